Context: an optimization exercise on an open-source flow, tuned for small area. The choices shown serve that exercise and are no tape-out recipe. In this exercise RTL edits were held to simulation tests only and were not proved equivalent to the original. The runs stand in the order in which they began. Some may have run side by side, so a run need not build on the results above it, and the first need not be the original design. Some runs may be left out. An edit can pass the tests and still lose a function that they never use. No activity file was given, so power comes from the tool's default toggle rates.

[flow/design.v]
`timescale 1ns / 1ps
module ALU(A, B, OP, F, ZF, OF);
input [31:0] A, B;
input [2:0] OP;
output reg [31:0] F;
output reg ZF, OF;
always @(*)
begin
	case(OP)
		3'b000:
		begin
			F = A & B;
			OF = 0;
		end
		3'b001:
		begin
			F = A | B;
			OF = 0;
		end
		3'b010:
		begin
			F = A ^ B;
			OF = 0;
		end
		3'b011:
		begin
			F = ~(A | B);
			OF = 0;
		end
		3'b100:
		begin
			F = A + B;
			OF = (A[31] == B[31]) && (F[31] != A[31]);
		end
		3'b101:
		begin
			F = A - B;
			OF = (A[31] != B[31]) && (F[31] != A[31]);
		end
		3'b110:
		begin
			if (A < B)
			begin
				F = 32'b00000000000000000000000000000001;
			end
			else
			begin
				F = 32'b00000000000000000000000000000000; 
			end
			OF = 0;
		end
		default:
		begin
			F = B << A;
			OF = 0;
		end
	endcase
	ZF = (F == 32'b0);
end
endmodule
`timescale 1ns / 1ps
module Reg(RA,RB,WR,WA,WD,RDA,RDB,Clk,Reset);
input [4:0] RA,RB,WA;
input [31:0] WD;
input WR,Clk,Reset;
output reg [31:0] RDA, RDB;
reg [31:0] REG[0:31];
reg [5:0] i;
always @ (posedge Clk or posedge Reset)
begin
	if(Reset)
		for(i=0;i<32;i=i+1)
			REG[i] <= 0;
	else
	begin
		if(WR)
			REG[WA] <= WD;
	end
end 
always @(*)
	begin
		RDA = REG[RA];
		RDB = REG[RB];
	end
endmodule
`timescale 1ns / 1ps
module qzl(Rst, Clk, Instr, op, rs, rt, rd, func);
input Rst,Clk;
input [31:0] Instr;
reg [31:0] Incode;
output reg [5:0] op,func;
output reg [4:0] rs,rt,rd;
always @(posedge Clk)
	Incode <= Instr;
always @(Incode)
begin
	op = Incode[31:26];
	rs = Incode[25:21];
	rt = Incode[20:16];
	rd = Incode[15:11];
	func = Incode[5:0];
end
endmodule
`timescale 1ns / 1ps
module CPU(Rst, Clk, Instr, ZF, OF, alu_out);
output ZF, OF;
output [31:0] alu_out;
input Rst, Clk;
input [31:0] Instr;
wire [5:0] op,func;
wire [4:0] rd,rs,rt;
reg [2:0] alu_op;
reg write;
wire [31:0]outa, outb, alu_out;
qzl x1(Rst, Clk, Instr, op, rs, rt, rd, func);
always @(func, write)
begin
		write = 1;
	case(func)
		6'b100000:
		alu_op = 3'b100;
		6'b100010:
		alu_op = 3'b101;
		6'b100100:
		alu_op = 3'b000;
		6'b100101:
		alu_op = 3'b001;
		6'b100110:
		alu_op = 3'b010;
		6'b100111:
		alu_op = 3'b011;
		6'b101011:
		alu_op = 3'b110;
		6'b000100:
		alu_op = 3'b111;
		default:
		begin
			alu_op = 000;
			write = 0;
		end
	endcase
end
Reg x2(rs, rt, write, rd, alu_out, outa, outb, Clk, Rst);
ALU x3(outa, outb, alu_op, alu_out, ZF, OF);
endmodule
`timescale 1ns / 1ps
module Top(Rst, Clk, SW, Instr, LED);
input Rst, Clk;
input [2:0] SW;
input [31:0] Instr;
output reg [7:0] LED;
wire ZF, OF;
wire [31:0] tmp;
CPU x4(Rst, Clk, Instr, ZF, OF, tmp);
always @(SW, tmp, ZF, OF)
begin
	case(SW)
		3'b000:
			LED = tmp[7:0];
		3'b001:
			LED = tmp[15:8];
		3'b010:
			LED = tmp[23:16];
		3'b011:
			LED = tmp[31:24];
		3'b100:
		begin
			LED[5:0] = 0;
			LED[6] = ZF;
			LED[7] = OF;
		end
		default:
			LED = 0;
	endcase
end
endmodule
[flow/run.sh]
#!/bin/bash
# synth_recipe.tcl (not shown) runs the flow's synth.tcl, then flattens the netlist and writes it again
# the make line also repeats each setting of config.mk as NAME=value (left out here)
make -C /OpenROAD-flow-scripts/flow DESIGN_CONFIG=/design/flow/config.mk WORK_HOME=/design/flow/orfs CLKGATE_MAP_FILE= SYNTH_SCRIPT=/design/flow/synth_recipe.tcl finish
[flow/config.mk]
export PLATFORM = sky130hd
export DESIGN_NAME = Top
export DESIGN_NICKNAME = Top
export VERILOG_FILES = /design/flow/design.v
export SDC_FILE = /design/flow/constraint.sdc
export NUM_CORES = 4
export LEC_CHECK = 0
export CAP_MARGIN = 20
export CORE_MARGIN = 2
export CORE_UTILIZATION = 30
export PLACE_DENSITY = 0.45
export SETUP_SLACK_MARGIN = 0.3
export SLEW_MARGIN = 20
[flow/constraint.sdc]
create_clock -name core_clock -period 14.0 [get_ports {Clk}]
set_input_delay 2.8000 -clock core_clock [delete_from_list [all_inputs] [get_ports {Clk}]]
set_output_delay 2.8000 -clock core_clock [all_outputs]
set_load 0.01 [all_outputs]
==> impl_metrics.toml, run 1 <==
[status]
status = "complete, no violations"

[global_routing]
grt_pass1_wl_um = 493000
grt_max_degree = 167
grt_pass1_vias = 59200
grtUsageTotal_pct = 34.0
antenna_found_initial = 43
grt_overflow = 0

[drt]
drt_drc_violations_left = 0
drt.antenna.violating_nets = 0
routed_wirelength_um = 362000
dr.pass1.iters = 9
viasPerCell = 6.53
initialDrtViolationCount = 10300
num_vias = 63400
wire_per_inst_um = 37.3

[setup_path]
cp.required_ns = 11.20
slowest_stage = "nor2_2"
path_max_fanout = 34
endpoint_kind = "primary output"
path_cells = "nand2_1 > nor2_2 > buf_4 > a222oi_1 > and3_1 > a31oi_2 > ha_1 > inv_1 > a21o_1 > o32ai_1 > o21ai_0 > o21a_1 > a31oi_1 > o21bai_1 > a221oi_1 > mux2i_1 > a211oi_4 > buf_4 > nand3_1 > nor4_1 > nand4_1 > o32ai_2 > clkdlybuf4s50_1"
crit_type = "flip-flop to primary output"
cp.arrival_ns = 10.25
worstSetupStartpointType = "flip-flop"
crit_path_max_incr_delay_ns = 1.04
path_common_cell = "buf_4"

[clock_network]
cts_buffers = 121
cts_sinks = 1045
holdBufCountCts = 0
root_buffer = "clkbuf_16"
path_clk_slew_ns = 0.06
cts_tree = "yes"
cts_setup_buffers = 0
clk_path_buf_depth = 3
cts_resized = 0
worst_skew_pair.late_latency_ns = 0.83
htree_levels = 3

[logic_synthesis]
yosysWarningCount = 6
synth_nets = 7356
syn_area_sq_um = 60900
synth_cells = 7202
synth_ff_type = "dfrtp_1"
synth-async-reset-ratio_pct = 98.0
seq_area_frac_synth_pct = 42.8
synth_edf_count = 0
syn_avg_cell_area_sq_um = 8.45
synth.ff_latch_count = 1045
ys_types = 115

[layout]
register_area_sq_um = 26100
nets = 7054
final_common_cell = "dfrtp_1"
drive_above_1_share_pct = 10.8
fill_cells = 21000
mostFrequentLayoutCells = "dfrtp_1, nand3_1, nor2_1"
synthToLayoutAreaGrowth_pct = 13.1
multi_input_area_sq_um = 32200

[power_and_ir_drop]
irDropWorstVdd_mv = 0.127
p_total_mw = 8.49
power_density_nw_per_um2 = 123
p_leak_nw = 30.3

[placement]
place_congestion = 0.955
post-dp-hpwl_um = 227000
io_buffers = 33

[timing]
holdWs_ns = 0.495
finalCritPeriodShare_pct = 93.2
max_slew_margin_pct = 12.5
worstMarginPinSlew_ns = 1.31
setup_violations = 0
maxSlewViolCount = 0
rsz0062_at_grt = "no"
setup-tns-final_ns = 0
period_needed_ns = 13.05
fin_skew_ns = 0.0904
final_hold_viol_count = 0
timing.fmax_mhz = 76.6

[die]
die_h_um = 454
core_sq_um = 202000
die_w_um = 454
start_util_pct = 30.2
die_area_sq_um = 207000
num_rows = 165
ioPinCount = 45

[flow_run]
cap_violations = 0

[worst_hold_path]
holdCritPathClass = "flip-flop to flip-flop"
## routing by layer
metal / GRT usage [%] / part of all wire [%]
met1: 43.2 / 39
met4: 21.9 / 7.4
met2: 49.3 / 42
met5: 0.210 / 0.056
met3: 11.3 / 12
## final timing paths
| path | cells past startpoint | end | slack (ns) | from |
|---|---|---|---|---|
| max reg2reg | 22 | x4.x2.REG[9][27] | 5.21 | x4.x1.Incode[25] |
| min | 2 | x4.x2.REG[1][0] | 0.50 | x4.x2.REG[1][0] |
| max in group asynchronous | 5 | x4.x2.REG[23][10] | 8.74 | Rst |
| max | 23 | LED[6] | 0.95 | x4.x1.Incode[25] |
| min in group asynchronous | 2 | x4.x2.REG[2][7] | 2.54 | Rst |
| min reg2reg | 2 | x4.x2.REG[1][0] | 0.50 | x4.x2.REG[1][0] |
## layout make-up
| class | instances | area share, % |
|---|---|---|
| clock buffer | 175 | 5.19 |
| inverter | 115 | 0.633 |
| clock inverter | 55 | 1.06 |
| tap | 2672 | 4.86 |
| timing repair buffer | 285 | 3.54 |
| sequential | 1045 | 37.9 |
| multi-input combinational | 5332 | 46.8 |
| antenna | 28 | 0.102 |
## power by group
group,leakage [nW],switching (mW),total (mW),internal [mW]
registers,14.1,0.242,3.50,3.26
clock network,2.12,1.46,3.49,2.03
logic,14.0,1.06,1.50,0.439
total,30.3,2.76,8.49,5.73
## logic make-up after synthesis
group / after synthesis / share of synthesized area (%)
AOI/OAI and AO/OA: 1972 / 20.8
xor gates and xnor gates: 30 / 0.432
adders and majority gates: 117 / 2.43
buffers and inverters: 825 / 5.68
DFF: 1045 / 42.8
muxes: 141 / 2.65
and+or+nand+nor: 3072 / 25.3
## state kept, by name (all words and copies together) (netlist names)
register / count
x4.x2.REG: 1024
x4.x1.Incode: 21
## worst max-delay path, delay by kind of cell, from the launching register on
kind / cells / cell delay (ns)
and+or+nand+nor: 6 / 2.43
muxes: 1 / 0.25
adders and majority gates: 1 / 0.42
DFF: 1 / 0.68
AOI/OAI and AO/OA: 11 / 4.05
buffers and inverters: 4 / 1.52
## cells in the mapped netlist (22+ instances only)
cell | count | area (sq um)
and3_1 | 484 | 3030
a21oi_1 | 589 | 2950
buf_2 | 161 | 806
mux2i_1 | 54 | 541
a32oi_1 | 37 | 324
nor4_1 | 59 | 369
and4_1 | 22 | 193
a221oi_1 | 43 | 377
a21o_1 | 22 | 165
dfrtp_1 | 1024 | 25600
o21ai_0 | 555 | 2780
a22o_1 | 31 | 272
a221o_1 | 30 | 300
inv_1 | 110 | 413
clkbuf_1 | 504 | 1890
a31oi_1 | 42 | 263
ha_1 | 115 | 1440
o32a_1 | 22 | 220
a2111oi_0 | 134 | 1170
nor3_1 | 66 | 330
nand2b_1 | 28 | 175
nand4_1 | 227 | 1420
nor2_1 | 699 | 2620
nand3_1 | 686 | 3430
a22oi_1 | 216 | 1620
mux2_2 | 78 | 878
nand2_1 | 610 | 2290
## per-stage QoR
| step | cells | util [%] | setup slack [ns] | instance area [sq um] |
|---|---|---|---|---|
| global placement | 9448 | 31.9 | 1.77 | 64400 |
| finish | 9707 | 34.1 | 0.951 | 68800 |
| detailed placement | 9449 | 31.9 | 2.24 | 64400 |
| global route | 9686 | 34.1 | 0.962 | 68800 |
| floorplan | 7202 | - | -2.91 | 60900 |
| CTS | 9679 | 34.0 | 1.34 | 68700 |
==> run 2: changes to the inputs <==
==> flow/design.v (replaced) <==
module ALU(A, B, OP, F, ZF, OF);
input [31:0] A, B;
input [2:0] OP;
output [31:0] F;
output ZF, OF;
wire sub = OP[0] | OP[1];                
wire [31:0] Bx = B ^ {32{sub}};
wire [31:0] P = A ^ Bx;
wire [31:0] G = A & Bx;
reg [31:0] g1, p1;
integer i, s;
always @(*)
begin
	g1 = G;
	p1 = P;
	g1[0] = G[0] | (P[0] & sub);
	for (s = 1; s < 32; s = s * 2)
		for (i = 2*s - 1; i < 32; i = i + 2*s) begin
			g1[i] = g1[i] | (p1[i] & g1[i-s]);
			p1[i] = p1[i] & p1[i-s];
		end
	for (s = 8; s >= 1; s = s / 2)
		for (i = 3*s - 1; i < 32; i = i + 2*s) begin
			g1[i] = g1[i] | (p1[i] & g1[i-s]);
			p1[i] = p1[i] & p1[i-s];
		end
end
wire [32:0] c = {g1, sub};
wire ltu = ~c[32];
wire [31:0] SH = (|A[31:5]) ? 32'b0 : (B << A[4:0]);
reg [3:0] tt;
always @(*)
	case (OP)
		3'b000: tt = 4'b1000;
		3'b001: tt = 4'b1110;
		3'b010: tt = 4'b0110;
		3'b011: tt = 4'b0001;
		3'b100: tt = 4'b0110;
		3'b101: tt = 4'b1001;
		default: tt = 4'b0000;
	endcase
wire o_sum = OP[2] & ~OP[1];
wire o_slt = OP[2] & OP[1] & ~OP[0];
wire [31:0] L;
genvar j;
generate for (j = 0; j < 32; j = j + 1) begin : b
	assign L[j] = tt[{A[j], B[j]}];
end endgenerate
assign F = (L ^ ({32{o_sum}} & c[31:0])) | SH & {32{OP[2] & OP[1] & OP[0]}} | {31'b0, o_slt & ltu};
assign OF = o_sum & (c[32] ^ c[31]);
assign ZF = ~|F;
endmodule
module Reg(RA, RB, WR, WA, WD, RDA, RDB, Clk, Reset);
input [4:0] RA, RB, WA;
input [31:0] WD;
input WR, Clk, Reset;
output [31:0] RDA, RDB;
reg [31:0] V;
wire [31:0] wsel = WR ? (32'b1 << WA) : 32'b0;
wire [31:0] asel = V & (32'b1 << RA);
wire [31:0] bsel = V & (32'b1 << RB);
always @(posedge Clk or posedge Reset)
	if (Reset)
		V <= 32'b0;
	else
		V <= V | wsel;
genvar i;
wire [31:0] ta [0:32];
wire [31:0] tb [0:32];
assign ta[0] = 32'b0;
assign tb[0] = 32'b0;
generate
	for (i = 0; i < 32; i = i + 1) begin : r
		reg [31:0] d;
		always @(posedge Clk)
			if (wsel[i])
				d <= WD;
		assign ta[i+1] = ta[i] | ({32{asel[i]}} & d);
		assign tb[i+1] = tb[i] | ({32{bsel[i]}} & d);
	end
endgenerate
assign RDA = ta[32];
assign RDB = tb[32];
endmodule
module qzl(Clk, Instr, rs, rt, rd, func);
input Clk;
input [31:0] Instr;
output [4:0] rs, rt, rd;
output [5:0] func;
reg [31:0] Incode;
always @(posedge Clk)
	Incode <= Instr;
assign rs = Incode[25:21];
assign rt = Incode[20:16];
assign rd = Incode[15:11];
assign func = Incode[5:0];
endmodule
module CPU(Rst, Clk, Instr, ZF, OF, alu_out);
output ZF, OF;
output [31:0] alu_out;
input Rst, Clk;
input [31:0] Instr;
wire [5:0] func;
wire [4:0] rd, rs, rt;
reg [2:0] alu_op;
reg write;
wire [31:0] outa, outb;
qzl x1(Clk, Instr, rs, rt, rd, func);
always @(*)
begin
	write = 1'b1;
	case (func)
		6'b100000: alu_op = 3'b100;
		6'b100010: alu_op = 3'b101;
		6'b100100: alu_op = 3'b000;
		6'b100101: alu_op = 3'b001;
		6'b100110: alu_op = 3'b010;
		6'b100111: alu_op = 3'b011;
		6'b101011: alu_op = 3'b110;
		6'b000100: alu_op = 3'b111;
		default:
		begin
			alu_op = 3'b000;
			write = 1'b0;
		end
	endcase
end
Reg x2(rs, rt, write, rd, alu_out, outa, outb, Clk, Rst);
ALU x3(outa, outb, alu_op, alu_out, ZF, OF);
endmodule
module Top(Rst, Clk, SW, Instr, LED);
input Rst, Clk;
input [2:0] SW;
input [31:0] Instr;
output reg [7:0] LED;
wire ZF, OF;
wire [31:0] tmp;
CPU x4(Rst, Clk, Instr, ZF, OF, tmp);
always @(*)
begin
	case (SW)
		3'b000: LED = tmp[7:0];
		3'b001: LED = tmp[15:8];
		3'b010: LED = tmp[23:16];
		3'b011: LED = tmp[31:24];
		3'b100: LED = {OF, ZF, 6'b000000};
		default: LED = 8'h00;
	endcase
end
endmodule
==> flow/flow/run.sh (new file) <==
#!/bin/bash
# Standard ORFS layout, except that synthesis maps with an area-oriented ABC
# script (flow/abc_area.script) in place of ORFS's delay-oriented one. The
# rest of the ORFS scripts are used unchanged from a private copy.
set -euo pipefail
cd "$(dirname "$0")/.."
rm -rf scripts_own
cp -r "$FLOW_HOME/scripts" scripts_own
cp flow/abc_area.script scripts_own/abc_speed.script
bash standard.sh SCRIPTS_DIR="$PWD/scripts_own" finish > own_flow.log 2>&1
==> flow/flow/abc_area.script (new file) <==
&get -n
&st
&dch -f
&nf -R 1000
&put
==> flow/standard.sh (new file) <==
#!/bin/bash
# synth_recipe.tcl (not shown) runs the flow's synth.tcl, then flattens the netlist and writes it again
# the make line also repeats each setting of config.mk as NAME=value (left out here)
make -C /OpenROAD-flow-scripts/flow DESIGN_CONFIG=/design/flow/config.mk WORK_HOME=/design/flow/orfs CLKGATE_MAP_FILE= SYNTH_SCRIPT=/design/flow/synth_recipe.tcl "${@:-finish}"
--- a/flow/config.mk
+++ b/flow/config.mk
@@ -7,7 +7,8 @@
 export LEC_CHECK = 0
 export CAP_MARGIN = 20
 export CORE_MARGIN = 2
-export CORE_UTILIZATION = 30
-export PLACE_DENSITY = 0.45
+export CORE_UTILIZATION = 50
+export CTS_BUF_LIST = sky130_fd_sc_hd__clkbuf_8
+export PLACE_DENSITY = 0.6
 export SETUP_SLACK_MARGIN = 0.3
 export SLEW_MARGIN = 20
removed: flow/run.sh
==> run 2 against run 1 <==
Still clean on timing, DRC and antenna. Global-route usage grew 1.2 points. Clock skew shrank 0.040 ns. Area after synthesis shrank 22%. Critical path type unchanged.
==> impl_metrics.toml, run 2 <==
[drt]
viasPerCell = 7.36
drt_drc_violations_left = 0
routed_wirelength_um = 175000
dr.pass1.iters = 11
wl_met3_um = 20500
drt.antenna.violating_nets = 0
initialDrtViolationCount = 6586
num_vias = 36500
route.met2.wl_um = 80400
highest_layer = "met5"
met1_length_um = 68000
wire_per_inst_um = 35.4

[timing]
timing.fmax_mhz = 76.4
setup-tns-final_ns = 0
final_hold_viol_count = 0
worstMarginPinSlew_ns = 1.11
period_needed_ns = 13.09
setup_violations = 0
fin_skew_ns = 0.0508
finalCritPeriodShare_pct = 93.5
maxSlewViolCount = 0
rsz0062_at_grt = "no"
max_slew_margin_pct = 25.6

[logic_synthesis]
yosysTopAreaCell = "edfxtp_1"
syn_area_sq_um = 47400
ys_types = 53
yosysMostFrequentCell = "edfxtp_1"
yosys-top-cells-count = "edfxtp_1, a221o_1, nand2_1"
synth_edf_count = 1024
synth-async-reset-ratio_pct = 2.97
seq_area_frac_synth_pct = 67.5
synth_ff_type = "edfxtp_1"
syn_avg_cell_area_sq_um = 15.1
synth.area.top_cells = "edfxtp_1, a221o_1, a222oi_1"
synth.ff_latch_count = 1077
synth_cells = 3143
synth_nets = 3211
synth_top_area_share_pct = 64.9
yosysWarningCount = 5

[die]
core_sq_um = 93600
num_rows = 112
die_w_um = 312
die_area_sq_um = 97200
start_util_pct = 50.6
ioPinCount = 45
die_h_um = 312

[layout]
fin_cells = 4957
drive_above_1_share_pct = 14.1
final_common_cell = "edfxtp_1"
largest_reg_flops = 1024
nets = 3628
mostFrequentLayoutCells = "edfxtp_1, a221o_1, nand2_1"
regMostFlops = "x4.x2.r.d"
top_regs = "x4.x2.r.d x1024, x4.x2.V x32, x4.x1.Incode x21"
synthToLayoutAreaGrowth_pct = 15.5

[setup_path]
path_max_fanout = 33
endpoint_kind = "primary output"
crit_type = "flip-flop to primary output"
slowest_stage = "clkdlybuf4s50_1"
crit_path_max_incr_delay_ns = 0.63
cp.required_ns = 11.20
worstSetupStartpointType = "flip-flop"
path_common_cell = "a221o_1"
cp.arrival_ns = 10.29

[global_routing]
grt_pass1_vias = 35800
grt_pass1_wl_um = 249000
grtUsageTotal_pct = 35.3
grt_max_degree = 40
grt_overflow = 0
antenna_found_initial = 4

[clock_network]
worst_skew_pair.late_latency_ns = 0.87
htree_levels = 4
clk_path_buf_depth = 3
cts_buffers = 175
root_buffer = "clkbuf_8"
path_clk_slew_ns = 0.06
cts_tree = "yes"
cts_sinks = 1077
holdBufCountCts = 0

[flow_run]
cap_violations = 0

[power_and_ir_drop]
p_leak_nw = 18.3
irDropWorstVdd_mv = 0.114
p_total_mw = 7.72
power_density_nw_per_um2 = 141

[placement]
post-dp-hpwl_um = 109000
io_buffers = 33
dp_cells = 4629
place_congestion = 0.975

[worst_hold_path]
holdCritPathClass = "flip-flop to flip-flop"

[status]
status = "complete, no violations"
-- run 2: final cells by class --
| class | instances | area [sq um] |
|---|---|---|
| fillers | 7599 | 38900 |
| flip-flops and latches | 1077 | 32000 |
| multi-input cells | 2024 | 15900 |
| clock buffers | 178 | 2450 |
| repair buffers | 240 | 1970 |
| well taps | 1254 | 1570 |
| clock inverters | 138 | 692 |
| inverters | 42 | 161 |
| diodes | 4 | 10.0 |
-- run 2: cell families (layout without fill, tap and decap cells) --
logic type	after synthesis	after routing	share of synthesized area (%)
flops	1077	1077	67.5
simple gates	740	740	7.86
xor+xnor	62	62	1.15
buf+inv	42	598	0.333
other cells	0	4	0
fa+ha+maj	31	31	0.819
compound gates	1093	1093	20.3
mux	98	98	2.08
-- run 2: layer usage --
layer  vias up  global-route usage, %
li1      15000                      -
met4         2                   14.1
met3       390                   8.49
met2      2696                   54.7
met5         -                  0.247
met1     18400                   48.0
-- run 2: critical path, delay by kind of cell, from the launching register on --
family,cells,cell delay (ns)
buf+inv,4,1.38
compound gates,23,6.28
xor+xnor,1,0.16
flops,1,0.41
simple gates,8,1.18
-- run 2: worst paths after layout --
kind	end	slack [ns]	cells past startpoint	start
setup / recovery	LED[5]	0.91	36	x4.x1.Incode[21]
hold / removal	x4.x2.V[13]	0.49	1	x4.x2.V[13]
setup reg to reg	x4.x2.r[9].d[22]	4.30	32	x4.x1.Incode[21]
hold reg to reg	x4.x2.V[13]	0.49	1	x4.x2.V[13]
max in group asynchronous	x4.x2.V[30]	11.29	3	Rst
min in group asynchronous	x4.x2.V[18]	2.36	3	Rst
-- run 2: per-stage QoR --
| step | instance area (sq um) | setup slack (ns) | hold slack [ns] | utilization, % |
|---|---|---|---|---|
| after floorplan | 47400 | 0.319 | 0.449 | - |
| after global placement | 51300 | 0.680 | 0.466 | 54.8 |
| after detailed placement | 51400 | 0.608 | 0.471 | 54.9 |
| after CTS | 54500 | 0.313 | 0.490 | 58.3 |
| after global routing | 54700 | 0.632 | 0.513 | 58.4 |
| final | 54700 | 0.908 | 0.490 | 58.4 |
-- run 2: where the power goes --
part / leakage [nW] / switching, mW / total, mW / internal, mW
registers: 9.96 / 0.0387 / 3.84 / 3.81
clock network: 1.80 / 1.27 / 2.50 / 1.23
logic: 6.53 / 0.935 / 1.37 / 0.439
-- run 2: repair_timing --
action / CTS / global route
resized for setup: 10 / 19
pin swaps: 0 / 4
endpoints found under the setup margin: 8 / 4
setup buffers: 0 / 5
==> run 3: changes to the inputs <==
--- a/flow/design.v
+++ b/flow/design.v
@@ -64,23 +64,28 @@
 		V <= 32'b0;
 	else
 		V <= V | wsel;
-genvar i;
-wire [31:0] ta [0:32];
-wire [31:0] tb [0:32];
-assign ta[0] = 32'b0;
-assign tb[0] = 32'b0;
+genvar i, j, g;
 generate
 	for (i = 0; i < 32; i = i + 1) begin : r
 		reg [31:0] d;
 		always @(posedge Clk)
 			if (wsel[i])
 				d <= WD;
-		assign ta[i+1] = ta[i] | ({32{asel[i]}} & d);
-		assign tb[i+1] = tb[i] | ({32{bsel[i]}} & d);
+	end
+	for (j = 0; j < 32; j = j + 1) begin : c
+		wire [10:0] qa, qb;
+		for (g = 0; g < 10; g = g + 1) begin : t
+			assign qa[g] = ~((r[3*g].d[j] & asel[3*g]) | (r[3*g+1].d[j] & asel[3*g+1])
+				| (r[3*g+2].d[j] & asel[3*g+2]));
+			assign qb[g] = ~((r[3*g].d[j] & bsel[3*g]) | (r[3*g+1].d[j] & bsel[3*g+1])
+				| (r[3*g+2].d[j] & bsel[3*g+2]));
+		end
+		assign qa[10] = ~((r[30].d[j] & asel[30]) | (r[31].d[j] & asel[31]));
+		assign qb[10] = ~((r[30].d[j] & bsel[30]) | (r[31].d[j] & bsel[31]));
+		assign RDA[j] = ~&qa[3:0] | ~&qa[7:4] | ~&qa[10:8];
+		assign RDB[j] = ~&qb[3:0] | ~&qb[7:4] | ~&qb[10:8];
 	end
 endgenerate
-assign RDA = ta[32];
-assign RDB = tb[32];
 endmodule
 module qzl(Clk, Instr, rs, rt, rd, func);
 input Clk;
==> flow/run.sh (new file) <==
#!/bin/bash
# synth_recipe.tcl (not shown) runs the flow's synth.tcl, then flattens the netlist and writes it again
# the make line also repeats each setting of config.mk as NAME=value (left out here)
make -C /OpenROAD-flow-scripts/flow DESIGN_CONFIG=/design/flow/config.mk WORK_HOME=/design/flow/orfs CLKGATE_MAP_FILE= SYNTH_SCRIPT=/design/flow/synth_recipe.tcl finish
--- a/flow/config.mk
+++ b/flow/config.mk
@@ -7,8 +7,10 @@
 export LEC_CHECK = 0
 export CAP_MARGIN = 20
 export CORE_MARGIN = 2
-export CORE_UTILIZATION = 50
+export CORE_UTILIZATION = 45
 export CTS_BUF_LIST = sky130_fd_sc_hd__clkbuf_8
-export PLACE_DENSITY = 0.6
-export SETUP_SLACK_MARGIN = 0.3
+export CTS_CLUSTER_DIAMETER = 50
+export CTS_CLUSTER_SIZE = 12
+export PLACE_DENSITY = 0.55
+export SETUP_SLACK_MARGIN = 0.2
 export SLEW_MARGIN = 20
removed: flow/flow/run.sh
removed: flow/flow/abc_area.script
removed: flow/standard.sh
==> run 3 against run 2 <==
Still clean on timing, DRC and antenna. Non-clock buffer count up 102. Hold slack lost 0.0073 ns. Flip-flop and latch count stayed put. Utilization down 7.8 points. Synthesized cell count increased by 60%. Maximum frequency shrank 0.45%. Largest cell class unchanged.
==> impl_metrics.toml, run 3 <==
[setup_path]
crit_type = "flip-flop to primary output"
path_cells = "buf_4 > nor3b_2 > nand2_1 > buf_4 > o22ai_1 > or4_1 > and4bb_1 > inv_2 > ha_1 > nand4_1 > inv_1 > o31a_1 > a21boi_2 > o211ai_1 > a21oi_1 > o311a_1 > or2_1 > a311oi_1 > o221ai_2 > buf_4 > or4_1 > o31ai_2 > clkdlybuf4s50_1"
worstSetupStartpointType = "flip-flop"
worst-r2r-setup-slack_ns = 4.98
path_max_fanout = 34
crit_path_max_incr_delay_ns = 1.08
endpoint_kind = "primary output"
crit_family = "simple AND/OR/NAND/NOR gates"
cp.required_ns = 11.20
slowest_stage = "nor3b_2"
crit_buf_inv = 6
path_common_cell = "buf_4"
cp.arrival_ns = 10.35

[drt]
routed_wirelength_um = 370000
initialDrtViolationCount = 13600
drt.antenna.violating_nets = 0
viasPerCell = 8.39
dr.pass1.iters = 9
wire_per_inst_um = 53.9
drt_drc_violations_left = 0
num_vias = 57600

[global_routing]
use_met1_pct = 67.6
top_usage_layer = "met2"
grt_pass1_wl_um = 472000
antenna_found_initial = 58
use_met3_pct = 36.2
grtUsageMet2_pct = 73.6
grt_pass1_vias = 50300
grt_max_degree = 65
grtUsageTotal_pct = 57.6
grt_overflow = 0

[status]
status = "complete, no violations"

[layout]
register_area_sq_um = 32000
multi_input_area_sq_um = 21000
mostFrequentLayoutCells = "nand2_1, edfxtp_1, o22ai_1"
regMostFlops = "x4.x2.r.d"
drive_above_1_share_pct = 15.2
largest_reg_flops = 1024
top_regs = "x4.x2.r.d x1024, x4.x2.V x32, x4.x1.Incode x21"
fill_cells = 11100
design_area_sq_um = 60900
nets = 5141
synthToLayoutAreaGrowth_pct = 11.3
final_common_cell = "nand2_1"

[timing]
max_slew_margin_pct = 9.85
period_needed_ns = 13.15
worstMarginPinSlew_ns = 1.34
maxSlewViolCount = 0
setup_violations = 0
final_hold_viol_count = 0
finalCritPeriodShare_pct = 93.9
rsz0062_at_grt = "no"
setup_slack_ns = 0.848
fin_skew_ns = 0.0809
setup-tns-final_ns = 0
timing.fmax_mhz = 76.0

[placement]
io_buffers = 33
place_congestion = 1.06
placed_area_sq_um = 57800
post-dp-hpwl_um = 224000
place_ws_ns = 2.39

[clock_network]
cts_sinks = 1077
cts_setup_buffers = 0
path_clk_slew_ns = 0.08
worst_skew_pair.late_latency_ns = 0.98
root_buffer = "clkbuf_8"
holdBufCountCts = 0
clk_path_buf_depth = 3
htree_levels = 4
cts_resized = 0
cts_buffers = 135
cts_tree = "yes"

[logic_synthesis]
synth.area.top_cells = "edfxtp_1, o22ai_1, nand2_1"
synth_ff_type = "edfxtp_1"
ys_types = 100
yosysTopAreaCell = "edfxtp_1"
yosys-top-cells-count = "nand2_1, edfxtp_1, o22ai_1"
synth-async-reset-ratio_pct = 2.97
yosysMostFrequentCell = "nand2_1"
syn_avg_cell_area_sq_um = 10.9
seq_area_frac_synth_pct = 58.5
synth_edf_count = 1024
synth_nets = 5094
synth.ff_latch_count = 1077
synth_cells = 5026
syn_area_sq_um = 54700
yosysWarningCount = 5
synth_top_area_share_pct = 56.2

[power_and_ir_drop]
p_leak_nw = 19.4
irDropWorstVdd_mv = 0.112
p_total_mw = 7.56
power_density_nw_per_um2 = 124

[die]
ioPinCount = 45
die_area_sq_um = 124000
num_rows = 127
die_w_um = 353
die_h_um = 353
start_util_pct = 45.5
core_sq_um = 120000

[worst_hold_path]
holdCritPathClass = "flip-flop to flip-flop"

[flow_run]
cap_violations = 0
==> run 3: cell count changes after synthesis, moves of 85 or more <==
| cell | change |
|---|---|
| a221o_1 | -460 |
| or3_1 | +85 |
| o22ai_1 | +661 |
| nor4_1 | +121 |
| nor3_1 | +158 |
| buf_2 | +130 |
| nand2_1 | +825 |
| a22oi_1 | -117 |
| clkbuf_1 | +208 |
| a222oi_1 | -218 |
==> run 3: final cells by class <==
class,instances,area share (%)
inverters,46,0.284
repair buffers,342,4.48
clock buffers,138,3.12
diodes,73,0.300
flip-flops and latches,1077,52.6
well taps,1612,3.31
multi-input cells,3471,34.5
clock inverters,102,1.46
==> run 3: cell families (layout without fill, tap and decap cells) <==
logic type               Yosys count  in the layout  synth area share, %
AO/OA/AOI/OAI                   1124           1124                 13.7
other                              0             73                    0
adder cells (fa/ha/maj)           31             31                0.709
flip-flops                      1077           1077                 58.5
buffers and inverters            478            628                 4.09
multiplexers                     190            190                 3.74
AND/OR/NAND/NOR                 2070           2070                 18.4
XOR/XNOR                          56             56                0.897
==> run 3: stage by stage <==
step	util [%]	hold WS (ns)	cells
final	50.6	0.482	6861
after global routing	50.5	0.486	6799
after CTS	50.4	0.481	6785
after detailed placement	48.1	0.463	6545
after global placement	48.1	0.460	6545
after floorplan	-	0.741	5026
==> run 3: power breakdown <==
| part | switching (mW) | internal, mW | total (mW) |
|---|---|---|---|
| Combinational | 1.07 | 0.270 | 1.34 |
| Clock | 1.40 | 1.14 | 2.54 |
| Sequential | 0.119 | 3.55 | 3.67 |
| Total | 2.59 | 4.96 | 7.56 |
==> run 3: worst paths after layout <==
check / startpoint / end / cells past startpoint
worst min register to register: x4.x2.V[11] / x4.x2.V[11] / 1
worst max-delay path: x4.x1.Incode[24] / LED[6] / 23
min in group asynchronous: Rst / x4.x2.V[18] / 3
max in group asynchronous: Rst / x4.x2.V[16] / 3
worst max register to register: x4.x1.Incode[24] / x4.x2.r[26].d[23] / 21
worst min-delay path: x4.x2.V[11] / x4.x2.V[11] / 1
==> run 3: worst reg2reg max path: cells and delay by family (launching register included) <==
kind            cells  cell delay (ns)
xor+xnor            1             0.23
flops               1             0.59
simple gates        5             2.75
fa+ha+maj           1             0.35
compound gates      9             2.42
buf+inv             5             2.20
==> run 3: per-layer routing <==
layer / vias up / wire length, um
met3: 2564 / 72700
met4: 41 / 39400
met5: - / 1140
met2: 7690 / 136000
li1: 19600 / -
met1: 27700 / 121000
==> run 4: changes to the inputs <==
==> flow/flow/run.sh (new file) <==
#!/bin/bash
set -euo pipefail
cd "$(dirname "$0")/.."
rm -rf scripts_own
cp -r "$FLOW_HOME/scripts" scripts_own
cp flow/abc_area.script scripts_own/abc_speed.script
CTS="-sink_clustering_enable -repair_clock_nets -dont_use_dummy_load"
CTS="$CTS -buf_list sky130_fd_sc_hd__clkbuf_4 -sink_clustering_size 8 -sink_clustering_max_diameter 40"
BP="-inputs -outputs -buffer_cell sky130_fd_sc_hd__buf_1"
bash standard.sh SCRIPTS_DIR="$PWD/scripts_own" "CTS_ARGS=$CTS" "BUFFER_PORTS_ARGS=$BP" finish > own_flow.log 2>&1
==> flow/flow/abc_area.script (new file) <==
&get -n
&st
&dch -f
&nf -R 1000
&put
==> flow/standard.sh (new file) <==
#!/bin/bash
# synth_recipe.tcl (not shown) runs the flow's synth.tcl, then flattens the netlist and writes it again
# the make line also repeats each setting of config.mk as NAME=value (left out here)
make -C /OpenROAD-flow-scripts/flow DESIGN_CONFIG=/design/flow/config.mk WORK_HOME=/design/flow/orfs CLKGATE_MAP_FILE= SYNTH_SCRIPT=/design/flow/synth_recipe.tcl "${@:-finish}"
==> flow/config.mk (replaced) <==
export PLATFORM = sky130hd
export DESIGN_NAME = Top
export DESIGN_NICKNAME = Top
export VERILOG_FILES = /design/flow/design.v
export SDC_FILE = /design/flow/constraint.sdc
export NUM_CORES = 4
export LEC_CHECK = 0
export CAP_MARGIN = 15
export CORE_MARGIN = 2
export CORE_UTILIZATION = 50
export CTS_BUF_LIST = sky130_fd_sc_hd__clkbuf_4
export CTS_CLUSTER_DIAMETER = 40
export CTS_CLUSTER_SIZE = 8
export PLACE_DENSITY = 0.6
export SETUP_SLACK_MARGIN = 0.1
export SLEW_MARGIN = 15
removed: flow/run.sh
==> run 4 against run 3 <==
Still clean. First-iteration DRC count fell by 30%. Via count is 38% lower. Combinational power down 38%. Die area fell by 24%. Global-route usage fell by 20 points. Sequential power about the same. Count of clock-buffer cells in the layout grew 30. Critical path type unchanged. Largest cell class unchanged.
==> impl_metrics.toml, run 4 <==
[flow_run]
cap_violations = 0

[die]
num_rows = 111
ioPinCount = 45
die_h_um = 307
core_sq_um = 91400
die_w_um = 307
start_util_pct = 50.2
die_area_sq_um = 94300

[clock_network]
cts_tree = "yes"
holdBufCountCts = 0
clk_path_buf_depth = 3
cts_sinks = 1077
path_clk_slew_ns = 0.08
cts_resized = 0
cts_setup_buffers = 0
cts_buffers = 168
htree_levels = 4
worst_skew_pair.late_latency_ns = 1.14
root_buffer = "clkbuf_4"

[layout]
synthToLayoutAreaGrowth_pct = 10.3
register_area_sq_um = 32000
top_regs = "x4.x2.r.d x1024, x4.x2.V x32, x4.x1.Incode x21"
fin_cells = 4439
fill_cells = 7332
drive_above_1_share_pct = 12.5
regMostFlops = "x4.x2.r.d"
final_common_cell = "edfxtp_1"
multi_input_area_sq_um = 14500
nets = 3312
largest_reg_flops = 1024
mostFrequentLayoutCells = "edfxtp_1, a222oi_1, nand4_1"

[drt]
routed_wirelength_um = 182000
drt_drc_violations_left = 0
drt.antenna.violating_nets = 0
viasPerCell = 8.07
initialDrtViolationCount = 9455
wire_per_inst_um = 41.1
dr.pass1.iters = 13
num_vias = 35800

[logic_synthesis]
synth.area.top_cells = "edfxtp_1, a222oi_1, nand4_1"
yosys.area_share.simple_pct = 7.98
synth-async-reset-ratio_pct = 2.97
syn_area_sq_um = 45900
ys_types = 58
synth_top_family_by_area = "compound AO/OA/AOI/OAI gates"
synth_top_area_share_pct = 67.0
yosysMostFrequentCell = "edfxtp_1"
synth_compound_area_share_pct = 17.5
syn_avg_cell_area_sq_um = 15.9
yosysWarningCount = 5
synth_nets = 2957
seq_area_frac_synth_pct = 69.6
synth_cells = 2889
synth.ff_latch_count = 1077
yosys.area_share.xor_xnor_pct = 1.13
muxShareOfSynthArea_pct = 2.77
synth_ff_type = "edfxtp_1"
yosysTopAreaCell = "edfxtp_1"
yosys-top-cells-count = "edfxtp_1, a222oi_1, nand4_1"
synthAdderAreaFrac_pct = 0.845
synth_edf_count = 1024

[placement]
io_buffers = 33
place_congestion = 0.982
post-dp-hpwl_um = 105000
dp_cells = 4258

[setup_path]
path_max_fanout = 33
worstSetupStartpointType = "flip-flop"
endpoint_kind = "primary output"
crit_type = "flip-flop to primary output"
cp.required_ns = 11.20
slowest_stage = "clkinv_1"
crit_path_max_incr_delay_ns = 0.90
r2r_start = "x4.x1.Incode[21]"
r2r_end = "x4.x2.r[8].d[27]"
worst-r2r-setup-slack_ns = 5.55
cp.arrival_ns = 10.22
r2r_cells = 21

[global_routing]
grt_pass1_wl_um = 251000
grt_max_degree = 65
grt_pass1_vias = 35200
grtUsageTotal_pct = 37.8
grt_overflow = 0
antenna_found_initial = 12

[timing]
maxSlewViolCount = 0
rsz0062_at_grt = "no"
final_hold_viol_count = 0
worstMarginPinSlew_ns = 1.19
setup_violations = 0
finalCritPeriodShare_pct = 93.0
max_slew_margin_pct = 19.9
fin_skew_ns = 0.133
period_needed_ns = 13.02
timing.fmax_mhz = 76.8
setup-tns-final_ns = 0

[worst_hold_path]
min-delay-start = "x4.x2.V[8]"
holdCritPathClass = "flip-flop to flip-flop"
hold_end = "x4.x2.V[8]"
holdPathStages = 1

[power_and_ir_drop]
p_leak_nw = 15.6
irDropWorstVdd_mv = 0.0926
p_sw_mw = 1.67
power_frac_clock_pct = 25.8
power.internal_mw = 4.44
pwr-share-comb_pct = 13.6
p_total_mw = 6.11
power_density_nw_per_um2 = 121
switching_share_pct = 27.3
pwr-share-seq_pct = 60.6

[status]
status = "complete, no violations"
-- run 4: cell types whose count changed in the layout (fill, tap and decap cells not counted), moves of 55 or more --
cell	previous run	this run
nand2_1	1036	103
o22ai_1	685	13
a222oi_1	0	640
nor3_1	188	10
clkbuf_4	0	168
buf_4	303	149
clkbuf_8	138	0
nor4_1	127	11
nand4_1	84	197
or3_1	90	7
a22oi_1	3	77
inv_1	63	0
diode_2	73	11
or4_1	57	2
-- run 4: power by group through the flow --
stage	clock, mW	sequential (mW)	combinational [mW]
after floorplan	0	3.77	0.442
after global placement	0	3.77	0.769
after detailed placement	0	3.77	0.791
after CTS	1.59	3.70	0.793
after global routing	1.72	3.70	0.867
final	1.58	3.70	0.834
-- run 4: stage by stage --
step                hold WS (ns)  utilization [%]  cell area (sq um)  setup slack (ns)
CTS                        0.493             55.3              50500              1.26
floorplan                  0.448                -              45900              2.21
finish                     0.491             55.4              50600             0.982
global placement           0.466             53.9              49300              2.65
detailed placement         0.478             53.9              49300              2.49
global route               0.517             55.4              50600             0.564
-- run 4: worst max-delay path by stage --
stage	from	endpoint	cells past startpoint
2_1_floorplan	x4.x1.Incode[25]	LED[6]	21
3_3_place_gp	x4.x1.Incode[24]	LED[6]	31
3_5_place_dp	x4.x1.Incode[24]	LED[6]	31
4_1_cts	x4.x1.Incode[24]	LED[6]	31
5_1_grt	x4.x1.Incode[24]	LED[6]	31
6_report	x4.x1.Incode[24]	LED[6]	31
-- run 4: worst max-delay path, delay by kind of cell (launching register included) --
kind	cells	cell delay, ns
AOI/OAI and AO/OA	9	2.48
buffers and inverters	7	2.73
xor gates and xnor gates	1	0.12
and+or+nand+nor	14	3.40
DFF	1	0.33
-- run 4: area by class of cell --
class / count / share of cell area (%)
flip-flops and latches: 1077 / 63.1
multi-input cells: 1794 / 28.7
inverters: 18 / 0.133
diodes: 11 / 0.0544
repair buffers: 185 / 2.59
clock buffers: 168 / 2.49
well taps: 1186 / 2.93
-- run 4: logic make-up (layout without fill, tap and decap cells) --
| group | Yosys count | after routing |
|---|---|---|
| flops | 1077 | 1077 |
| compound gates | 896 | 896 |
| simple gates | 684 | 684 |
| mux | 124 | 124 |
| xor+xnor | 59 | 59 |
| fa+ha+maj | 31 | 31 |
| buf+inv | 18 | 371 |
| other cells | 0 | 11 |
-- run 4: per-layer routing --
layer,vias up,wire [um],part of all wire [%],GRT usage [%]
li1,14200,-,-,-
met1,17700,62000,34,46.6
met2,3293,78000,43,55.2
met3,627,30100,17,16.0
met4,2,12100,6.7,23.3
met5,-,29,0.016,0.413
==> run 5: changes to the inputs <==
--- a/flow/config.mk
+++ b/flow/config.mk
@@ -7,10 +7,10 @@
 export LEC_CHECK = 0
 export CAP_MARGIN = 15
 export CORE_MARGIN = 2
-export CORE_UTILIZATION = 50
+export CORE_UTILIZATION = 55
 export CTS_BUF_LIST = sky130_fd_sc_hd__clkbuf_4
 export CTS_CLUSTER_DIAMETER = 40
 export CTS_CLUSTER_SIZE = 8
-export PLACE_DENSITY = 0.6
+export PLACE_DENSITY = 0.7
 export SETUP_SLACK_MARGIN = 0.1
 export SLEW_MARGIN = 15
==> run 5 against run 4 <==
Cell area shrank 0.56%. Utilization grew 5.7 points. Setup slack lost 0.38 ns. Area after synthesis is the same. Synthesized cell count is the same. Critical path depth shrank 2. Critical path type unchanged. Largest cell class unchanged. Largest power group unchanged. Highest routed layer unchanged.
==> impl_metrics.toml, run 5 <==
[timing]
setup-tns-final_ns = 0
setup_violations = 0
period_needed_ns = 13.39
finalCritPeriodShare_pct = 95.7
timing.fmax_mhz = 74.7
fin_skew_ns = 0.135
worstMarginPinSlew_ns = 1.20
setup_slack_ns = 0.607
final_hold_viol_count = 0
maxSlewViolCount = 0
max_slew_margin_pct = 19.9
rsz0062_at_grt = "no"

[die]
die_area_sq_um = 85800
num_rows = 105
die_w_um = 293
ioPinCount = 45
start_util_pct = 55.7
core_sq_um = 82400
die_h_um = 293

[logic_synthesis]
synth_ff_type = "edfxtp_1"
synth_cells = 2889
synth-async-reset-ratio_pct = 2.97
syn_avg_cell_area_sq_um = 15.9
yosysTopAreaCell = "edfxtp_1"
syn_area_sq_um = 45900
yosys-top-cells-count = "edfxtp_1, a222oi_1, nand4_1"
ys_types = 58
synth_top_area_share_pct = 67.0
synth.area.top_cells = "edfxtp_1, a222oi_1, nand4_1"
yosysMostFrequentCell = "edfxtp_1"
synth_nets = 2957
seq_area_frac_synth_pct = 69.6
yosysWarningCount = 5
synth_edf_count = 1024
synth.ff_latch_count = 1077

[global_routing]
grtUsageMet2_pct = 55.4
grt_overflow = 0
grt_pass1_wl_um = 243000
top_usage_layer = "met2"
use_met1_pct = 51.3
use_met3_pct = 15.7
antenna_found_initial = 10
grt_pass1_vias = 35400
grtUsageTotal_pct = 40.1
grt_max_degree = 43

[setup_path]
cp.arrival_ns = 10.59
worst-r2r-setup-slack_ns = 5.42
r2r_cells = 21
cp.required_ns = 11.20
worstSetupStartpointType = "flip-flop"
cp.depth = 29
crit_buf_inv = 6
crit_family = "simple AND/OR/NAND/NOR gates"
crit_path_max_incr_delay_ns = 1.05
endpoint_kind = "primary output"
path_max_fanout = 42
crit_type = "flip-flop to primary output"
r2r_start = "x4.x1.Incode[25]"
r2r_end = "x4.x2.r[23].d[19]"
slowest_stage = "dfxtp_1"

[drt]
initialDrtViolationCount = 10800
num_vias = 36200
wire_per_inst_um = 40.8
dr.pass1.iters = 15
drt.antenna.violating_nets = 0
routed_wirelength_um = 176000
viasPerCell = 8.41
drt_drc_violations_left = 0

[power_and_ir_drop]
power.internal_mw = 4.41
p_sw_mw = 1.65
power_frac_clock_pct = 25.1
pwr-share-comb_pct = 13.8
p_leak_nw = 15.6
switching_share_pct = 27.2
pwr-share-seq_pct = 61.1
power_density_nw_per_um2 = 120
irDropWorstVdd_mv = 0.0822

[flow_run]
cap_violations = 0

[placement]
place_ws_ns = 2.26
io_buffers = 33
post-dp-hpwl_um = 99100
place_congestion = 0.994

[layout]
top_regs = "x4.x2.r.d x1024, x4.x2.V x32, x4.x1.Incode x21"
mostFrequentLayoutCells = "edfxtp_1, a222oi_1, nand4_1"
final_common_cell = "edfxtp_1"
synthToLayoutAreaGrowth_pct = 9.64
utilization_pct = 61.1
largest_reg_flops = 1024
regMostFlops = "x4.x2.r.d"
nets = 3301
drive_above_1_share_pct = 12.3

[clock_network]
root_buffer = "clkbuf_4"
cts_tree = "yes"
cts_resized = 0
cts_sinks = 1077
holdBufCountCts = 0
htree_levels = 4
path_clk_slew_ns = 0.08
cts_buffers = 158
clk_path_buf_depth = 3
worst_skew_pair.late_latency_ns = 1.08
cts_setup_buffers = 0

[worst_hold_path]
hold_end = "x4.x2.V[26]"
min-delay-start = "x4.x2.V[26]"
holdCritPathClass = "flip-flop to flip-flop"
holdPathStages = 1

[status]
status = "complete, no violations"
[run 5: cell counts after synthesis]
No cell type changed its count.
[run 5: cells by family (layout without fill, tap and decap cells)]
kind of cell	Yosys count	count (layout)	synth area share, %
simple gates	684	684	7.98
other cells	0	8	0
compound gates	896	896	17.5
xor+xnor	59	59	1.13
flops	1077	1077	69.6
mux	124	124	2.77
fa+ha+maj	31	31	0.845
buf+inv	18	360	0.147
[run 5: power by group through the flow]
stage          logic (mW)  clock network [mW]  registers, mW
2_1_floorplan       0.442                   0           3.77
3_3_place_gp        0.762                   0           3.77
3_5_place_dp        0.789                   0           3.77
4_1_cts             0.790                1.52           3.70
5_1_grt             0.863                1.65           3.70
6_report            0.834                1.52           3.70
[run 5: final cells by class]
cell class / instances / area [sq um]
clock buffer: 158 / 1190
timing repair buffer: 184 / 1260
tap: 1070 / 1340
antenna: 8 / 20.0
multi-input combinational: 1794 / 14500
inverter: 18 / 67.6
fill: 6119 / 32000
sequential: 1077 / 32000
[run 5: worst max-delay path by stage]
| stage | startpoint | slack (ns) | endpoint |
|---|---|---|---|
| finish | x4.x1.Incode[25] | 0.61 | LED[6] |
| global route | x4.x1.Incode[25] | 0.35 | LED[6] |
| CTS | x4.x1.Incode[25] | 1.10 | LED[6] |
| detailed placement | x4.x1.Incode[25] | 2.26 | LED[6] |
| floorplan | x4.x1.Incode[25] | 2.21 | LED[6] |
| global placement | x4.x1.Incode[25] | 2.34 | LED[6] |
[run 5: per-layer routing]
metal / vias up / wire, um
met5: - / 48
met4: 8 / 14600
met3: 757 / 32800
met2: 3982 / 72500
met1: 17300 / 55700
li1: 14200 / -
[run 5: stage by stage]
stage               std cells  power [mW]  hold WS [ns]  instance area [sq um]
global placement         4142        4.53         0.466                  49100
global route             4304        6.22         0.513                  50300
finish                   4309        6.05         0.489                  50300
detailed placement       4142        4.56         0.472                  49100
CTS                      4300        6.01         0.489                  50300
floorplan                2889        4.21         0.448                  45900
==> run 6: changes to the inputs <==
--- a/flow/design.v
+++ b/flow/design.v
@@ -27,7 +27,9 @@
 end
 wire [32:0] c = {g1, sub};
 wire ltu = ~c[32];
-wire [31:0] SH = (|A[31:5]) ? 32'b0 : (B << A[4:0]);
+wire [3:0] h = 4'b1 << A[1:0];
+wire [31:0] t0 = ({32{h[0]}} & B) | ({32{h[1]}} & {B[30:0],1'b0}) | ({32{h[2]}} & {B[29:0],2'b0}) | ({32{h[3]}} & {B[28:0],3'b0});
+wire [31:0] SH = (|A[31:5]) ? 32'b0 : (t0 << {A[4:2], 2'b00});
 reg [3:0] tt;
 always @(*)
 	case (OP)
--- a/flow/config.mk
+++ b/flow/config.mk
@@ -7,10 +7,10 @@
 export LEC_CHECK = 0
 export CAP_MARGIN = 15
 export CORE_MARGIN = 2
-export CORE_UTILIZATION = 55
+export CORE_UTILIZATION = 50
 export CTS_BUF_LIST = sky130_fd_sc_hd__clkbuf_4
 export CTS_CLUSTER_DIAMETER = 40
 export CTS_CLUSTER_SIZE = 8
-export PLACE_DENSITY = 0.7
+export PLACE_DENSITY = 0.6
 export SETUP_SLACK_MARGIN = 0.1
 export SLEW_MARGIN = 15
==> run 6 against run 5 <==
Still clean. Cell area about the same. Combinational power rose by 15%. Routed wire length is 3.3% higher. Area after synthesis decreased by 0.29%. Critical path depth decreased by 2. Flip-flop and latch count did not move. Critical path type unchanged. Largest power group unchanged.
==> impl_metrics.toml, run 6 <==
[timing]
finalCritPeriodShare_pct = 91.6
setup_violations = 0
maxSlewViolCount = 0
fin_skew_ns = 0.139
period_needed_ns = 12.82
final_hold_viol_count = 0
max_slew_margin_pct = 22.8
worstMarginPinSlew_ns = 1.15
rsz0062_at_grt = "no"
timing.fmax_mhz = 78.0
setup-tns-final_ns = 0

[global_routing]
grt_overflow = 0
antenna_found_initial = 10
grtUsageTotal_pct = 37.8
grt_pass1_wl_um = 250000
grt_pass1_vias = 35400
grt_max_degree = 65

[drt]
num_vias = 36200
dr.pass1.iters = 13
routed_wirelength_um = 181000
viasPerCell = 8.11
wire_per_inst_um = 40.7
initialDrtViolationCount = 9818
drt.antenna.violating_nets = 0
drt_drc_violations_left = 0

[clock_network]
cts_buffers = 165
cts_setup_buffers = 0
cts_sinks = 1077
path_clk_slew_ns = 0.08
root_buffer = "clkbuf_4"
clk_path_buf_depth = 3
cts_tree = "yes"
worst_skew_pair.late_latency_ns = 1.14
holdBufCountCts = 0
cts_resized = 0
htree_levels = 4

[setup_path]
worstSetupStartpointType = "flip-flop"
startpoint = "x4.x1.Incode[20]"
endpoint_kind = "primary output"
r2r_cells = 19
cp.required_ns = 11.20
path_max_fanout = 34
cp.arrival_ns = 10.02
r2r_start = "x4.x1.Incode[20]"
crit_end = "LED[6]"
crit_type = "flip-flop to primary output"
worst-r2r-setup-slack_ns = 4.67
r2r_end = "x4.x2.r[17].d[27]"

[logic_synthesis]
yosysMostFrequentCell = "edfxtp_1"
syn_area_sq_um = 45800
yosysTopAreaCell = "edfxtp_1"
seq_area_frac_synth_pct = 69.8
yosys-top-cells-count = "edfxtp_1, a222oi_1, nand4_1"
ys_types = 52
synth_cells = 2931
syn_avg_cell_area_sq_um = 15.6
synth_edf_count = 1024
synth.ff_latch_count = 1077
yosysWarningCount = 5
synth_nets = 2999
synth_top_area_share_pct = 67.2
synth.area.top_cells = "edfxtp_1, a222oi_1, nand4_1"
synth_ff_type = "edfxtp_1"
synth-async-reset-ratio_pct = 2.97

[layout]
regMostFlops = "x4.x2.r.d"
utilization_pct = 55.7
synthToLayoutAreaGrowth_pct = 10.0
multi_input_area_sq_um = 14400
largest_reg_flops = 1024
final_common_cell = "edfxtp_1"
fill_cells = 7227
nets = 3346
register_area_sq_um = 32000
drive_above_1_share_pct = 12.2
top_regs = "x4.x2.r.d x1024, x4.x2.V x32, x4.x1.Incode x21"
mostFrequentLayoutCells = "edfxtp_1, a222oi_1, nand4_1"

[die]
start_util_pct = 50.6
ioPinCount = 45
die_area_sq_um = 94000
die_h_um = 307
num_rows = 110
die_w_um = 307
core_sq_um = 90400

[power_and_ir_drop]
irDropWorstVdd_mv = 0.0828
power_density_nw_per_um2 = 125
p_leak_nw = 15.6

[placement]
io_buffers = 33
place_congestion = 0.944
post-dp-hpwl_um = 104000

[worst_hold_path]
holdCritPathClass = "flip-flop to flip-flop"

[flow_run]
cap_violations = 0

[status]
status = "complete, no violations"
-- run 6: where the power goes --
part | internal [mW] | switching, mW | total, mW
Clock | 0.539 | 1.02 | 1.56
Combinational | 0.236 | 0.726 | 0.963
Sequential | 3.73 | 0.0293 | 3.76
Total | 4.51 | 1.78 | 6.28
-- run 6: routing by layer --
layer | track usage [%] | vias to the layer above | part of all wire (%) | wire, um
met5 | 0 | - | 0 | 0
met4 | 23.5 | 0 | 6.5 | 11900
met3 | 12.9 | 611 | 16 | 29800
met2 | 55.9 | 3486 | 44 | 79000
met1 | 48.1 | 17700 | 34 | 60800
li1 | - | 14400 | - | -
-- run 6: worst min path at each step --
| stage | cells past startpoint | startpoint | slack, ns | endpoint |
|---|---|---|---|---|
| 2_1_floorplan | 1 | x4.x2.V[0] | 0.45 | x4.x2.V[0] |
| 3_3_place_gp | 1 | x4.x2.V[6] | 0.47 | x4.x2.V[6] |
| 3_5_place_dp | 1 | x4.x2.V[14] | 0.47 | x4.x2.V[14] |
| 4_1_cts | 1 | x4.x2.V[11] | 0.49 | x4.x2.V[11] |
| 5_1_grt | 1 | x4.x2.V[28] | 0.51 | x4.x2.V[28] |
| 6_report | 1 | x4.x2.V[11] | 0.49 | x4.x2.V[11] |
-- run 6: logic make-up after synthesis --
| kind of cell | count (synthesis) | share of synthesized area [%] |
|---|---|---|
| AO/OA/AOI/OAI | 959 | 18.7 |
| XOR/XNOR | 59 | 1.13 |
| adder cells (fa/ha/maj) | 31 | 0.847 |
| buffers and inverters | 23 | 0.189 |
| flip-flops | 1077 | 69.8 |
| multiplexers | 40 | 0.880 |
| AND/OR/NAND/NOR | 742 | 8.45 |
-- run 6: stage by stage --
step / std cells / total power [mW] / area [sq um] / hold slack, ns / setup WS, ns
after floorplan: 2931 / 4.33 / 45800 / 0.448 / 2.18
after global placement: 4287 / 4.73 / 49100 / 0.465 / 2.58
after detailed placement: 4287 / 4.76 / 49100 / 0.473 / 2.57
after CTS: 4452 / 6.26 / 50400 / 0.488 / 1.36
after global routing: 4456 / 6.48 / 50400 / 0.510 / 0.907
final: 4462 / 6.28 / 50400 / 0.494 / 1.18
-- run 6: layout make-up --
cell class	instances	share of cell area, %
diodes	10	0.0497
repair buffers	180	2.44
well taps	1176	2.92
flip-flops and latches	1077	63.5
multi-input cells	1831	28.5
inverters	23	0.171
clock buffers	165	2.46
-- run 6: critical path, cell delays in order, from the launching register on --
cell      delay (ns)
dfxtp_1         0.94
buf_4           0.37
and3b_1         0.20
buf_4           0.30
a222oi_1        0.35
nand4_1         0.47
nor2_1          0.50
nand4_1         0.51
xnor2_1         0.28
ha_1            0.34
nand4_1         0.10
o211ai_1        0.53
a221oi_1        0.29
o41ai_1         0.96
a21oi_1         0.30
o21ai_0         0.36
a21oi_1         0.15
nor2_1          0.14
xor2_1          0.17
nand2_1         0.07
buf_4           0.26
nor4_1          0.20
nand4_1         0.14
nor4_1          0.37
nor2b_1         0.18
a21oi_1         0.05
nand3_1         0.18
buf_1           0.18
==> run 7: changes to the inputs <==
--- a/flow/config.mk
+++ b/flow/config.mk
@@ -7,10 +7,10 @@
 export LEC_CHECK = 0
 export CAP_MARGIN = 15
 export CORE_MARGIN = 2
-export CORE_UTILIZATION = 50
+export CORE_UTILIZATION = 55
 export CTS_BUF_LIST = sky130_fd_sc_hd__clkbuf_4
 export CTS_CLUSTER_DIAMETER = 40
 export CTS_CLUSTER_SIZE = 8
-export PLACE_DENSITY = 0.6
+export PLACE_DENSITY = 0.7
 export SETUP_SLACK_MARGIN = 0.1
 export SLEW_MARGIN = 15
==> run 7 against run 6 <==
Still clean. Non-clock buffer count fell by 2. Routed wire length down 2.9%. Power decreased by 0.90%. Clock skew rose by 0.023 ns. Critical path type unchanged. Critical endpoint unchanged. Largest power group unchanged. Highest routed layer is now met5.
==> impl_metrics.toml, run 7 <==
[logic_synthesis]
syn_avg_cell_area_sq_um = 15.6
yosysTopAreaCell = "edfxtp_1"
synth_edf_count = 1024
synth_cells = 2931
yosysMostFrequentCell = "edfxtp_1"
synth_ff_type = "edfxtp_1"
yosysWarningCount = 5
ys_types = 52
syn_area_sq_um = 45800
synth_nets = 2999
synth.area.top_cells = "edfxtp_1, a222oi_1, nand4_1"
synth-async-reset-ratio_pct = 2.97
seq_area_frac_synth_pct = 69.8
synth.ff_latch_count = 1077
yosys-top-cells-count = "edfxtp_1, a222oi_1, nand4_1"
synth_top_area_share_pct = 67.2

[drt]
drt.antenna.violating_nets = 0
num_vias = 36800
drt_drc_violations_left = 0
dr.pass1.iters = 15
wire_per_inst_um = 40.6
initialDrtViolationCount = 11300
routed_wirelength_um = 176000
viasPerCell = 8.49

[timing]
rsz0062_at_grt = "no"
holdWs_ns = 0.496
period_needed_ns = 13.06
setup-tns-final_ns = 0
fin_skew_ns = 0.162
timing.fmax_mhz = 76.6
finalCritPeriodShare_pct = 93.3
setup_violations = 0
max_slew_margin_pct = 19.5
worstMarginPinSlew_ns = 1.20
maxSlewViolCount = 0
final_hold_viol_count = 0

[placement]
placed_area_sq_um = 49000
place_congestion = 0.931
post-dp-hpwl_um = 101000
io_buffers = 33
dp_cells = 4179

[power_and_ir_drop]
irDropWorstVdd_mv = 0.0765
p_leak_nw = 15.6
power_density_nw_per_um2 = 124

[global_routing]
grtUsageTotal_pct = 40.5
grt_max_degree = 65
antenna_found_initial = 6
grt_pass1_wl_um = 246000
grt_overflow = 0
grt_pass1_vias = 35900

[die]
core_sq_um = 82200
num_rows = 105
start_util_pct = 55.7
die_area_sq_um = 85600
ioPinCount = 45
die_h_um = 293
die_w_um = 293

[layout]
largest_reg_flops = 1024
synthToLayoutAreaGrowth_pct = 9.61
final_common_cell = "edfxtp_1"
fill_cells = 6198
design_area_sq_um = 50200
regMostFlops = "x4.x2.r.d"
mostFrequentLayoutCells = "edfxtp_1, a222oi_1, nand4_1"
drive_above_1_share_pct = 11.9
top_regs = "x4.x2.r.d x1024, x4.x2.V x32, x4.x1.Incode x21"
utilization_pct = 61.0
fin_cells = 4341
nets = 3335

[setup_path]
endpoint_kind = "primary output"
cp.arrival_ns = 10.26
crit_type = "flip-flop to primary output"
worstSetupStartpointType = "flip-flop"
path_max_fanout = 34
cp.required_ns = 11.20

[worst_hold_path]
holdCritPathClass = "flip-flop to flip-flop"

[status]
status = "complete, no violations"

[clock_network]
root_buffer = "clkbuf_4"
cts_tree = "yes"
holdBufCountCts = 0
path_clk_slew_ns = 0.08
cts_setup_buffers = 0
worst_skew_pair.late_latency_ns = 1.11
cts_buffers = 156
htree_levels = 4
cts_resized = 0
cts_sinks = 1077
clk_path_buf_depth = 3

[flow_run]
cap_violations = 0
-- run 7: cell types whose count changed in the layout (fill, tap and decap cells not counted), moves of 2 or more --
cell and change:
diode_2 -4, clkbuf_4 -9, buf_4 -4, buf_12 +2
-- run 7: final timing paths --
check                                  from           endpoint  slack [ns]  cells past startpoint
min in group asynchronous               Rst        x4.x2.V[16]        1.77                      3
min reg2reg                     x4.x2.V[14]        x4.x2.V[14]        0.50                      1
max in group asynchronous               Rst        x4.x2.V[31]       11.82                      3
max                        x4.x1.Incode[20]             LED[6]        0.94                     27
max reg2reg                x4.x1.Incode[20]  x4.x2.r[31].d[27]        4.24                     19
min                             x4.x2.V[14]        x4.x2.V[14]        0.50                      1
-- run 7: through the flow --
stage	worst slack (ns)	power, mW
2_1_floorplan	2.18	4.33
3_3_place_gp	2.53	4.72
3_5_place_dp	2.52	4.75
4_1_cts	1.44	6.18
5_1_grt	0.637	6.40
6_report	0.943	6.23
-- run 7: layout make-up --
class	count	area [sq um]	area share, %
Timing Repair Buffer	178	1240	2.47
Tap cell	1070	1340	2.67
Antenna cell	6	15.0	0.0299
Inverter	23	86.3	0.172
Sequential cell	1077	32000	63.7
Multi-Input combinational cell	1831	14400	28.6
Clock buffer	156	1170	2.33
-- run 7: power breakdown --
part / internal, mW / total, mW / switching [mW]
logic: 0.234 / 0.964 / 0.730
clock network: 0.511 / 1.50 / 0.988
registers: 3.74 / 3.77 / 0.0301
-- run 7: worst max-delay path: stages, from the launching register on --
cell and delay (ns):
dfxtp_1 0.93, and4b_1 0.28, buf_4 0.31, a222oi_1 0.49, nand4_1 0.43, nor2_1 0.50
nand4_1 0.55, xnor2_1 0.29, ha_1 0.33, a31o_1 0.18, a31oi_1 0.15, o211ai_1 0.54
a221oi_1 0.29, o41ai_1 1.09, a21oi_1 0.33, o21ai_0 0.38, a21oi_1 0.16, nor2_1 0.15
xor2_1 0.15, nand2_1 0.07, buf_4 0.29, nor4_1 0.23, nand4_1 0.13, nor4_1 0.30
nor2b_1 0.16, a21oi_1 0.05, nand3_1 0.21, buf_1 0.19
-- run 7: cell families (layout without fill, tap and decap cells) --
group                      count (synthesis)  in the layout  synth area share (%)
buffers and inverters                     23            357                 0.189
muxes                                     40             40                 0.880
adders and majority gates                 31             31                 0.847
other                                      0              6                     0
xor gates and xnor gates                  59             59                  1.13
and+or+nand+nor                          742            742                  8.45
AOI/OAI and AO/OA                        959            959                  18.7
DFF                                     1077           1077                  69.8
-- run 7: per-layer routing --
metal / vias up / track usage, % / wire (um)
met5: - / 0 / 13
met4: 2 / 27.4 / 13900
met3: 761 / 16.5 / 32400
met2: 3914 / 57.3 / 73800
met1: 17800 / 51.1 / 56200
li1: 14400 / - / -
==> run 8: changes to the inputs <==
==> flow/flow/run.sh (replaced) <==
#!/bin/bash
set -euo pipefail
cd "$(dirname "$0")/.."
rm -rf scripts_own
cp -r "$FLOW_HOME/scripts" scripts_own
cp flow/abc_area.script scripts_own/abc_speed.script
CTS="-sink_clustering_enable -repair_clock_nets -dont_use_dummy_load"
CTS="$CTS -buf_list sky130_fd_sc_hd__clkbuf_4 -sink_clustering_size 10 -sink_clustering_max_diameter 40"
BP="-inputs -outputs -buffer_cell sky130_fd_sc_hd__buf_1"
bash standard.sh SCRIPTS_DIR="$PWD/scripts_own" "CTS_ARGS=$CTS" "BUFFER_PORTS_ARGS=$BP" finish > own_flow.log 2>&1
--- a/flow/config.mk
+++ b/flow/config.mk
@@ -7,10 +7,10 @@
 export LEC_CHECK = 0
 export CAP_MARGIN = 15
 export CORE_MARGIN = 2
-export CORE_UTILIZATION = 55
+export CORE_UTILIZATION = 50
 export CTS_BUF_LIST = sky130_fd_sc_hd__clkbuf_4
 export CTS_CLUSTER_DIAMETER = 40
-export CTS_CLUSTER_SIZE = 8
-export PLACE_DENSITY = 0.7
-export SETUP_SLACK_MARGIN = 0.1
+export CTS_CLUSTER_SIZE = 10
+export PLACE_DENSITY = 0.6
+export SETUP_SLACK_MARGIN = 0.0
 export SLEW_MARGIN = 15
==> run 8 against run 7 <==
Via count down 1.6%. Area after synthesis unchanged. Die area up 9.9%. Utilization down 5.4 points. Sequential share of layout area down 0.10 points. Power about the same. Final cell count up 2.4%. Flip-flop and latch count unchanged. Sequential power about the same. Clock skew down 0.014 ns. Register-to-register slack better by 0.30 ns. Critical endpoint unchanged. Highest routed layer unchanged.
==> impl_metrics.toml, run 8 <==
[status]
status = "complete, no violations"

[placement]
io_buffers = 33
post-dp-hpwl_um = 104000
place_congestion = 0.944
place_ws_ns = 2.57
dp_cells = 4287
placed_area_sq_um = 49100

[drt]
viasPerCell = 8.15
num_vias = 36200
drt_drc_violations_left = 0
dr.pass1.iters = 14
drt.antenna.violating_nets = 0
initialDrtViolationCount = 10000
routed_wirelength_um = 182000
wire_per_inst_um = 40.9

[layout]
utilization_pct = 55.6
fill_cells = 7217
synthToLayoutAreaGrowth_pct = 9.78
fin_cells = 4445
register_area_sq_um = 32000
mostFrequentLayoutCells = "edfxtp_1, a222oi_1, nand4_1"
nets = 3330
largest_reg_flops = 1024
top_regs = "x4.x2.r.d x1024, x4.x2.V x32, x4.x1.Incode x21"
regMostFlops = "x4.x2.r.d"
drive_above_1_share_pct = 11.8
design_area_sq_um = 50300
multi_input_area_sq_um = 14400
final_common_cell = "edfxtp_1"

[worst_hold_path]
holdCritPathClass = "flip-flop to flip-flop"
min-delay-start = "x4.x2.V[11]"
holdPathStages = 1
hold_end = "x4.x2.V[11]"

[power_and_ir_drop]
pwr-share-comb_pct = 15.5
p_sw_mw = 1.77
p_total_mw = 6.23
irDropWorstVdd_mv = 0.0813
switching_share_pct = 28.4
power_frac_clock_pct = 24.0
pwr-share-seq_pct = 60.5
p_leak_nw = 15.5
power.internal_mw = 4.46
power_density_nw_per_um2 = 124

[logic_synthesis]
synth-async-reset-ratio_pct = 2.97
synth_cells = 2931
syn_avg_cell_area_sq_um = 15.6
synth.area.top_cells = "edfxtp_1, a222oi_1, nand4_1"
synth_edf_count = 1024
seq_area_frac_synth_pct = 69.8
synth_top_area_share_pct = 67.2
synth_nets = 2999
yosysMostFrequentCell = "edfxtp_1"
syn_area_sq_um = 45800
synth.ff_latch_count = 1077
yosysWarningCount = 5
yosysTopAreaCell = "edfxtp_1"
synth_ff_type = "edfxtp_1"
yosys-top-cells-count = "edfxtp_1, a222oi_1, nand4_1"
ys_types = 52

[clock_network]
cts_tree = "yes"
root_buffer = "clkbuf_4"
clk_path_buf_depth = 3
cts_buffers = 149
worst_skew_pair.late_latency_ns = 1.14
cts_sinks = 1077
path_clk_slew_ns = 0.09
cts_setup_buffers = 0
htree_levels = 4
cts_resized = 0
holdBufCountCts = 0

[timing]
setup-tns-final_ns = 0
maxSlewViolCount = 0
setup_slack_ns = 1.04
holdWs_ns = 0.493
period_needed_ns = 12.96
setup_violations = 0
max_slew_margin_pct = 21.2
worstMarginPinSlew_ns = 1.18
rsz0062_at_grt = "no"
final_hold_viol_count = 0
fin_skew_ns = 0.148
timing.fmax_mhz = 77.2
finalCritPeriodShare_pct = 92.5

[global_routing]
grt_overflow = 0
antenna_found_initial = 12
grtUsageTotal_pct = 37.8
grt_max_degree = 65
grt_pass1_vias = 35200
grt_pass1_wl_um = 250000

[setup_path]
cp.arrival_ns = 10.16
crit_type = "flip-flop to primary output"
r2r_cells = 19
cp.required_ns = 11.20
endpoint_kind = "primary output"
r2r_end = "x4.x2.r[19].d[27]"
r2r_start = "x4.x1.Incode[20]"
path_max_fanout = 33
worstSetupStartpointType = "flip-flop"
worst-r2r-setup-slack_ns = 4.54

[flow_run]
cap_violations = 0

[die]
num_rows = 110
die_area_sq_um = 94000
die_w_um = 307
die_h_um = 307
start_util_pct = 50.6
ioPinCount = 45
core_sq_um = 90400
## run 8: changes by cell type in the layout (fill, tap and decap cells not counted), sizes merged
cell    change
inv         -1
clkinv      +1
buf         +2
clkbuf      -7
diode       +3
## run 8: worst max-delay path, cell delays in order, from the launching register on
cell and delay, ns:
dfxtp_1 0.94, buf_4 0.37, nor3b_2 0.07, buf_4 0.32
a222oi_1 0.46, nand4_1 0.53, nor2_1 0.53, nand4_1 0.50
xnor2_1 0.27, ha_1 0.34, nand4_1 0.10, o211ai_1 0.55
clkinv_1 0.13, o21ai_0 0.34, nand2_1 0.11, xor2_1 0.18
a21oi_1 0.35, clkinv_1 1.01, nor4_1 0.93, nand4_1 0.17
nor4_1 0.26, nor2b_1 0.18, a21oi_1 0.05, nand3_1 0.18
buf_1 0.18
## run 8: area by class of cell
cell class              instances  share of cell area [%]
repair buffers                180                    2.44
well taps                    1176                    2.93
clock buffers                 149                    2.23
multi-input cells            1831                    28.6
diodes                          9                  0.0448
flip-flops and latches       1077                    63.6
inverters                      23                   0.172
## run 8: routing by layer
metal	up-vias	GRT usage, %	share of wire (%)
li1	14400	-	-
met1	17700	47.9	33
met2	3508	55.8	43
met3	668	13.1	16
met4	2	24.0	6.7
met5	-	0	0.0083
## run 8: cells by family after synthesis
group | after synthesis | share of synthesized area (%)
buf+inv | 23 | 0.189
simple gates | 742 | 8.45
compound gates | 959 | 18.7
mux | 40 | 0.880
flops | 1077 | 69.8
fa+ha+maj | 31 | 0.847
xor+xnor | 59 | 1.13
## run 8: worst max-delay path by stage
stage | from | to | slack (ns) | depth (start not counted)
3_5_place_dp | x4.x1.Incode[20] | LED[6] | 2.57 | 27
3_3_place_gp | x4.x1.Incode[20] | LED[6] | 2.58 | 27
4_1_cts | x4.x1.Incode[20] | LED[6] | 1.31 | 27
5_1_grt | x4.x1.Incode[20] | LED[6] | 0.81 | 24
2_1_floorplan | x4.x1.Incode[4] | LED[6] | 2.18 | 15
6_report | x4.x1.Incode[20] | LED[6] | 1.04 | 24
## run 8: power groups by stage
| stage | clock network, mW | logic, mW | registers, mW |
|---|---|---|---|
| CTS | 1.52 | 0.928 | 3.76 |
| global route | 1.63 | 1.01 | 3.77 |
| detailed placement | 0 | 0.925 | 3.84 |
| finish | 1.50 | 0.965 | 3.76 |
| global placement | 0 | 0.902 | 3.83 |
| floorplan | 0 | 0.500 | 3.83 |
==> run 9: changes to the inputs <==
--- a/flow/config.mk
+++ b/flow/config.mk
@@ -7,10 +7,10 @@
 export LEC_CHECK = 0
 export CAP_MARGIN = 15
 export CORE_MARGIN = 2
-export CORE_UTILIZATION = 50
+export CORE_UTILIZATION = 55
 export CTS_BUF_LIST = sky130_fd_sc_hd__clkbuf_4
 export CTS_CLUSTER_DIAMETER = 40
 export CTS_CLUSTER_SIZE = 10
-export PLACE_DENSITY = 0.6
+export PLACE_DENSITY = 0.7
 export SETUP_SLACK_MARGIN = 0.0
 export SLEW_MARGIN = 15
==> run 9 against run 8 <==
Critical path depth rose by 3. Cell area down 0.40%. Clock power fell by 5%. Final cell count down 2.7%. Critical endpoint unchanged. Largest cell class unchanged.
==> impl_metrics.toml, run 9 <==
[status]
status = "complete, no violations"

[clock_network]
worst_skew_pair.late_latency_ns = 1.08
htree_levels = 4
holdBufCountCts = 0
cts_sinks = 1077
cts_resized = 0
cts_buffers = 140
cts_setup_buffers = 0
cts_tree = "yes"
clk_path_buf_depth = 3
root_buffer = "clkbuf_4"
path_clk_slew_ns = 0.09

[layout]
nets = 3319
largest_reg_flops = 1024
mostFrequentLayoutCells = "edfxtp_1, a222oi_1, nand4_1"
synthToLayoutAreaGrowth_pct = 9.34
utilization_pct = 60.9
regMostFlops = "x4.x2.r.d"
drive_above_1_share_pct = 11.5
top_regs = "x4.x2.r.d x1024, x4.x2.V x32, x4.x1.Incode x21"
final_common_cell = "edfxtp_1"

[die]
die_w_um = 293
num_rows = 105
start_util_pct = 55.7
die_area_sq_um = 85600
core_sq_um = 82200
die_h_um = 293
ioPinCount = 45

[placement]
place_ws_ns = 2.52
place_congestion = 0.931
io_buffers = 33
post-dp-hpwl_um = 101000

[global_routing]
grt_pass1_vias = 35600
grt_pass1_wl_um = 246000
grt_overflow = 0
antenna_found_initial = 8
grt_max_degree = 65
grtUsageTotal_pct = 40.5

[setup_path]
worstSetupStartpointType = "flip-flop"
cp.arrival_ns = 10.27
cp.required_ns = 11.20
r2r_cells = 18
path_max_fanout = 34
endpoint_kind = "primary output"
worst-r2r-setup-slack_ns = 4.22
crit_type = "flip-flop to primary output"
r2r_end = "x4.x2.r[5].d[26]"
r2r_start = "x4.x1.Incode[25]"

[logic_synthesis]
seq_area_frac_synth_pct = 69.8
syn_avg_cell_area_sq_um = 15.6
synth_cells = 2931
synth.ff_latch_count = 1077
yosysTopAreaCell = "edfxtp_1"
synth_top_area_share_pct = 67.2
synth_ff_type = "edfxtp_1"
yosysMostFrequentCell = "edfxtp_1"
ys_types = 52
synth_edf_count = 1024
synth_nets = 2999
syn_area_sq_um = 45800
synth.area.top_cells = "edfxtp_1, a222oi_1, nand4_1"
yosys-top-cells-count = "edfxtp_1, a222oi_1, nand4_1"
yosysWarningCount = 5
synth-async-reset-ratio_pct = 2.97

[timing]
max_slew_margin_pct = 14.4
setup_violations = 0
rsz0062_at_grt = "no"
setup-tns-final_ns = 0
period_needed_ns = 13.07
final_hold_viol_count = 0
maxSlewViolCount = 0
timing.fmax_mhz = 76.5
fin_skew_ns = 0.162
setup_slack_ns = 0.933
holdWs_ns = 0.490
finalCritPeriodShare_pct = 93.3
worstMarginPinSlew_ns = 1.27

[power_and_ir_drop]
irDropWorstVdd_mv = 0.0878
p_total_mw = 6.16
p_leak_nw = 15.5
power_density_nw_per_um2 = 123

[worst_hold_path]
hold_end = "x4.x2.V[15]"
min-delay-start = "x4.x2.V[15]"
holdPathStages = 1
holdCritPathClass = "flip-flop to flip-flop"

[drt]
initialDrtViolationCount = 10900
drt_drc_violations_left = 0
routed_wirelength_um = 176000
dr.pass1.iters = 15
viasPerCell = 8.50
wire_per_inst_um = 40.7
drt.antenna.violating_nets = 0
num_vias = 36800

[flow_run]
cap_violations = 0
==> run 9: cell types whose count changed in the layout (fill, tap and decap cells not counted), sizes merged <==
| cell | before | now |
|---|---|---|
| inv | 0 | 1 |
| buf | 180 | 178 |
| clkbuf | 149 | 140 |
| clkinv | 23 | 22 |
| diode | 9 | 6 |
==> run 9: per-layer routing <==
metal	routed length, um	part of all wire, %	track usage [%]
met1	56800	32	52.2
met2	74600	42	57.7
met3	31300	18	14.7
met4	13300	7.6	26.9
met5	175	0.099	1.08
==> run 9: logic make-up after synthesis <==
logic type / Yosys count / share of synthesized area (%)
simple gates: 742 / 8.45
mux: 40 / 0.880
flops: 1077 / 69.8
buf+inv: 23 / 0.189
xor+xnor: 59 / 1.13
compound gates: 959 / 18.7
fa+ha+maj: 31 / 0.847
==> run 9: final cells by class <==
class / instances / area, sq um
Timing Repair Buffer: 178 / 1240
Sequential cell: 1077 / 32000
Fill cell: 6199 / 32200
Tap cell: 1070 / 1340
Inverter: 23 / 86.3
Clock buffer: 140 / 1050
Multi-Input combinational cell: 1831 / 14400
Antenna cell: 6 / 15.0
==> run 9: critical path: stages, from the launching register on <==
cell and delay (ns):
dfxtp_1 0.96, buf_4 0.37, and4b_1 0.22, buf_4 0.31
a222oi_1 0.40, nand4_1 0.38, nor2_1 0.43, nand4_1 0.53
ha_1 0.51, a31o_1 0.18, a31oi_1 0.15, o211ai_1 0.56
a221oi_1 0.29, o41ai_1 1.16, a21oi_1 0.34, o21ai_0 0.39
a21oi_1 0.16, nor2_1 0.16, xor2_1 0.15, nand2_1 0.07
buf_4 0.30, nor4_1 0.24, nand4_1 0.13, nor4_1 0.31
nor2b_1 0.16, a21oi_1 0.05, nand3_1 0.17, buf_1 0.18
==> run 9: power breakdown <==
part / internal (mW) / switching [mW]
Clock: 0.460 / 0.967
Sequential: 3.74 / 0.0301
Combinational: 0.234 / 0.729
Total: 4.43 / 1.73
==> run 9: worst max-delay path by stage <==
stage / startpoint / to / cells after the start
floorplan: x4.x1.Incode[4] / LED[6] / 15
global placement: x4.x1.Incode[25] / LED[6] / 27
detailed placement: x4.x1.Incode[25] / LED[6] / 27
CTS: x4.x1.Incode[25] / LED[6] / 27
global route: x4.x1.Incode[25] / LED[6] / 27
finish: x4.x1.Incode[25] / LED[6] / 27
==> run 9: metrics by stage <==
step                      instance area, sq um  instances
final                                    50100       4325
after global routing                     50100       4323
after CTS                                50000       4319
after detailed placement                 49000       4179
after global placement                   49000       4179
after floorplan                          45800       2931
==> run 10: changes to the inputs <==
--- a/flow/config.mk
+++ b/flow/config.mk
@@ -7,10 +7,10 @@
 export LEC_CHECK = 0
 export CAP_MARGIN = 15
 export CORE_MARGIN = 2
-export CORE_UTILIZATION = 55
+export CORE_UTILIZATION = 52
 export CTS_BUF_LIST = sky130_fd_sc_hd__clkbuf_4
 export CTS_CLUSTER_DIAMETER = 40
 export CTS_CLUSTER_SIZE = 10
-export PLACE_DENSITY = 0.7
+export PLACE_DENSITY = 0.65
 export SETUP_SLACK_MARGIN = 0.0
 export SLEW_MARGIN = 15
==> run 10 against run 9 <==
Still clean on timing, DRC and antenna. Hold slack better by 0.0038 ns. Critical path depth down 2. Area after synthesis unchanged. Cell area up 0.35%. Global-route usage down 2.0 points. Power up 0.69%. Sequential share of layout area down 0.22 points. Setup slack worse by 0.13 ns. Sequential power about the same. Die area up 5.7%. Final cell count up 2.2%. Largest power group unchanged.
==> impl_metrics.toml, run 10 <==
[flow_run]
cap_violations = 0

[timing]
setup_violations = 0
final_hold_viol_count = 0
max_slew_margin_pct = 18.9
period_needed_ns = 13.19
worstMarginPinSlew_ns = 1.21
setup-tns-final_ns = 0
fin_skew_ns = 0.143
finalCritPeriodShare_pct = 94.2
maxSlewViolCount = 0
rsz0062_at_grt = "no"
timing.fmax_mhz = 75.8

[layout]
top_regs = "x4.x2.r.d x1024, x4.x2.V x32, x4.x1.Incode x21"
multi_input_area_sq_um = 14400
mostFrequentLayoutCells = "edfxtp_1, a222oi_1, nand4_1"
nets = 3331
register_area_sq_um = 32000
synthToLayoutAreaGrowth_pct = 9.72
final_common_cell = "edfxtp_1"
design_area_sq_um = 50200
drive_above_1_share_pct = 11.7
fill_cells = 6817
largest_reg_flops = 1024
regMostFlops = "x4.x2.r.d"

[setup_path]
endpoint_kind = "primary output"
cp.required_ns = 11.20
worstSetupStartpointType = "flip-flop"
path_max_fanout = 34
startpoint = "x4.x1.Incode[19]"
r2r_start = "x4.x1.Incode[19]"
crit_path_max_incr_delay_ns = 0.93
crit_type = "flip-flop to primary output"
slowest_stage = "clkinv_1"
cp.arrival_ns = 10.39

[power_and_ir_drop]
p_sw_mw = 1.75
pwr-share-seq_pct = 60.8
pwr-share-comb_pct = 15.4
switching_share_pct = 28.2
power.internal_mw = 4.45
power_frac_clock_pct = 23.8
power_density_nw_per_um2 = 123
irDropWorstVdd_mv = 0.0853
p_leak_nw = 15.6

[clock_network]
clk_path_buf_depth = 3
path_clk_slew_ns = 0.10
cts_buffers = 146
cts_tree = "yes"
cts_sinks = 1077
holdBufCountCts = 0
root_buffer = "clkbuf_4"
worst_skew_pair.late_latency_ns = 1.15
cts_resized = 0
cts_setup_buffers = 0
htree_levels = 4

[logic_synthesis]
syn_area_sq_um = 45800
synth.ff_latch_count = 1077
synth_edf_count = 1024
yosysTopAreaCell = "edfxtp_1"
synth_cells = 2931
synth_ff_type = "edfxtp_1"
syn_avg_cell_area_sq_um = 15.6
ys_types = 52
seq_area_frac_synth_pct = 69.8
synth.area.top_cells = "edfxtp_1, a222oi_1, nand4_1"
yosys-top-cells-count = "edfxtp_1, a222oi_1, nand4_1"
synth_top_area_share_pct = 67.2
yosysWarningCount = 5
synth-async-reset-ratio_pct = 2.97
yosysMostFrequentCell = "edfxtp_1"
synth_nets = 2999

[drt]
drt_drc_violations_left = 0
wire_per_inst_um = 40.3
routed_wirelength_um = 178000
dr.pass1.iters = 17
initialDrtViolationCount = 11200
viasPerCell = 8.26
num_vias = 36500
drt.antenna.violating_nets = 0

[global_routing]
grt_max_degree = 65
grt_pass1_wl_um = 245000
grt_overflow = 0
grtUsageTotal_pct = 38.5
grt_pass1_vias = 35000
antenna_found_initial = 7

[worst_hold_path]
min-delay-start = "x4.x2.V[27]"
holdCritPathClass = "flip-flop to flip-flop"

[status]
status = "complete, no violations"

[die]
num_rows = 108
ioPinCount = 45
die_area_sq_um = 90400
start_util_pct = 52.6
die_w_um = 301
die_h_um = 301
core_sq_um = 87000

[placement]
io_buffers = 33
placed_area_sq_um = 49100
place_congestion = 0.965
post-dp-hpwl_um = 102000
[run 10: cell counts after synthesis]
Identical to the previous run, type by type.
[run 10: per-stage QoR]
stage                     std cells  setup WS, ns  power, mW  hold slack, ns  utilization (%)
after floorplan                2931          2.18       4.33           0.448                -
after global placement         4269          2.42       4.72           0.465             56.4
final                          4418         0.806       6.20           0.493             57.7
after global routing           4417         0.636       6.37           0.516             57.7
after CTS                      4415          1.09       6.16           0.497             57.7
after detailed placement       4269          2.31       4.75           0.478             56.4
[run 10: logic make-up after synthesis]
group | after synthesis | synth area share (%)
DFF | 1077 | 69.8
AOI/OAI and AO/OA | 959 | 18.7
and+or+nand+nor | 742 | 8.45
xor gates and xnor gates | 59 | 1.13
muxes | 40 | 0.880
adders and majority gates | 31 | 0.847
buffers and inverters | 23 | 0.189
[run 10: power groups by stage]
stage	sequential, mW	combinational [mW]	clock (mW)
final	3.77	0.957	1.47
after global placement	3.84	0.881	0
after CTS	3.77	0.910	1.48
after detailed placement	3.84	0.907	0
after global routing	3.77	0.995	1.61
after floorplan	3.83	0.500	0
[run 10: area by class of cell]
cell class / count / share of cell area (%)
inverter: 23 / 0.172
tap: 1155 / 2.88
antenna: 2 / 0.00996
sequential: 1077 / 63.6
timing repair buffer: 184 / 2.54
clock buffer: 146 / 2.18
multi-input combinational: 1831 / 28.6
[run 10: routing by layer]
metal | vias up | track usage [%] | part of all wire (%)
met3 | 667 | 13.7 | 18
met4 | 6 | 25.8 | 7.5
met5 | - | 1.43 | 0.11
met2 | 3840 | 54.3 | 42
li1 | 14400 | - | -
met1 | 17600 | 50.0 | 33
[run 10: worst paths after layout]
check	endpoint	slack, ns	cells past startpoint
max in group asynchronous	x4.x2.V[26]	11.81	3
worst max register to register	x4.x2.r[3].d[27]	4.70	20
worst max-delay path	LED[6]	0.81	25
worst min register to register	x4.x2.V[27]	0.49	1
worst min-delay path	x4.x2.V[27]	0.49	1
min in group asynchronous	x4.x2.V[15]	1.72	3
[run 10: critical path: cells and delay by family (launching register included)]
kind                     cells  cell delay, ns
AO/OA/AOI/OAI                8            2.50
XOR/XNOR                     2            0.40
adder cells (fa/ha/maj)      1            0.26
buffers and inverters        4            1.87
flip-flops                   1            0.87
AND/OR/NAND/NOR             10            3.42

what the ideal ports hide:
Ports are ideal in the flow. The routed layouts listed here were re-timed in OpenROAD. Step 1 (the two cells are an assumption about what drives the block):
set clk [get_ports {Clk}]
set_driving_cell -lib_cell sky130_fd_sc_hd__clkbuf_16 $clk
set_driving_cell -lib_cell sky130_fd_sc_hd__buf_2 [delete_from_list [all_inputs] $clk]
Step 2 adds t to the input delays and takes it off the output delays; t is the mean of the earliest and latest rising clock arrival at the registers after step 1. Input paths then give back, and output paths get back, about the clock's delay inside the block. a / b / c = ideal / step 1 / step 2; a / b = the first two.
| run | t (ns) | setup slack, ns | worst setup path after step 2 | worst slew at a driven data input, ns |
|---|---|---|---|---|
| run 1 | 0.872 | 0.951 / 0.862 / 1.734 | register to output | 0.07 |
| run 2 | 0.905 | 0.908 / 0.846 / 1.751 | register to output | 0.06 |
| run 3 | 1.028 | 0.848 / 0.757 / 1.786 | register to output | 0.06 |
| run 4 | 1.142 | 0.982 / 0.919 / 2.061 | register to output | 0.04 |
| run 5 | 1.080 | 0.607 / 0.539 / 1.620 | register to output | 0.15 |
| run 6 | 1.131 | 1.175 / 1.110 / 2.242 | register to output | 0.07 |
| run 7 | 1.095 | 0.943 / 0.873 / 1.968 | register to output | 0.04 |
| run 8 | 1.141 | 1.043 / 0.970 / 2.111 | register to output | 0.07 |
| run 9 | 1.066 | 0.933 / 0.868 / 1.934 | register to output | 0.04 |
| run 10 | 1.143 | 0.806 / 0.743 / 1.886 | register to output | 0.08 |
After both steps setup and hold are still met in every run listed.
